What follows belongs to an exercise in optimizing a design on an open flow for small area and a short achievable clock period; a production flow would make more cautious choices.
In this exercise RTL edits were held to simulation tests only and were not proved equivalent to the original.
Runs are listed by start time; runs that overlapped did not see each other's results, and the first one shown may already differ from the original design.
Not every run is shown, and edits may drop behaviour that the tests do not exercise.
No activity file was given, so power comes from the tool's default toggle rates.

<file path="flow/run.sh">
#!/bin/bash
# synth_recipe.tcl (not shown) runs the flow's synth.tcl, then flattens the netlist and writes it again
# the make line also repeats each setting of config.mk as NAME=value (left out here)
make -C /OpenROAD-flow-scripts/flow DESIGN_CONFIG=/design/flow/config.mk WORK_HOME=/design/flow/orfs CLKGATE_MAP_FILE= SYNTH_SCRIPT=/design/flow/synth_recipe.tcl finish
</file>
<file path="flow/config.mk">
export PLATFORM = sky130hd
export DESIGN_NAME = top
export DESIGN_NICKNAME = top
export VERILOG_FILES = /design/flow/design.v
export SDC_FILE = /design/flow/constraint.sdc
export NUM_CORES = 4
export LEC_CHECK = 0
export CAP_MARGIN = 20
export CORE_MARGIN = 2
export CORE_UTILIZATION = 40
export PLACE_DENSITY = 0.6
export SLEW_MARGIN = 20
</file>
<file path="flow/constraint.sdc">
create_clock -name core_clock -period 14.0 [get_ports {clk}]
set_input_delay 2.8000 -clock core_clock [delete_from_list [all_inputs] [get_ports {clk}]]
set_output_delay 2.8000 -clock core_clock [all_outputs]
set_load 0.01 [all_outputs]
</file>
<file path="flow/design.v">
module top(clk,reset,data,valid,ready,result);
    input clk,reset;
    input [9:0]data;
    input valid;
    output ready;
    output [8:0]result;
    wire [9:0]data_out_fifo;
    wire [8:0]data_out_alu;
    wire ready_out_alu;
    wire done_alu;
    wire full,empty,valid_out;
    wire full_out,empty_out;
    fifo f_in(clk,reset,data,data_out_fifo,valid,valid_out,ready_out_alu,full,empty);
    alu alu1(clk,reset,valid_out,data_out_fifo[3:0],data_out_fifo[7:4],data_out_fifo[9:8],data_out_alu,ready_out_alu,done_alu);
    fifo #(.memory_width(8)) f_out(clk,reset,data_out_alu,result,done_alu,ready,1'b1,full_out,empty_out);
endmodule
module fifo(clk,reset,data_in,data_out,valid,valid_out,ready,full,empty);
    parameter memory_width = 9;
    parameter depth = 8;
    input clk,reset;
    input [memory_width:0]data_in;
    output reg [memory_width:0]data_out;
    input ready;
    input valid;
    output reg valid_out;
    output full,empty;
    reg [memory_width:0] mem [0:7];
    reg [2:0]wptr;
    reg [2:0]rptr;
    reg [3:0]count;
    integer i;
    wire wr = valid && !full;
    wire rd = !empty && (!valid_out || ready);
    assign full  = (count == depth);
    assign empty = (count == 0);
    always@(posedge clk or posedge reset) begin
        if (reset) begin
            wptr <= 0;
            rptr <= 0;
            count <= 0;
            data_out <= 0;
            valid_out <= 0;
            for (i = 0; i < 8; i = i + 1) begin
               mem[i] <= 0;
            end
        end
        else begin
            if (wr) begin
                mem[wptr] <= data_in;
                if (wptr == (depth -1))
                    wptr <= 0;
                else
                    wptr <= wptr + 1;
            end
            if (rd) begin
                data_out <= mem[rptr];
                valid_out <= 1;
                if (rptr == (depth -1))
                    rptr <= 0;
                else
                    rptr <= rptr + 1;
            end
            else if (ready) begin
                valid_out <= 0;
            end
            if (wr && !rd)
                count <= count + 1;
            else if (rd && !wr)
                count <= count - 1;
        end
    end
endmodule
module alu(clk, reset, valid, data1, data2, operand, result, ready, done);
    parameter cycles = 3;
    input clk, reset;
    input valid;
    input [3:0] data1, data2;
    input [1:0] operand;
    output reg [8:0] result;
    output ready;
    output reg done;
    reg [1:0]operand_latch;
    reg [4:0] count;
    reg state;
    reg [3:0]data1_latch,data2_latch;  
    parameter compute = 1'b0;
    parameter wait_state = 1'b1;
    assign ready = (state == compute);
    always @(posedge clk or posedge reset) begin
        if (reset) begin
            done <= 0;
            result <= 0;
            count <= 0;
            state <= compute;
        end else begin
            case (state)
                compute: begin
                    done <= 0;
                    if (valid) begin
                        case (operand)
                            2'b00: begin
                                result <= data1 + data2;   
                                done <= 1;
                            end
                            2'b01: begin
                                result <= data1 - data2;   
                                done <= 1;
                            end
                            2'b10: begin   
                                count <= count + 1;
                                state <= wait_state;
                                operand_latch <= operand;
                                data1_latch <= data1;
                                data2_latch <= data2;
                            end
                            2'b11: begin   
                                if (data2 != 0) begin
                                    count <= count + 1;
                                    state <= wait_state;
                                    operand_latch <= operand;
                                    data1_latch <= data1;
                                    data2_latch <= data2;
                                end else begin
                                    result <= 9'b0;   
                                    done <= 1;
                                end
                            end
                        endcase
                    end
                end
                wait_state: begin
                    if (count == cycles - 1) begin
                        if (operand_latch == 2'b10)
                            result <= data1_latch * data2_latch;
                        else
                            result <= data1_latch / data2_latch;
                        done <= 1;
                        count <= 0;
                        state <= compute;
                    end else begin
                        count <= count + 1;
                    end
                end
            endcase
        end
    end
endmodule
</file>
==> results of run 1 <==
cells in the final DEF, fill, tap and decap left out, types with 13 or more instances in the layout:
cell type	n
o21ai_0	47
nor2_1	67
mux2_2	171
a221oi_1	14
o21a_1	17
a21oi_1	45
clkdlybuf4s50_1	22
o211ai_1	13
xnor2_1	14
nand2_1	63
a222oi_1	19
ha_1	84
clkbuf_16	23
inv_1	42
dfrtp_1	209
nand3_1	16
nor3_1	17
final cells by class:
cell class | instances | area share (%)
repair buffers | 29 | 2.062
inverters | 44 | 1.343
multi-input cells | 735 | 45.50
well taps | 390 | 3.689
flip-flops and latches | 219 | 41.81
clock inverters | 11 | 1.041
clock buffers | 30 | 4.550
logic make-up (layout without fill, tap and decap cells):
family	Yosys count	in the layout	share of synthesized area, %
other cells	1	5	0.03164
xor+xnor	23	23	1.700
buf+inv	85	114	2.692
flops	219	219	46.66
compound gates	212	212	12.68
mux	180	180	17.18
simple gates	224	224	9.015
fa+ha+maj	91	91	10.05
per-layer routing:
layer / vias up / share of wire, % / global-route usage (%)
li1: 3830 / - / -
met1: 3945 / 45 / 22.65
met2: 135 / 49 / 29.56
met3: 41 / 3.2 / 2.541
met4: 0 / 2.3 / 4.339
met5: - / 0 / 0
sequential cells by signal (all words and copies together) (netlist names), 4 cells and up:
signal	cells
f_in.count	4
f_out.data_out	9
f_in.data_out	10
f_out.count	4
alu1.data2_latch	4
alu1.result	9
alu1.data1_latch	4
f_in.mem	80
f_out.mem	72
alu1.count	5
through the flow:
| stage | power (mW) | instance area [um2] | setup slack, ps |
|---|---|---|---|
| global route | 3.231 | 13230 | 702.7 |
| detailed placement | 2.391 | 12470 | 1908 |
| global placement | 2.355 | 12470 | 2210 |
| CTS | 3.010 | 13210 | 1802 |
| finish | 2.989 | 13230 | 1708 |
| floorplan | 2.069 | 11870 | 3065 |
worst min-delay path by stage:
stage	cells past startpoint	endpoint	slack (ps)	from
6_report	2	f_out.data_out[1]	480	f_out.data_out[1]
5_1_grt	0	alu1.data1_latch[0]	510	f_in.data_out[0]
4_1_cts	0	alu1.data1_latch[0]	480	f_in.data_out[0]
3_5_place_dp	0	alu1.data1_latch[0]	470	f_in.data_out[0]
3_3_place_gp	2	f_out.data_out[1]	460	f_out.data_out[1]
2_1_floorplan	0	alu1.operand_latch[0]	440	f_in.data_out[8]
worst max-delay path, delay by kind of cell, from the launching register on:
kind | cells | cell delay, ps
buffers and inverters | 2 | 340
AND/OR/NAND/NOR | 17 | 3670
multiplexers | 1 | 350
adder cells (fa/ha/maj) | 8 | 2310
AO/OA/AOI/OAI | 22 | 4980
flip-flops | 1 | 530
power breakdown:
group	total (mW)	switching [mW]	internal, mW
Combinational	1.21	0.604	0.605
Clock	0.609	0.250	0.359
Sequential	1.17	0.219	0.952
Total	2.99	1.07	1.92
==> impl_metrics.csv, run 1 <==
group,metric,value,unit
synth,synthTopCellsByArea,"dfrtp_1, mux2_2, ha_1",
synth,yosys.cell_count.top_type,"dfrtp_1",
placement,routabilityCongestion,0.8071,
worst_setup_path,cp-endpoint,"alu1.result[0]",
timing,slew_violations,0,
clocking,clockBufferDepth,3,
floorplan,dieArea,0.03103,mm2
detailed_routing,vias,7951,
detailed_routing,ant_nets,0,
global_route,grtUsageTotal,17.14,%
worst_setup_path,ff2ff_path_depth,50,
synth,synthDistinctLibCells,67,
timing,tns,0,ps
floorplan,ios,23,
cells_and_area,stdcell_count,1458,
clocking,ctsResizeCount,0,
floorplan,dieHeight,176.1,um
clocking,root_buffer,"clkbuf_16",
detailed_routing,drtIter0Drc,571,
placement,io_buffers,22,
clocking,cts_tree,"built",
cells_and_area,nNetsFinal,1156,
cells_and_area,utilization,44.98,%
synth,yosys_register_bits,219,
worst_setup_path,crit_type,"register to register",
synth,syn_avg_cell_area,11.45,um2
timing,max_slew_margin,45.96,%
global_route,grt_antenna_before_repair,0,
timing,final_hold_viol_count,0,
timing,final.period_utilization,87.80,%
synth,synth_common_cells,"dfrtp_1, mux2_2, ha_1",
cells_and_area,antenna_cells,0,
worst_setup_path,crit_fanout,9,
outcome,status,"no timing/DRC/antenna violations",
detailed_routing,dr.pass1.iters,5,
flow_run,max_cap_violations,0,
global_route,grt_max_degree,149,
power,leakagePower,5.777,nW
worst_setup_path,timing.rr.end,"alu1.result[0]",
timing,tightestPinTransition,810.6,ps
worst_setup_path,worst_setup_path_end_kind,"register",
floorplan,die_w,176.1,um
cells_and_area,fillCellCount,2724,
worst_setup_path,required,14380,ps
detailed_routing,wire_per_inst,17.63,um
clocking,numClockSinks,219,
floorplan,rows,63,
global_route,grt_first_pass_wirelength,43040,um
synth,synth_top_area_cell,"dfrtp_1",
cells_and_area,drive_above_1_share,20.97,%
placement,dp_cells,1416,
synth,async_flop_share,95.43,%
detailed_routing,viasPerCell,5.453,
floorplan,initial_core_util,40.31,%
clocking,ctsHoldBuffers,0,
floorplan,design.core.area,0.02940,mm2
timing,finalSetupViolations,0,
worst_setup_path,critical-path-max-stage-delay,610,ps
worst_setup_path,crit_start,"alu1.data2_latch[0]",
clocking,clk_pin_slew,60,ps
synth,synthCells,1035,
synth,synth_top_area_share,44.13,%
timing,min_period,12290,ps
synth,ys.flop_type,"dfrtp_1",
detailed_routing,totalWireLength,25700,um
cells_and_area,multiInputGateArea,0.006018,mm2
clocking,htreeDepth,1,
placement,dp_hpwl,17230,um
timing,rsz0062_at_grt,"false",
clocking,numCtsBuffers,23,
clocking,postCtsSetupBuffers,0,
detailed_routing,drc_errors,0,
synth,ys_warn_count,5,
global_route,grt_overflow,0,
synth,synth_area,0.01185,mm2
min_path,hp-class,"register to register",
cells_and_area,seq_area,0.005530,mm2
timing,fmax,81.35,MHz
clocking,clk_latency,520,ps
worst_setup_path,cp.arrival,12670,ps
worst_setup_path,cpMaxStageDelayCell,"o31ai_1",
cells_and_area,area_delta_synth_final,11.59,%
power,powerDensity,226.0,mW/mm2
timing,hold_ws,477.9,ps
power,peakVddDrop,120.4,uV
worst_setup_path,rrSetupSlack,1710,ps
worst_setup_path,crit_path_frequent_cell,"ha_1",
timing,finClkSkew,23.34,ps
worst_setup_path,start_kind,"register",
global_route,grt_pass1_vias,8249,
synth,synth_seq_area_share,46.66,%
worst_setup_path,r2r_start,"alu1.data2_latch[0]",
synth,synth_edf_count,10,
==> run 2: changes to the inputs <==
==> flow/design.v (replaced) <==
module top(clk,reset,data,valid,ready,result);
    input clk,reset;
    input [9:0]data;
    input valid;
    output ready;
    output [8:0]result;
    reg  [9:0] buf_q [0:8];
    reg  [3:0] wptr, rptr;       
    reg        dv;               
    reg  [1:0] st;               
    reg        done, done_d, rdy;
    reg  [9:0] op_q;
    reg  [7:0] res1;
    reg  [8:0] res2;
    wire [3:0] wptr_inc = (wptr == 4'd8) ? 4'd0 : wptr + 4'd1;
    wire [3:0] rptr_inc = (rptr == 4'd8) ? 4'd0 : rptr + 4'd1;
    wire full    = dv && (wptr == rptr);              
    wire compute = (st == 2'd0);
    wire take    = dv && compute;
    wire nonempty = dv ? !(wptr == rptr_inc) : !(wptr == rptr);
    wire rd      = nonempty && (!dv || compute);
    wire wr      = valid && !full;
    wire [9:0] head = buf_q[rptr];
    wire [1:0] hop  = head[9:8];
    wire long_op    = hop[1] && (!hop[0] || head[7:4] != 4'd0);
    integer i;
    always @(posedge clk) begin
        for (i = 0; i < 9; i = i + 1)
            if (wr && wptr == i) buf_q[i] <= data;
    end
    always @(posedge clk or posedge reset) begin
        if (reset) begin
            wptr <= 0;
            rptr <= 0;
            dv <= 0;
            st <= 0;
            done <= 0;
            done_d <= 0;
            rdy <= 0;
        end else begin
            if (wr) wptr <= wptr_inc;
            if (take) rptr <= rptr_inc;
            if (rd) dv <= 1'b1;
            else if (compute) dv <= 1'b0;
            case (st)
                2'd0: st <= (take && long_op) ? 2'd1 : 2'd0;
                2'd1: st <= 2'd2;
                default: st <= 2'd0;
            endcase
            done <= (take && !long_op) || (st == 2'd2);
            done_d <= done;
            rdy <= done_d;
        end
    end
    always @(posedge clk) begin
        if (take) op_q <= head;
    end
    wire [3:0] a = op_q[3:0];
    wire [3:0] b = op_q[7:4];
    reg  [7:0] alu;
    always @(*) begin
        case (op_q[9:8])
            2'b00: alu = a + b;
            2'b01: alu = a - b;
            2'b10: alu = a * b;
            default: alu = (b == 4'd0) ? 8'd0 : a / b;
        endcase
    end
    always @(posedge clk) begin
        res1 <= alu;
        res2 <= {&res1[7:4], res1};
    end
    assign ready  = rdy;
    assign result = res2;
endmodule
==> run 2 against run 1 <==
Against the previous run: still clean on timing, DRC and antenna; first-iteration DRC count fell by 46%; sequential cell count fell by 88; utilization increased by 1.8 points; final area fell by 39%; area after synthesis is 41% lower; setup slack better by 3500 ps; non-clock buffer count fell by 4; sequential share of layout area grew 4.0 points; synthesized cell count shrank 43%; critical path type unchanged; largest cell class is now sequential cells.
==> impl_metrics.csv, run 2 <==
group,metric,value,unit
worst_setup_path,crit_fanout,8,
clocking,root_buffer,"clkbuf_16",
synth,syn_avg_cell_area,11.80,um2
clocking,numCtsBuffers,17,
placement,io_buffers,22,
floorplan,initial_core_util,40.74,%
placement,routabilityCongestion,0.8713,
worst_setup_path,cp.arrival,9120,ps
clocking,cts_tree,"built",
global_route,grt_max_degree,38,
timing,slew_violations,0,
synth,synth_top_area_share,42.76,%
timing,tightestPinTransition,975.6,ps
synth,synth_common_cells,"edfxtp_1, ha_1, inv_1",
global_route,grtUsageTotal,17.95,%
detailed_routing,vias,4829,
cells_and_area,nNetsFinal,700,
synth,ys_warn_count,2,
detailed_routing,drtIter0Drc,310,
floorplan,dieHeight,136.5,um
worst_setup_path,crit_path_frequent_cell,"ha_1",
timing,max_slew_margin,34.72,%
worst_setup_path,start_kind,"register",
cells_and_area,reg_top3,"buf_q (90), op_q (10), res2 (9)",
global_route,grt_pass1_vias,4946,
timing,finClkSkew,11.87,ps
synth,synth_edf_count,100,
detailed_routing,viasPerCell,5.609,
timing,final_hold_viol_count,0,
floorplan,die_w,136.5,um
cells_and_area,largest-register,"buf_q",
floorplan,ios,23,
clocking,clk_latency,410,ps
timing,rsz0062_at_grt,"false",
timing,min_period,8834,ps
synth,synthDistinctLibCells,69,
cells_and_area,final_cell_mix,"edfxtp_1, ha_1, inv_1",
detailed_routing,drc_errors,0,
global_route,globalRouteMet3Util,3.741,%
clocking,clk_pin_slew,50,ps
worst_setup_path,cpMaxStageDelayCell,"edfxtp_1",
worst_setup_path,worst_setup_path_end_kind,"register",
clocking,ctsHoldBuffers,0,
cells_and_area,fillCellCount,1517,
synth,async_flop_share,10.69,%
global_route,grt_first_pass_wirelength,25540,um
placement,dp_cells,830,
synth,synth_seq_area_share,52.59,%
timing,final.period_utilization,63.10,%
synth,yosys_register_bits,131,
clocking,numClockSinks,131,
detailed_routing,dr.pass1.iters,5,
floorplan,design.core.area,0.01724,mm2
synth,ys.flop_type,"edfxtp_1",
clocking,ctsResizeCount,0,
clocking,htreeDepth,4,
worst_setup_path,critical-path-max-stage-delay,550,ps
synth,synthCells,595,
global_route,grt_antenna_before_repair,0,
flow_run,max_cap_violations,0,
placement,dp_hpwl,10670,um
outcome,status,"no timing/DRC/antenna violations",
synth,synthTopCellsByArea,"edfxtp_1, ha_1, dfrtp_1",
global_route,grt_overflow,0,
timing,tns,0,ps
timing,finalSetupViolations,0,
detailed_routing,totalWireLength,15710,um
clocking,clockBufferDepth,2,
floorplan,rows,48,
timing,hold_ws,324.3,ps
detailed_routing,ant_nets,0,
global_route,gr-usage-met1,22.51,%
timing,fmax,113.2,MHz
cells_and_area,antenna_cells,0,
cells_and_area,stdcell_count,861,
synth,synth_area,0.007023,mm2
cells_and_area,largest_reg_flops,90,
global_route,met2_usage,31.36,%
floorplan,dieArea,0.01863,mm2
worst_setup_path,crit_type,"register to register",
cells_and_area,drive_above_1_share,8.805,%
synth,synth_top_area_cell,"edfxtp_1",
cells_and_area,area_delta_synth_final,14.73,%
clocking,postCtsSetupBuffers,0,
global_route,grt_busiest_layer,"met2",
min_path,hp-class,"register to register",
cells_and_area,final_common_cell,"edfxtp_1",
worst_setup_path,required,14280,ps
synth,yosys.cell_count.top_type,"edfxtp_1",
detailed_routing,wire_per_inst,18.25,um
[run 2: changes by cell type after synthesis, sizes merged, moves of 27 or more]
cell	delta
mux2	-163
nand2	-28
ha	-27
edfxtp	+90
nor2	-34
dfrtp	-195
[run 2: critical path, delay by kind of cell (launching register included)]
family / cells / cell delay (ps)
buffers and inverters: 1 / 230
AO/OA/AOI/OAI: 19 / 3530
multiplexers: 3 / 960
adder cells (fa/ha/maj): 6 / 1960
flip-flops: 1 / 550
AND/OR/NAND/NOR: 8 / 1470
[run 2: through the flow]
stage               setup slack [ps]  area [um2]  utilization [%]
floorplan                       6345        7034                -
global placement                5618        7480            43.39
detailed placement              5279        7480            43.39
CTS                             5239        8058            46.75
global route                    4560        8058            46.75
finish                          5166        8058            46.75
[run 2: cell families (layout without fill, tap and decap cells)]
group	after synthesis	count (layout)	synth area share, %
simple gates	153	153	11.21
compound gates	146	146	14.81
flops	131	131	52.59
fa+ha+maj	63	63	11.87
buf+inv	57	95	3.278
mux	23	23	3.581
xor+xnor	21	21	2.619
other cells	1	4	0.05340
[run 2: layout make-up]
type / count / area (um2) / share of cell area, %
repair buffers: 25 / 242.7 / 3.012
multi-input cells: 410 / 3115 / 38.66
inverters: 39 / 146.4 / 1.817
well taps: 225 / 281.5 / 3.494
clock inverters: 14 / 152.6 / 1.894
clock buffers: 17 / 425.4 / 5.280
flip-flops and latches: 131 / 3694 / 45.84
[run 2: final timing paths]
path / from / endpoint / slack, ps / cells after the start
min reg2reg: res1[1] / res2[1] / 320 / 0
min in group asynchronous: reset / wptr[0] / 2730 / 2
max reg2reg: op_q[4] / res1[0] / 5170 / 37
min: res1[1] / res2[1] / 320 / 0
max in group asynchronous: reset / rptr[3] / 10910 / 2
max: op_q[4] / res1[0] / 5170 / 37
[run 2: routing by layer]
| layer | wire length, um | up-vias |
|---|---|---|
| li1 | - | 2304 |
| met1 | 6869 | 2410 |
| met2 | 8167 | 105 |
| met3 | 538 | 10 |
| met4 | 133 | 0 |
| met5 | 0 | - |
Power of run 2 is left out: the tool's default activity adds up to more than one toggle a clock period on the data nets, which glitch-free logic cannot reach.
==> run 3: changes to the inputs <==
==> flow/design.v (replaced) <==
module top(clk,reset,data,valid,ready,result);
    input clk,reset;
    input [9:0]data;
    input valid;
    output ready;
    output [8:0]result;
    reg  [9:0] buf_q [0:8];
    reg  [3:0] wptr;             
    reg  [3:0] pptr;             
    reg        took;             
    reg        dv;               
    reg        w2, w3;           
    reg        done_d, rdy;
    reg  [3:0] x, y, z;
    reg  [1:0] kind;             
    reg  [8:0] res;
    function [3:0] inc9;
        input [3:0] p;
        case (p)
            4'd0: inc9 = 4'd1;
            4'd1: inc9 = 4'd2;
            4'd2: inc9 = 4'd3;
            4'd3: inc9 = 4'd4;
            4'd4: inc9 = 4'd5;
            4'd5: inc9 = 4'd6;
            4'd6: inc9 = 4'd7;
            4'd7: inc9 = 4'd8;
            default: inc9 = 4'd0;
        endcase
    endfunction
    function [3:0] inc9x2;
        input [3:0] p;
        case (p)
            4'd0: inc9x2 = 4'd2;
            4'd1: inc9x2 = 4'd3;
            4'd2: inc9x2 = 4'd4;
            4'd3: inc9x2 = 4'd5;
            4'd4: inc9x2 = 4'd6;
            4'd5: inc9x2 = 4'd7;
            4'd6: inc9x2 = 4'd8;
            4'd7: inc9x2 = 4'd0;
            default: inc9x2 = 4'd1;
        endcase
    endfunction
    wire [3:0] wptr_inc = inc9(wptr);
    wire [3:0] pptr_inc = inc9(pptr);
    wire [3:0] rptr     = took ? pptr_inc : pptr;          
    wire [3:0] rptr_inc = took ? inc9x2(pptr) : pptr_inc;
    wire [9:0] last = buf_q[pptr];
    wire [3:0] la   = last[3:0];
    wire [3:0] lb   = last[7:4];
    wire [1:0] lop  = last[9:8];
    wire lbz        = (lb == 4'd0);
    wire long_last  = lop[1] && (!lop[0] || !lbz);
    wire busy1      = took && long_last;                   
    wire full     = dv && (wptr == rptr);
    wire compute  = !busy1 && !w2;
    wire take     = dv && compute;
    wire nonempty = dv ? (wptr != rptr_inc) : (wptr != rptr);
    wire rd       = nonempty && (!dv || compute);
    reg  [8:0] wsel;
    integer i;
    always @(*) begin
        for (i = 0; i < 9; i = i + 1)
            wsel[i] = !full && (wptr == i);
    end
    always @(posedge clk) begin
        for (i = 0; i < 9; i = i + 1)
            if (valid && wsel[i]) buf_q[i] <= data;
    end
    always @(posedge clk or posedge reset) begin
        if (reset) begin
            wptr <= 0;
            pptr <= 0;
            took <= 0;
            dv <= 0;
            w2 <= 0;
            w3 <= 0;
            done_d <= 0;
            rdy <= 0;
        end else begin
            if (valid && !full) wptr <= wptr_inc;
            pptr <= rptr;
            took <= take;
            if (rd) dv <= 1'b1;
            else if (compute) dv <= 1'b0;
            w2 <= busy1;
            w3 <= w2;
            done_d <= (took && !long_last) || w3;
            rdy <= done_d;
        end
    end
    wire [4:0] dt   = {x, y[3]} - {1'b0, z};
    wire       dge  = !dt[4];
    wire [3:0] dx   = dge ? dt[3:0] : {x[2:0], y[3]};
    wire [3:0] dy   = {y[2:0], dge};
    wire [4:0] ms   = {1'b0, x} + {1'b0, z & {4{y[0]}}};
    wire [3:0] mx   = ms[4:1];
    wire [3:0] my   = {ms[0], y[3:1]};
    wire [3:0] sx   = kind[0] ? dx : mx;
    wire [3:0] sy   = kind[0] ? dy : my;
    wire ldiv0 = (lop == 2'b11) && lbz;
    wire dge1  = la[3] && (lb == 4'd1);
    reg  [3:0] lx, ly;
    always @(*) begin
        case (lop)
            2'b10: begin lx = {1'b0, lb[3:1] & {3{la[0]}}}; ly = {la[0] & lb[0], la[3:1]}; end
            2'b11: begin lx = {3'b000, la[3] && !dge1};     ly = lbz ? 4'd0 : {la[2:0], dge1}; end
            default: begin lx = 4'd0;                       ly = la; end
        endcase
    end
    always @(posedge clk) begin
        if (took) begin
            x <= lx;
            y <= ly;
        end else begin
            x <= sx;
            y <= sy;
        end
        if (took) begin
            z <= lb;
            kind <= ldiv0 ? 2'b00 : lop;
        end
    end
    wire       sub = (kind == 2'b01);
    wire [4:0] as  = {1'b0, y} + {sub, z ^ {4{sub}}} + {4'd0, sub};
    always @(posedge clk) begin
        case (kind)
            2'b10:   res <= {1'b0, mx, my};
            2'b11:   res <= {5'd0, dy};
            2'b01:   res <= {{4{as[4]}}, as};
            default: res <= {4'd0, as};
        endcase
    end
    assign ready  = rdy;
    assign result = res;
endmodule
==> run 3 against run 2 <==
Against the previous run: non-clock buffer count is the same; sequential share of layout area up 6.8 points; wire length decreased by 15%; hold slack improved by 22 ps; cell count is 21% lower; area after synthesis decreased by 16%; count of clock-buffer cells in the layout is 1 higher; synthesized cell count down 22%.
==> impl_metrics.csv, run 3 <==
group,metric,value,unit
synth,synth_top_area_cell,"edfxtp_1",
detailed_routing,dr.pass1.iters,5,
global_route,grt_pass1_vias,3693,
detailed_routing,drtIter0Drc,331,
outcome,status,"no timing/DRC/antenna violations",
placement,routabilityCongestion,0.8627,
synth,ys.flop_type,"edfxtp_1",
synth,synth_common_cells,"edfxtp_1, a21oi_1, nor2_1",
timing,rsz0062_at_grt,"false",
clocking,root_buffer,"clkbuf_16",
clocking,numClockSinks,127,
placement,io_buffers,22,
cells_and_area,largest-register,"buf_q",
synth,synthTopCellsByArea,"edfxtp_1, dfrtp_1, dfxtp_1",
synth,ys_warn_count,2,
timing,fmax,225.4,MHz
synth,yosys_register_bits,127,
clocking,clockBufferDepth,2,
cells_and_area,final_cell_mix,"edfxtp_1, a21oi_1, nor2_1",
detailed_routing,ant_nets,0,
synth,muxShareOfSynthArea,2.898,%
clocking,cts_tree,"built",
worst_setup_path,cpMaxStageDelayCell,"nor3_1",
worst_setup_path,start_kind,"primary input",
timing,min_period,4436,ps
timing,slew_violations,0,
timing,tightestPinTransition,1011,ps
floorplan,dieArea,0.01567,mm2
cells_and_area,final_common_cell,"edfxtp_1",
worst_setup_path,worst_setup_path_end_kind,"register",
placement,dp_hpwl,9028,um
detailed_routing,vias,3778,
global_route,gr-usage-met1,23.30,%
flow_run,max_cap_violations,0,
cells_and_area,nNetsFinal,522,
timing,finalSetupViolations,0,
synth,synth_fa_ha_area_share,6.350,%
synth,async_flop_share,11.02,%
cells_and_area,area_delta_synth_final,15.60,%
synth,yosys.cell_count.top_type,"edfxtp_1",
min_path,hp-class,"register to register",
floorplan,ios,23,
timing,final.period_utilization,31.69,%
clocking,ctsHoldBuffers,0,
cells_and_area,fillCellCount,1267,
global_route,grt_antenna_before_repair,0,
synth,synthXorXnorAreaFrac,2.834,%
synth,synth_top_family_by_area,"compound AO/OA/AOI/OAI gates",
global_route,grt_overflow,0,
global_route,grt_busiest_layer,"met2",
worst_setup_path,crit_family,"simple AND/OR/NAND/NOR gates",
worst_setup_path,required,14060,ps
global_route,grt_first_pass_wirelength,20960,um
detailed_routing,wire_per_inst,19.68,um
floorplan,initial_core_util,40.71,%
worst_setup_path,critical-path-max-stage-delay,550,ps
clocking,clk_latency,420,ps
timing,tns,0,ps
cells_and_area,largest_reg_flops,90,
clocking,postCtsSetupBuffers,0,
clocking,clk_pin_slew,60,ps
synth,synth_seq_area_share,60.86,%
cells_and_area,antenna_cells,0,
worst_setup_path,crit_fanout,10,
global_route,grt_max_degree,36,
clocking,numCtsBuffers,17,
worst_setup_path,cp_num_buf_inv,1,
synth,synthCells,462,
detailed_routing,drc_errors,0,
global_route,met2_usage,28.45,%
cells_and_area,drive_above_1_share,10.93,%
floorplan,rows,44,
cells_and_area,reg_top3,"buf_q (90), res (9)",
detailed_routing,viasPerCell,5.572,
worst_setup_path,cp.arrival,4500,ps
synth,synth_top_area_share,49.09,%
detailed_routing,totalWireLength,13340,um
synth,synthSimpleGateAreaFrac,8.097,%
timing,final_hold_viol_count,0,
timing,max_slew_margin,32.59,%
synth,synth_edf_count,96,
clocking,htreeDepth,4,
synth,synthDistinctLibCells,58,
synth,syn_avg_cell_area,12.71,um2
global_route,grtUsageTotal,17.89,%
global_route,globalRouteMet3Util,4.450,%
floorplan,dieHeight,125.2,um
clocking,ctsResizeCount,0,
floorplan,design.core.area,0.01442,mm2
worst_setup_path,crit_type,"primary input to register",
worst_setup_path,crit_chain,"clkdlybuf4s50_1 > o41ai_4 > nor3_1 > and2_1",
timing,finClkSkew,6.902,ps
synth,synth_compound_area_share,15.30,%
floorplan,die_w,125.2,um
synth,synth_area,0.005872,mm2
==> run 3: cell count changes in the layout (fill, tap and decap cells not counted), sizes merged, moves of 6 or more <==
cell,delta
a221oi,+10
inv,-16
a22oi,+6
nand3,-10
nand2,-10
ha,-32
a21oi,-6
==> run 3: metrics by stage <==
stage	setup slack (ps)	cell area [um2]	hold WS, ps	std cells	utilization, %
6_report	9564	6788	346.8	678	47.06
5_1_grt	9431	6788	373.9	678	47.06
4_1_cts	9609	6788	348.1	678	47.06
3_5_place_dp	9172	6223	334.7	646	43.15
3_3_place_gp	9151	6223	335.2	646	43.15
2_1_floorplan	9917	5872	331.2	462	-
==> run 3: logic make-up (layout without fill, tap and decap cells) <==
kind of cell             count (synthesis)  count (layout)
AO/OA/AOI/OAI                          124             124
XOR/XNOR                                19              19
adder cells (fa/ha/maj)                 28              28
buffers and inverters                   50              82
flip-flops                             127             127
multiplexers                            16              16
AND/OR/NAND/NOR                         98              98
==> run 3: path summary, 6_finish.rpt <==
check                      startpoint     endpoint  slack [ps]  cells after the start
min in group asynchronous       reset      wptr[1]        2730                      2
max in group asynchronous       reset       done_d       10900                      2
max                             valid  buf_q[1][1]        9560                      4
min reg2reg                    done_d          rdy         350                      0
max reg2reg                   pptr[0]  buf_q[1][1]       10380                      7
min                            done_d          rdy         350                      0
==> run 3: cell type report <==
type / count / area [um2] / share of cell area, %
multi-input cells: 285 / 2083 / 30.69
clock buffers: 18 / 429.2 / 6.323
inverters: 25 / 93.84 / 1.382
repair buffers: 25 / 242.7 / 3.576
well taps: 184 / 230.2 / 3.392
flip-flops and latches: 127 / 3573 / 52.65
clock inverters: 14 / 135.1 / 1.991
==> run 3: layer usage <==
metal | wire length [um] | vias up
met5 | 0 | -
met4 | 372 | 0
met3 | 648 | 23
met2 | 6574 | 122
met1 | 5744 | 1848
li1 | - | 1785
Power of run 3 is not shown: the default activity estimate is doubtful for this run.
==> run 4: changes to the inputs <==
--- a/flow/design.v
+++ b/flow/design.v
@@ -58,15 +58,10 @@
     wire take     = dv && compute;
     wire nonempty = dv ? (wptr != rptr_inc) : (wptr != rptr);
     wire rd       = nonempty && (!dv || compute);
-    reg  [8:0] wsel;
     integer i;
-    always @(*) begin
-        for (i = 0; i < 9; i = i + 1)
-            wsel[i] = !full && (wptr == i);
-    end
     always @(posedge clk) begin
         for (i = 0; i < 9; i = i + 1)
-            if (valid && wsel[i]) buf_q[i] <= data;
+            if (!full && wptr == i) buf_q[i] <= data;
     end
     always @(posedge clk or posedge reset) begin
         if (reset) begin
--- a/flow/config.mk
+++ b/flow/config.mk
@@ -8,5 +8,8 @@
 export CAP_MARGIN = 20
 export CORE_MARGIN = 2
 export CORE_UTILIZATION = 40
+export CTS_BUF_LIST = sky130_fd_sc_hd__clkbuf_8
+export CTS_CLUSTER_DIAMETER = 200
+export CTS_CLUSTER_SIZE = 40
 export PLACE_DENSITY = 0.6
 export SLEW_MARGIN = 20
==> run 4 against run 3 <==
Against the previous run: register-to-register slack worse by 120 ps; count of clock-buffer cells in the layout down 1; die area up 1.9%; area after synthesis up 1.9%; synthesized cell count up 3.5%; wire length up 1.6%; global-route usage down 0.062 points; maximum frequency up 8.7%; highest routed layer unchanged; sequential share of layout area up 0.42 points; non-clock buffer count up 4; critical path depth down 3.
==> impl_metrics.csv, run 4 <==
group,metric,value,unit
synth,synthSimpleGateAreaFrac,9.657,%
min_path,worstHoldStart,"done_d",
synth,synth_compound_area_share,15.89,%
clocking,numClockSinks,127,
synth,ys.flop_type,"edfxtp_1",
clocking,clk_pin_slew,70,ps
cells_and_area,final_common_cell,"edfxtp_1",
floorplan,initial_core_util,41.03,%
synth,synth_top_area_share,48.16,%
synth,synthTopCellsByArea,"edfxtp_1, dfrtp_1, dfxtp_1",
timing,final_hold_viol_count,0,
min_path,hp-class,"register to register",
synth,synthXorXnorAreaFrac,2.613,%
floorplan,design.core.area,0.01459,mm2
cells_and_area,drive_above_1_share,9.608,%
synth,synth_top_area_cell,"edfxtp_1",
synth,yosys_register_bits,127,
synth,synth_top_family_by_area,"compound AO/OA/AOI/OAI gates",
placement,dp_cells,662,
detailed_routing,viasPerCell,5.650,
flow_run,max_cap_violations,0,
global_route,grt_antenna_before_repair,0,
clocking,postCtsSetupBuffers,0,
cells_and_area,stdcell_count,694,
cells_and_area,reg_top3,"buf_q (90), res (9)",
placement,io_buffers,22,
timing,fmax,245.1,MHz
clocking,cts_tree,"built",
global_route,grt_pass1_vias,3971,
synth,yosys.cell_count.top_type,"edfxtp_1",
detailed_routing,dr_wl_met2,6870,um
cells_and_area,final_cell_mix,"edfxtp_1, nor2_1, ha_1",
timing,rsz0062_at_grt,"false",
timing,hold_ws,349.8,ps
worst_setup_path,r2r_start,"pptr[0]",
worst_setup_path,start_kind,"register",
synth,synthDistinctLibCells,63,
worst_setup_path,rrSetupSlack,10260,ps
worst_setup_path,critical-path-max-stage-delay,530,ps
floorplan,dieHeight,126.3,um
synth,synth_seq_area_share,59.70,%
cells_and_area,largest_reg_flops,90,
cells_and_area,antenna_cells,0,
synth,ys_warn_count,2,
timing,tightestPinTransition,961.2,ps
worst_setup_path,worst_setup_path_end_kind,"output pin",
detailed_routing,vias,3921,
synth,synth_fa_ha_area_share,6.229,%
worst_setup_path,ff2ff_path_depth,8,
synth,synth_edf_count,96,
timing,max_slew_margin,35.33,%
cells_and_area,design_area,0.006734,mm2
placement,routabilityCongestion,0.7962,
synth,synthCells,478,
detailed_routing,wl_met1,5863,um
worst_setup_path,timing.rr.end,"dv",
outcome,status,"no timing/DRC/antenna violations",
detailed_routing,drc_errors,0,
timing,final.period_utilization,29.14,%
detailed_routing,drtIter0Drc,319,
timing,tns,0,ps
timing,finalSetupViolations,0,
detailed_routing,ant_nets,0,
global_route,grt_first_pass_wirelength,21670,um
clocking,clockBufferDepth,2,
global_route,grt_max_degree,38,
synth,muxShareOfSynthArea,2.383,%
cells_and_area,largest-register,"buf_q",
worst_setup_path,crit_type,"register to output pin",
floorplan,dieArea,0.01596,mm2
clocking,ctsHoldBuffers,0,
global_route,grtUsageTotal,17.83,%
timing,slew_violations,0,
detailed_routing,top_layer_used,"met4",
timing,min_period,4080,ps
detailed_routing,wire_per_inst,19.52,um
worst_setup_path,crit_family,"buffers and inverters",
worst_setup_path,cp_num_buf_inv,1,
clocking,ctsResizeCount,0,
timing,finClkSkew,10.26,ps
worst_setup_path,required,11200,ps
synth,async_flop_share,11.02,%
clocking,htreeDepth,4,
placement,place_area,0.006379,mm2
synth,synth_common_cells,"edfxtp_1, nor2_1, ha_1",
min_path,holdPathEnd,"rdy",
floorplan,rows,44,
detailed_routing,route.met3.wl,675,um
floorplan,ios,23,
min_path,whs_path_depth,0,
detailed_routing,dr.pass1.iters,4,
worst_setup_path,cpMaxStageDelayCell,"clkdlybuf4s50_1",
detailed_routing,totalWireLength,13550,um
worst_setup_path,crit_chain,"clkdlybuf4s50_1",
clocking,root_buffer,"clkbuf_8",
global_route,grt_overflow,0,
worst_setup_path,crit_fanout,1,
clocking,numCtsBuffers,17,
synth,syn_avg_cell_area,12.52,um2
floorplan,die_w,126.3,um
worst_setup_path,cp.arrival,1280,ps
clocking,clk_latency,440,ps
synth,synth_area,0.005986,mm2
cells_and_area,area_delta_synth_final,12.50,%
placement,dp_hpwl,8714,um
cells_and_area,nNetsFinal,538,
[run 4: cell count changes in the layout (fill, tap and decap cells not counted), moves of 5 or more]
cell,delta
mux2_2,-6
nor2_1,+5
clkbuf_16,-17
clkbuf_8,+17
nand3b_1,+5
a21oi_1,-7
[run 4: worst max-delay path by stage]
stage / start / to / slack (ps) / depth (start not counted)
final: res[0] / result[0] / 9920 / 1
after global routing: rdy / ready / 9850 / 1
after CTS: rdy / ready / 9890 / 1
after detailed placement: valid / wptr[0] / 10120 / 3
after global placement: valid / wptr[0] / 10160 / 3
after floorplan: valid / wptr[0] / 10610 / 2
[run 4: logic make-up (layout without fill, tap and decap cells)]
group / after synthesis / count (layout)
AO/OA/AOI/OAI: 127 / 127
AND/OR/NAND/NOR: 113 / 113
flip-flops: 127 / 127
XOR/XNOR: 17 / 17
buffers and inverters: 52 / 84
adder cells (fa/ha/maj): 28 / 28
multiplexers: 14 / 14
[run 4: stage by stage]
| step | util (%) | setup slack [ps] |
|---|---|---|
| 2_1_floorplan | - | 10610 |
| 3_3_place_gp | 43.72 | 10160 |
| 3_5_place_dp | 43.72 | 10120 |
| 4_1_cts | 46.16 | 9885 |
| 5_1_grt | 46.16 | 9855 |
| 6_report | 46.16 | 9920 |
[run 4: cell type report]
type | count | area [um2]
Clock buffer | 17 | 234.0
Sequential cell | 127 | 3573
Tap cell | 184 | 230.2
Fill cell | 1298 | 7855
Inverter | 23 | 86.33
Multi-Input combinational cell | 299 | 2216
Timing Repair Buffer | 29 | 272.8
Clock inverter | 15 | 121.4
[run 4: metal layers]
layer  global-route usage (%)  up-vias
met4                    5.495        0
li1                         -     1859
met3                    5.103       16
met2                    30.52       96
met5                        0        -
met1                    21.95     1950
Power of run 4 is not shown: the default activity estimate is doubtful for this run.
==> run 5: changes to the inputs <==
--- a/flow/config.mk
+++ b/flow/config.mk
@@ -8,8 +8,7 @@
 export CAP_MARGIN = 20
 export CORE_MARGIN = 2
 export CORE_UTILIZATION = 40
-export CTS_BUF_LIST = sky130_fd_sc_hd__clkbuf_8
-export CTS_CLUSTER_DIAMETER = 200
-export CTS_CLUSTER_SIZE = 40
+export CTS_BUF_LIST = sky130_fd_sc_hd__clkbuf_4
+export CTS_CLUSTER_SIZE = 20
 export PLACE_DENSITY = 0.6
 export SLEW_MARGIN = 20
==> run 5 against run 4 <==
Against the previous run: still clean on timing, DRC and antenna; synthesized cell count unchanged; clock skew rose by 5.9 ps; first-iteration DRC count grew 12%; global-route usage is 0.10 points higher; sequential share of layout area increased by 0.85 points; wire length down 0.18%; sequential cell count unchanged; via count down 0.38%; area after synthesis is the same.
==> impl_metrics.csv, run 5 <==
group,metric,value,unit
floorplan,dieArea,0.01596,mm2
clocking,ctsHoldBuffers,0,
clocking,htreeDepth,4,
synth,ys_warn_count,2,
flow_run,max_cap_violations,0,
worst_setup_path,cp_num_buf_inv,1,
synth,synth_common_cells,"edfxtp_1, nor2_1, ha_1",
synth,yosys_register_bits,127,
timing,tns,0,ps
placement,routabilityCongestion,0.7962,
floorplan,ios,23,
worst_setup_path,critical-path-max-stage-delay,530,ps
cells_and_area,fillCellCount,1314,
detailed_routing,drc_errors,0,
clocking,clk_latency,560,ps
placement,place_area,0.006379,mm2
synth,syn_avg_cell_area,12.52,um2
worst_setup_path,crit_fanout,1,
synth,synth_edf_count,96,
worst_setup_path,start_kind,"register",
worst_setup_path,worst_setup_path_end_kind,"output pin",
timing,finalSetupViolations,0,
detailed_routing,viasPerCell,5.628,
timing,final_hold_viol_count,0,
cells_and_area,antenna_cells,0,
global_route,grt_first_pass_wirelength,21690,um
clocking,clk_pin_slew,120,ps
clocking,root_buffer,"clkbuf_4",
detailed_routing,dr.pass1.iters,5,
timing,final.period_utilization,30.15,%
cells_and_area,seq_area,0.003573,mm2
placement,io_buffers,22,
worst_setup_path,cp.arrival,1420,ps
timing,tightestPinTransition,968.6,ps
floorplan,initial_core_util,41.03,%
cells_and_area,final_common_cell,"edfxtp_1",
worst_setup_path,crit_type,"register to output pin",
global_route,grt_max_degree,38,
global_route,grt_overflow,0,
cells_and_area,nNetsFinal,538,
placement,dp_cells,662,
global_route,grt_pass1_vias,3971,
floorplan,dieHeight,126.3,um
synth,synth_seq_area_share,59.70,%
cells_and_area,final_cell_mix,"edfxtp_1, nor2_1, ha_1",
clocking,numCtsBuffers,17,
synth,synthDistinctLibCells,63,
floorplan,die_w,126.3,um
worst_setup_path,cpMaxStageDelayCell,"clkdlybuf4s50_1",
floorplan,rows,44,
outcome,status,"no timing/DRC/antenna violations",
cells_and_area,largest-register,"buf_q",
clocking,postCtsSetupBuffers,0,
floorplan,design.core.area,0.01459,mm2
clocking,cts_tree,"built",
placement,dp_hpwl,8714,um
cells_and_area,area_delta_synth_final,10.72,%
detailed_routing,drtIter0Drc,357,
min_path,hp-class,"register to register",
detailed_routing,ant_nets,0,
clocking,ctsResizeCount,0,
cells_and_area,largest_reg_flops,90,
synth,async_flop_share,11.02,%
synth,synth_area,0.005986,mm2
cells_and_area,reg_top3,"buf_q (90), res (9)",
worst_setup_path,crit_family,"buffers and inverters",
global_route,grtUsageTotal,17.92,%
synth,synthCells,478,
synth,synth_top_area_share,48.16,%
detailed_routing,wire_per_inst,19.49,um
timing,fmax,236.9,MHz
timing,min_period,4221,ps
worst_setup_path,crit_chain,"clkdlybuf4s50_1",
synth,yosys.cell_count.top_type,"edfxtp_1",
timing,finClkSkew,16.15,ps
cells_and_area,multiInputGateArea,0.002216,mm2
clocking,numClockSinks,127,
cells_and_area,stdcell_count,694,
global_route,grt_antenna_before_repair,0,
timing,rsz0062_at_grt,"false",
synth,ys.flop_type,"edfxtp_1",
cells_and_area,drive_above_1_share,9.608,%
worst_setup_path,required,11200,ps
detailed_routing,vias,3906,
timing,slew_violations,0,
synth,synthTopCellsByArea,"edfxtp_1, dfrtp_1, dfxtp_1",
timing,max_slew_margin,34.94,%
detailed_routing,totalWireLength,13520,um
cells_and_area,design_area,0.006628,mm2
clocking,clockBufferDepth,2,
synth,synth_top_area_cell,"edfxtp_1",
-- run 5: cells by family (layout without fill, tap and decap cells) --
group | count (synthesis) | count (layout) | synth area share, %
multiplexers | 14 | 14 | 2.383
flip-flops | 127 | 127 | 59.70
AO/OA/AOI/OAI | 127 | 127 | 15.89
adder cells (fa/ha/maj) | 28 | 28 | 6.229
XOR/XNOR | 17 | 17 | 2.613
buffers and inverters | 52 | 84 | 3.533
AND/OR/NAND/NOR | 113 | 113 | 9.657
-- run 5: area by class of cell --
class	count	area share (%)
clock inverters	15	1.831
well taps	184	3.474
flip-flops and latches	127	53.92
multi-input cells	299	33.43
inverters	23	1.303
repair buffers	29	4.116
clock buffers	17	1.926
-- run 5: metal layers --
layer | vias to the layer above | GRT usage (%) | share of wire [%]
li1 | 1864 | - | -
met1 | 1922 | 22.23 | 43
met2 | 102 | 30.39 | 50
met3 | 18 | 4.344 | 4.8
met4 | 0 | 6.981 | 1.8
met5 | - | 0 | 0
-- run 5: through the flow --
stage	worst slack (ps)	utilization, %	hold WS [ps]
after floorplan	10610	-	331.2
after global placement	10160	43.72	333.5
after detailed placement	10120	43.72	336.2
after CTS	9736	45.43	360.4
after global routing	9713	45.43	372.4
final	9779	45.43	357.5
-- run 5: worst paths after layout --
| kind | from | to | slack [ps] | depth (start not counted) |
|---|---|---|---|---|
| min reg2reg | done_d | rdy | 360 | 0 |
| max | res[0] | result[0] | 9780 | 1 |
| min | done_d | rdy | 360 | 0 |
| max reg2reg | pptr[0] | dv | 10240 | 8 |
| max in group asynchronous | reset | w2 | 11010 | 2 |
| min in group asynchronous | reset | wptr[2] | 2590 | 2 |
Power of run 5 is not shown: the default activity estimate is doubtful for this run.
==> run 6: changes to the inputs <==
==> flow/flow/run.sh (new file) <==
#!/bin/bash
# Standard layout with faster port buffers and no CTS dummy loads.
set -uo pipefail
export BUFFER_PORTS_ARGS="-buffer_cell sky130_fd_sc_hd__buf_4"
export CTS_ARGS="-sink_clustering_enable -repair_clock_nets -dont_use_dummy_load"
bash standard.sh > standard.log 2>&1
==> flow/standard.sh (new file) <==
#!/bin/bash
# synth_recipe.tcl (not shown) runs the flow's synth.tcl, then flattens the netlist and writes it again
# the make line also repeats each setting of config.mk as NAME=value (left out here)
make -C /OpenROAD-flow-scripts/flow DESIGN_CONFIG=/design/flow/config.mk WORK_HOME=/design/flow/orfs CLKGATE_MAP_FILE= SYNTH_SCRIPT=/design/flow/synth_recipe.tcl "${@:-finish}"
--- a/flow/config.mk
+++ b/flow/config.mk
@@ -8,7 +8,5 @@
 export CAP_MARGIN = 20
 export CORE_MARGIN = 2
 export CORE_UTILIZATION = 40
-export CTS_BUF_LIST = sky130_fd_sc_hd__clkbuf_4
-export CTS_CLUSTER_SIZE = 20
 export PLACE_DENSITY = 0.6
 export SLEW_MARGIN = 20
removed: flow/run.sh
==> run 6 against run 5 <==
Against the previous run: still clean; first-iteration DRC count decreased by 26%; clock skew hardly changed; sequential share of layout area is 0.90 points lower; critical endpoint is now dv; register-to-register slack gained 20 ps; area after synthesis unchanged; hold slack got worse by 9.7 ps; die area did not move; utilization rose by 0.77 points.
==> impl_metrics.csv, run 6 <==
group,metric,value,unit
synth,ys.flop_type,"edfxtp_1",
cells_and_area,final_common_cell,"edfxtp_1",
global_route,grtUsageTotal,17.16,%
global_route,grt_antenna_before_repair,0,
detailed_routing,drc_errors,0,
detailed_routing,totalWireLength,13000,um
global_route,grt_first_pass_wirelength,21150,um
global_route,grt_pass1_vias,3946,
clocking,cts_tree,"built",
cells_and_area,multiInputGateArea,0.002207,mm2
floorplan,design.core.area,0.01459,mm2
placement,dp_hpwl,8712,um
synth,synthXorXnorAreaFrac,2.613,%
detailed_routing,drtIter0Drc,263,
synth,synth_area,0.005986,mm2
synth,async_flop_share,11.02,%
worst_setup_path,crit_start,"pptr[0]",
clocking,numCtsBuffers,17,
detailed_routing,wire_per_inst,19.14,um
synth,yosys_register_bits,127,
clocking,clk_latency,410,ps
worst_setup_path,required,14280,ps
worst_setup_path,rrSetupSlack,10260,ps
cells_and_area,fillCellCount,1281,
floorplan,dieHeight,126.3,um
worst_setup_path,timing.rr.end,"dv",
min_path,hp-class,"register to register",
synth,synth_seq_area_share,59.70,%
timing,fmax,267.7,MHz
clocking,ctsResizeCount,0,
synth,synthTopCellsByArea,"edfxtp_1, dfrtp_1, dfxtp_1",
worst_setup_path,cp-endpoint,"dv",
timing,max_slew_margin,38.08,%
synth,synth_top_area_cell,"edfxtp_1",
detailed_routing,viasPerCell,5.666,
cells_and_area,nNetsFinal,538,
timing,tightestPinTransition,928.8,ps
timing,rsz0062_at_grt,"false",
timing,finalSetupViolations,0,
cells_and_area,drive_above_1_share,11.92,%
clocking,numClockSinks,127,
clocking,clockBufferDepth,2,
worst_setup_path,cp.arrival,4020,ps
worst_setup_path,start_kind,"register",
worst_setup_path,ff2ff_path_depth,8,
detailed_routing,ant_nets,0,
synth,synthDistinctLibCells,63,
floorplan,dieArea,0.01596,mm2
clocking,postCtsSetupBuffers,0,
clocking,root_buffer,"clkbuf_16",
synth,synth_top_area_share,48.16,%
floorplan,ios,23,
floorplan,rows,44,
synth,synthSimpleGateAreaFrac,9.657,%
synth,synthCells,478,
floorplan,initial_core_util,41.03,%
cells_and_area,seq_area,0.003573,mm2
synth,ys_warn_count,2,
clocking,ctsHoldBuffers,0,
timing,final_hold_viol_count,0,
worst_setup_path,r2r_start,"pptr[0]",
outcome,status,"no timing/DRC/antenna violations",
timing,min_period,3735,ps
synth,muxShareOfSynthArea,2.383,%
synth,syn_avg_cell_area,12.52,um2
global_route,grt_overflow,0,
cells_and_area,largest_reg_flops,90,
cells_and_area,final_cell_mix,"edfxtp_1, nor2_1, buf_4",
synth,synth_common_cells,"edfxtp_1, nor2_1, ha_1",
cells_and_area,antenna_cells,0,
timing,final.period_utilization,26.68,%
cells_and_area,largest-register,"buf_q",
synth,synth_top_family_by_area,"compound AO/OA/AOI/OAI gates",
flow_run,max_cap_violations,0,
worst_setup_path,worst_setup_path_end_kind,"register",
placement,io_buffers,22,
synth,synth_compound_area_share,15.89,%
detailed_routing,vias,3847,
clocking,clk_pin_slew,50,ps
clocking,htreeDepth,4,
timing,finClkSkew,16.01,ps
worst_setup_path,crit_fanout,22,
synth,synth_edf_count,96,
cells_and_area,area_delta_synth_final,12.60,%
timing,tns,0,ps
floorplan,die_w,126.3,um
synth,yosys.cell_count.top_type,"edfxtp_1",
cells_and_area,reg_top3,"buf_q (90), res (9)",
detailed_routing,dr.pass1.iters,5,
worst_setup_path,crit_type,"register to register",
timing,slew_violations,0,
placement,routabilityCongestion,0.8400,
synth,synth_fa_ha_area_share,6.229,%
global_route,grt_max_degree,38,
[run 6: changes by cell type in the layout (fill, tap and decap cells not counted), moves of 3 or more]
cell	previous run	this run
buf_4	7	29
clkbuf_16	0	17
clkbuf_4	17	0
clkdlybuf4s50_1	22	0
clkinv_1	5	2
clkinv_2	3	0
clkinvlp_4	4	0
[run 6: cell type report]
cell class                 count  share of cell area (%)
clock buffer                  17                   6.311
inverter                      23                   1.281
multi-input combinational    299                   32.75
sequential                   127                   53.02
tap                          184                   3.416
timing repair buffer          29                   3.230
[run 6: critical path, cell delays in order (launching register included)]
cell and delay (ps):
dfrtp_1 450, inv_1 130, ha_1 780, or3_1 320, a22o_1 400, a31oi_1 250
or4_1 690, o211a_4 310, a211o_1 280
[run 6: cell families (layout without fill, tap and decap cells)]
family,Yosys count,in the layout
XOR/XNOR,17,17
AND/OR/NAND/NOR,113,113
AO/OA/AOI/OAI,127,127
flip-flops,127,127
multiplexers,14,14
adder cells (fa/ha/maj),28,28
buffers and inverters,52,69
[run 6: worst min-delay path by stage]
stage | from | end | slack (ps) | depth (start not counted)
final | done_d | rdy | 350 | 0
after global routing | done_d | rdy | 350 | 0
after CTS | done_d | rdy | 350 | 0
after detailed placement | done_d | rdy | 340 | 0
after global placement | done_d | rdy | 330 | 0
after floorplan | done_d | rdy | 330 | 0
[run 6: stage by stage]
step	std cells	setup slack, ps	area [um2]	utilization, %	hold WS, ps
4_1_cts	679	10290	6740	46.20	350.8
6_report	679	10260	6740	46.20	347.8
5_1_grt	679	10070	6740	46.20	354.7
3_3_place_gp	662	10470	6315	43.28	333.2
3_5_place_dp	662	10320	6315	43.28	341.1
2_1_floorplan	478	10610	5986	-	331.2
[run 6: routing by layer]
layer | routed length [um] | GRT usage [%] | part of all wire, % | up-vias
li1 | - | - | - | 1849
met1 | 5868 | 22.20 | 45 | 1875
met2 | 6344 | 27.96 | 49 | 106
met3 | 631 | 4.850 | 4.9 | 17
met4 | 151 | 5.753 | 1.2 | 0
met5 | 0 | 0 | 0 | -
Power of run 6 is not shown: the default activity estimate is doubtful for this run.
==> run 7: changes to the inputs <==
==> flow/flow/run.sh (replaced) <==
#!/bin/bash
# Standard layout with faster port buffers and a lighter clock tree.
set -uo pipefail
export BUFFER_PORTS_ARGS="-buffer_cell sky130_fd_sc_hd__buf_2"
export CTS_ARGS="-sink_clustering_enable -repair_clock_nets -dont_use_dummy_load -buf_list sky130_fd_sc_hd__clkbuf_8 -sink_clustering_size 30 -sink_clustering_max_diameter 100"
bash standard.sh > standard.log 2>&1
==> run 7 against run 6 <==
Against the previous run: still clean; sequential share of layout area up 2.1 points; wire length up 0.41%; area after synthesis unchanged; utilization down 1.7 points; register-to-register slack better by 70 ps; hold slack better by 7.9 ps; first-iteration DRC count up 17%; count of clock-buffer cells in the layout unchanged; largest cell class unchanged; highest routed layer unchanged.
==> impl_metrics.csv, run 7 <==
group,metric,value,unit
outcome,status,"no timing/DRC/antenna violations",
detailed_routing,drc_errors,0,
cells_and_area,seq_area,0.003573,mm2
synth,yosys.cell_count.top_type,"edfxtp_1",
cells_and_area,final_common_cell,"edfxtp_1",
cells_and_area,largest_reg_flops,90,
cells_and_area,largest-register,"buf_q",
worst_setup_path,ff2ff_path_depth,8,
cells_and_area,drive_above_1_share,11.74,%
timing,rsz0062_at_grt,"false",
worst_setup_path,crit_cells,1,
worst_setup_path,crit_fanout,1,
worst_setup_path,critical-path-max-stage-delay,360,ps
min_path,worstHoldStart,"done_d",
clocking,clk_pin_slew,60,ps
cells_and_area,antenna_cells,0,
floorplan,die_w,126.3,um
synth,synth_seq_area_share,59.70,%
global_route,grt_first_pass_wirelength,20870,um
clocking,htreeDepth,4,
worst_setup_path,crit_family,"flip-flops",
clocking,postCtsSetupBuffers,0,
global_route,grt_max_degree,38,
worst_setup_path,rrSetupSlack,10330,ps
detailed_routing,ant_nets,0,
global_route,grt_overflow,0,
floorplan,rows,44,
placement,routabilityCongestion,0.8166,
timing,max_slew_margin,31.63,%
placement,place_area,0.006252,mm2
timing,finClkSkew,24.93,ps
timing,min_period,3714,ps
min_path,holdPathEnd,"rdy",
clocking,numClockSinks,127,
worst_setup_path,timing.rr.end,"dv",
worst_setup_path,crit_chain,"buf_2",
cells_and_area,utilization,44.46,%
timing,final_hold_viol_count,0,
worst_setup_path,worst_setup_path_end_kind,"output pin",
timing,fmax,269.2,MHz
detailed_routing,totalWireLength,13050,um
worst_setup_path,start_kind,"register",
min_path,hp-class,"register to register",
clocking,root_buffer,"clkbuf_8",
floorplan,ios,23,
timing,tightestPinTransition,1026,ps
synth,synthDistinctLibCells,63,
synth,async_flop_share,11.02,%
detailed_routing,dr.pass1.iters,5,
cells_and_area,final_cell_mix,"edfxtp_1, nor2_1, ha_1",
synth,ys_warn_count,2,
clocking,clockBufferDepth,2,
synth,yosys_register_bits,127,
cells_and_area,area_delta_synth_final,8.361,%
global_route,grt_pass1_vias,3877,
timing,tns,0,ps
worst_setup_path,cpMaxStageDelayCell,"dfrtp_1",
cells_and_area,multiInputGateArea,0.002207,mm2
floorplan,design.core.area,0.01459,mm2
clocking,ctsHoldBuffers,0,
detailed_routing,wire_per_inst,19.25,um
timing,finalSetupViolations,0,
synth,synth_common_cells,"edfxtp_1, nor2_1, ha_1",
clocking,numCtsBuffers,17,
global_route,grtUsageTotal,17.04,%
cells_and_area,fillCellCount,1291,
floorplan,dieHeight,126.3,um
worst_setup_path,cp_num_buf_inv,1,
timing,slew_violations,0,
detailed_routing,viasPerCell,5.729,
cells_and_area,design_area,0.006486,mm2
floorplan,initial_core_util,41.03,%
cells_and_area,stdcell_count,678,
synth,synth_top_area_cell,"edfxtp_1",
detailed_routing,drtIter0Drc,308,
worst_setup_path,cp.arrival,910,ps
clocking,cts_tree,"built",
cells_and_area,reg_top3,"buf_q (90), res (9)",
flow_run,max_cap_violations,0,
floorplan,dieArea,0.01596,mm2
worst_setup_path,r2r_start,"pptr[0]",
synth,synthCells,478,
placement,dp_cells,661,
cells_and_area,nNetsFinal,537,
clocking,ctsResizeCount,0,
placement,io_buffers,22,
placement,dp_hpwl,8779,um
synth,ys.flop_type,"edfxtp_1",
synth,synth_edf_count,96,
timing,final.period_utilization,26.53,%
synth,synthTopCellsByArea,"edfxtp_1, dfrtp_1, dfxtp_1",
global_route,grt_antenna_before_repair,0,
worst_setup_path,crit_type,"register to output pin",
worst_setup_path,required,11200,ps
synth,synth_area,0.005986,mm2
synth,synth_top_area_share,48.16,%
clocking,clk_latency,440,ps
synth,syn_avg_cell_area,12.52,um2
detailed_routing,vias,3884,
min_path,whs_path_depth,0,
-- run 7: cells by family after synthesis --
logic type	synth area share, %
AOI/OAI and AO/OA	15.89
DFF	59.70
and+or+nand+nor	9.657
buffers and inverters	3.533
adders and majority gates	6.229
xor gates and xnor gates	2.613
muxes	2.383
-- run 7: metal layers --
metal	share of wire (%)	vias up	global-route usage [%]
met4	2.0	0	6.141
met5	0	-	0
met2	48	123	27.89
met1	45	1890	22.36
met3	5.7	23	3.922
li1	-	1848	-
-- run 7: area by class of cell --
cell class                 instances  area share, %
sequential                       127          55.09
tap                              184          3.549
timing repair buffer              28          2.392
clock buffer                      17          3.607
inverter                          23          1.331
multi-input combinational        299          34.03
-- run 7: worst max-delay path by stage --
stage / slack [ps] / end / from
final: 10290 / ready / rdy
after CTS: 10260 / ready / rdy
after global placement: 10470 / dv / pptr[0]
after floorplan: 10610 / wptr[0] / valid
after detailed placement: 10330 / dv / pptr[0]
after global routing: 10040 / dv / pptr[0]
-- run 7: metrics by stage --
stage | hold WS [ps] | worst slack (ps)
floorplan | 331.2 | 10610
global placement | 332.4 | 10470
detailed placement | 347.1 | 10330
CTS | 361.2 | 10260
global route | 363.7 | 10040
finish | 355.6 | 10290
Power of run 7 is not shown: the default activity estimate is doubtful for this run.
==> run 8: changes to the inputs <==
==> flow/flow/run.sh (replaced) <==
#!/bin/bash
# Standard layout with faster port buffers, a lighter clock tree, and the
# resizer's setup repair aimed well below the clock period.
set -uo pipefail
export BUFFER_PORTS_ARGS="-buffer_cell sky130_fd_sc_hd__buf_2"
export CTS_ARGS="-sink_clustering_enable -repair_clock_nets -dont_use_dummy_load -buf_list sky130_fd_sc_hd__clkbuf_8 -sink_clustering_size 30 -sink_clustering_max_diameter 100"
export SETUP_SLACK_MARGIN=10.4
bash standard.sh > standard.log 2>&1
==> run 8 against run 7 <==
Against the previous run: still clean on timing, DRC and antenna; clock skew decreased by 1.0 ps; synthesized cell count unchanged; first-iteration DRC count decreased by 2.6%; setup slack improved by 0.80 ps; sequential cell count unchanged.
==> impl_metrics.csv, run 8 <==
group,metric,value,unit
synth,synth_area,0.005986,mm2
worst_setup_path,worst_setup_path_end_kind,"output pin",
worst_setup_path,critical-path-max-stage-delay,360,ps
min_path,whs_path_depth,0,
min_path,hp-class,"register to register",
synth,synth_top_area_share,48.16,%
clocking,cts_tree,"built",
floorplan,die_w,126.3,um
synth,synth_compound_area_share,15.89,%
floorplan,dieArea,0.01596,mm2
floorplan,dieHeight,126.3,um
synth,synth_fa_ha_area_share,6.229,%
synth,synth_common_cells,"edfxtp_1, nor2_1, ha_1",
clocking,clk_pin_slew,60,ps
cells_and_area,drive_above_1_share,13.16,%
timing,finalSetupViolations,0,
cells_and_area,area_delta_synth_final,8.800,%
timing,tns,0,ps
synth,synth_top_area_cell,"edfxtp_1",
global_route,grt_max_degree,38,
floorplan,rows,44,
detailed_routing,vias,3889,
timing,final_hold_viol_count,0,
timing,rsz0062_at_grt,"true",
synth,synth_edf_count,96,
min_path,worstHoldStart,"done_d",
detailed_routing,ant_nets,0,
timing,final.period_utilization,26.53,%
synth,synthDistinctLibCells,63,
worst_setup_path,timing.rr.end,"dv",
global_route,grt_antenna_before_repair,0,
clocking,root_buffer,"clkbuf_8",
worst_setup_path,cp.arrival,910,ps
timing,slew_violations,0,
clocking,clockBufferDepth,2,
synth,synthXorXnorAreaFrac,2.613,%
synth,synthTopCellsByArea,"edfxtp_1, dfrtp_1, dfxtp_1",
timing,tightestPinTransition,840.3,ps
worst_setup_path,cp_num_buf_inv,1,
synth,syn_avg_cell_area,12.52,um2
detailed_routing,dr.pass1.iters,5,
clocking,htreeDepth,4,
clocking,numClockSinks,127,
placement,routabilityCongestion,0.8166,
synth,muxShareOfSynthArea,2.383,%
detailed_routing,drc_errors,0,
timing,fmax,269.3,MHz
detailed_routing,drtIter0Drc,300,
worst_setup_path,crit_start,"rdy",
worst_setup_path,start_kind,"register",
synth,ys_warn_count,2,
synth,async_flop_share,11.02,%
cells_and_area,largest_reg_flops,90,
synth,ys.flop_type,"edfxtp_1",
synth,yosys_register_bits,127,
detailed_routing,viasPerCell,5.736,
worst_setup_path,crit_type,"register to output pin",
synth,synth_top_family_by_area,"compound AO/OA/AOI/OAI gates",
detailed_routing,totalWireLength,13090,um
clocking,clk_latency,440,ps
floorplan,initial_core_util,41.03,%
flow_run,max_cap_violations,0,
synth,synthSimpleGateAreaFrac,9.657,%
global_route,grt_overflow,0,
cells_and_area,final_cell_mix,"edfxtp_1, nor2_1, nand2_1",
timing,min_period,3714,ps
global_route,grtUsageTotal,17.03,%
worst_setup_path,rrSetupSlack,10580,ps
clocking,numCtsBuffers,17,
global_route,grt_pass1_vias,3876,
min_path,holdPathEnd,"rdy",
global_route,grt_first_pass_wirelength,20860,um
floorplan,design.core.area,0.01459,mm2
floorplan,ios,23,
outcome,status,"no timing/DRC/antenna violations",
worst_setup_path,crit_chain,"buf_2",
cells_and_area,reg_top3,"buf_q (90), res (9)",
timing,finClkSkew,23.91,ps
placement,io_buffers,22,
worst_setup_path,crit_family,"flip-flops",
cells_and_area,nNetsFinal,537,
detailed_routing,wire_per_inst,19.31,um
cells_and_area,antenna_cells,0,
placement,dp_hpwl,8779,um
cells_and_area,final_common_cell,"edfxtp_1",
timing,max_slew_margin,43.46,%
synth,yosys.cell_count.top_type,"edfxtp_1",
worst_setup_path,required,11200,ps
worst_setup_path,cpMaxStageDelayCell,"dfrtp_1",
worst_setup_path,crit_fanout,1,
synth,synthCells,478,
cells_and_area,largest-register,"buf_q",
worst_setup_path,r2r_start,"pptr[0]",
worst_setup_path,ff2ff_path_depth,8,
synth,synth_seq_area_share,59.70,%
-- run 8: cell counts after synthesis --
No cell type changed its count.
-- run 8: layout make-up --
class	count	area, um2
Fill cell	1286	8077
Inverter	23	86.33
Clock buffer	17	234.0
Timing Repair Buffer	28	167.7
Tap cell	184	230.2
Sequential cell	127	3577
Multi-Input combinational cell	299	2217
-- run 8: timing repair --
item / CTS / global route
endpoints found under the hold margin: 0 / 0
setup endpoints to repair: 11 / 74
setup buffers: 0 / 0
hold buffers: 0 / 0
gates resized for setup: 2 / 7
-- run 8: worst max-delay path by stage --
stage / to / slack (ps) / depth (start not counted)
after floorplan: wptr[0] / 10610 / 2
after global placement: dv / 10470 / 8
after detailed placement: dv / 10330 / 8
after CTS: ready / 10260 / 1
after global routing: ready / 10240 / 1
final: ready / 10290 / 1
-- run 8: cells by family after synthesis --
group	Yosys count
XOR/XNOR	17
adder cells (fa/ha/maj)	28
AND/OR/NAND/NOR	113
AO/OA/AOI/OAI	127
multiplexers	14
flip-flops	127
buffers and inverters	52
-- run 8: layer usage --
metal | GRT usage, % | vias to the layer above | routed length, um
met5 | 0 | - | 0
met4 | 6.141 | 0 | 263
met3 | 3.922 | 22 | 586
met2 | 27.89 | 105 | 6249
met1 | 22.33 | 1913 | 5991
li1 | - | 1849 | -
-- run 8: worst register-to-register path: cells and delay by family (launching register included) --
kind / cells / cell delay [ps]
fa+ha+maj: 1 / 390
simple gates: 2 / 940
flops: 1 / 460
compound gates: 4 / 1210
buf+inv: 1 / 290
-- run 8: through the flow --
step	cell area (um2)	util [%]	setup WS [ps]	hold slack [ps]	cells
after floorplan	5986	-	10610	331.2	478
after global placement	6252	42.86	10470	332.4	661
after detailed placement	6252	42.86	10330	347.1	661
after CTS	6491	44.49	10260	361.2	678
after global routing	6513	44.64	10240	363.7	678
final	6513	44.64	10290	355.6	678
Power of run 8 is not shown: the default activity estimate is doubtful for this run.
==> run 9: changes to the inputs <==
--- a/flow/design.v
+++ b/flow/design.v
@@ -85,23 +85,26 @@
             rdy <= done_d;
         end
     end
+    wire [4:0] ms   = {1'b0, x} + {1'b0, z & {4{y[0]}}};
+    wire [3:0] mx   = ms[4:1];
+    wire [3:0] my   = {ms[0], y[3:1]};
     wire [4:0] dt   = {x, y[3]} - {1'b0, z};
     wire       dge  = !dt[4];
     wire [3:0] dx   = dge ? dt[3:0] : {x[2:0], y[3]};
     wire [3:0] dy   = {y[2:0], dge};
-    wire [4:0] ms   = {1'b0, x} + {1'b0, z & {4{y[0]}}};
-    wire [3:0] mx   = ms[4:1];
-    wire [3:0] my   = {ms[0], y[3:1]};
     wire [3:0] sx   = kind[0] ? dx : mx;
     wire [3:0] sy   = kind[0] ? dy : my;
-    wire ldiv0 = (lop == 2'b11) && lbz;
     wire dge1  = la[3] && (lb == 4'd1);
     reg  [3:0] lx, ly;
     always @(*) begin
         case (lop)
+            2'b00: begin lx = la;                           ly = 4'b0001; end
+            2'b01: begin lx = {1'b0, la[3:1]};              ly = {la[0], 3'b000}; end
             2'b10: begin lx = {1'b0, lb[3:1] & {3{la[0]}}}; ly = {la[0] & lb[0], la[3:1]}; end
-            2'b11: begin lx = {3'b000, la[3] && !dge1};     ly = lbz ? 4'd0 : {la[2:0], dge1}; end
-            default: begin lx = 4'd0;                       ly = la; end
+            default: begin
+                if (lbz) begin lx = 4'd0;                   ly = 4'b0001; end
+                else     begin lx = {3'b000, la[3] && !dge1}; ly = {la[2:0], dge1}; end
+            end
         endcase
     end
     always @(posedge clk) begin
@@ -114,17 +117,15 @@
         end
         if (took) begin
             z <= lb;
-            kind <= ldiv0 ? 2'b00 : lop;
+            kind <= (lop == 2'b11 && lbz) ? 2'b00 : lop;
         end
     end
-    wire       sub = (kind == 2'b01);
-    wire [4:0] as  = {1'b0, y} + {sub, z ^ {4{sub}}} + {4'd0, sub};
     always @(posedge clk) begin
         case (kind)
             2'b10:   res <= {1'b0, mx, my};
             2'b11:   res <= {5'd0, dy};
-            2'b01:   res <= {{4{as[4]}}, as};
-            default: res <= {4'd0, as};
+            2'b01:   res <= {{4{dt[4]}}, dt};
+            default: res <= {4'd0, ms};
         endcase
     end
     assign ready  = rdy;
==> run 9 against run 8 <==
Against the previous run: synthesized cell count down 4.8%; sequential cell count unchanged; critical path type unchanged; via count down 4.9%; clock skew down 2.1 ps; area after synthesis down 3.2%; non-clock buffer count up 2; cell count down 3.1%; die area down 3.1%; register-to-register slack better by 50 ps.
==> impl_metrics.csv, run 9 <==
group,metric,value,unit
global_route,grt_pass1_vias,3741,
cells_and_area,largest_reg_flops,90,
cells_and_area,stdcell_count,657,
placement,dp_worst_setup_slack,10050,ps
placement,dp_cells,640,
timing,slew_violations,0,
worst_setup_path,required,11200,ps
clocking,clockBufferDepth,2,
synth,synthDistinctLibCells,64,
timing,finalSetupViolations,0,
detailed_routing,wire_per_inst,19.69,um
clocking,clk_latency,440,ps
timing,final_hold_viol_count,0,
detailed_routing,vias,3699,
cells_and_area,reg_top3,"buf_q (90), res (9)",
worst_setup_path,cp_num_buf_inv,1,
global_route,grt_first_pass_wirelength,20490,um
floorplan,dieArea,0.01546,mm2
placement,dp_hpwl,8791,um
synth,synth_top_area_cell,"edfxtp_1",
outcome,status,"no timing/DRC/antenna violations",
global_route,grt_max_degree,35,
timing,max_slew_margin,45.09,%
synth,synth_edf_count,96,
clocking,clk_pin_slew,50,ps
worst_setup_path,crit_family,"flip-flops",
global_route,grt_overflow,0,
cells_and_area,final_cell_mix,"edfxtp_1, a21oi_1, inv_1",
timing,fmax,270.3,MHz
clocking,root_buffer,"clkbuf_8",
synth,synth_seq_area_share,61.67,%
timing,hold_ws,345.4,ps
synth,yosys.cell_count.top_type,"edfxtp_1",
clocking,numClockSinks,127,
floorplan,dieHeight,124.4,um
floorplan,die_w,124.4,um
cells_and_area,nNetsFinal,514,
placement,io_buffers,22,
synth,syn_avg_cell_area,12.73,um2
worst_setup_path,cp.arrival,900,ps
floorplan,design.core.area,0.01399,mm2
worst_setup_path,worst_setup_path_end_kind,"output pin",
clocking,numCtsBuffers,17,
worst_setup_path,crit_chain,"buf_2",
synth,synth_area,0.005794,mm2
worst_setup_path,critical-path-max-stage-delay,350,ps
detailed_routing,drtIter0Drc,319,
floorplan,rows,43,
floorplan,initial_core_util,41.42,%
floorplan,ios,23,
timing,rsz0062_at_grt,"true",
worst_setup_path,start_kind,"register",
detailed_routing,ant_nets,0,
cells_and_area,largest-register,"buf_q",
detailed_routing,dr.pass1.iters,5,
detailed_routing,drc_errors,0,
worst_setup_path,crit_fanout,1,
placement,routabilityCongestion,0.8218,
synth,synthTopCellsByArea,"edfxtp_1, dfrtp_1, dfxtp_1",
cells_and_area,final_common_cell,"edfxtp_1",
clocking,cts_tree,"built",
cells_and_area,drive_above_1_share,15.30,%
cells_and_area,antenna_cells,0,
timing,tightestPinTransition,817.7,ps
timing,tns,0,ps
synth,ys_warn_count,2,
clocking,htreeDepth,4,
synth,ys.flop_type,"edfxtp_1",
flow_run,max_cap_violations,0,
timing,setup_slack,10300,ps
timing,min_period,3699,ps
min_path,hp-class,"register to register",
timing,finClkSkew,21.80,ps
synth,synth_common_cells,"edfxtp_1, a21oi_1, inv_1",
synth,synth_top_area_share,49.75,%
global_route,grt_antenna_before_repair,0,
detailed_routing,viasPerCell,5.630,
global_route,grtUsageTotal,17.23,%
clocking,postCtsSetupBuffers,0,
cells_and_area,area_delta_synth_final,10.65,%
worst_setup_path,cpMaxStageDelayCell,"dfrtp_1",
timing,final.period_utilization,26.42,%
detailed_routing,totalWireLength,12940,um
synth,synthCells,455,
synth,yosys_register_bits,127,
worst_setup_path,crit_type,"register to output pin",
synth,async_flop_share,11.02,%
==> run 9: through the flow <==
step,area [um2],utilization (%)
after CTS,6347,45.38
after global placement,6100,43.60
final,6411,45.83
after floorplan,5794,-
after global routing,6411,45.83
after detailed placement,6100,43.60
==> run 9: cell families (layout without fill, tap and decap cells) <==
| family | count (synthesis) | count (layout) | share of synthesized area (%) |
|---|---|---|---|
| buffers and inverters | 51 | 73 | 3.671 |
| and+or+nand+nor | 92 | 92 | 8.335 |
| DFF | 127 | 127 | 61.67 |
| xor gates and xnor gates | 13 | 13 | 1.965 |
| muxes | 16 | 16 | 3.131 |
| AOI/OAI and AO/OA | 134 | 134 | 16.22 |
| adders and majority gates | 22 | 22 | 5.010 |
==> run 9: cell type report <==
class | instances | area [um2]
well taps | 180 | 225.2
repair buffers | 30 | 176.4
clock buffers | 17 | 234.0
fillers | 1281 | 7577
multi-input cells | 277 | 2102
flip-flops and latches | 127 | 3576
inverters | 26 | 97.59
==> run 9: timing repair <==
item | in CTS | in global routing
setup endpoints to repair | 71 | 52
hold buffers | 0 | 0
hold endpoints to repair | 0 | 0
resized for setup | 6 | 8
==> run 9: path summary, 6_finish.rpt <==
kind	from	endpoint	slack (ps)	cells past startpoint
setup reg to reg	took	buf_q[0][4]	10630	6
hold reg to reg	done_d	rdy	350	0
min in group asynchronous	reset	wptr[0]	2430	2
hold / removal	done_d	rdy	350	0
setup / recovery	rdy	ready	10300	1
max in group asynchronous	reset	took	11140	2
==> run 9: routing by layer <==
metal  GRT usage, %  wire length (um)
met3          4.381               734
met5              0                 0
met4          6.279               223
met1          22.28              5678
met2          28.09              6302
Power of run 9 is not shown: the default activity estimate is doubtful for this run.

what the ideal ports hide:
The results above use ideal ports. As a check the final layouts listed here were re-extracted and re-timed, cells and wires unchanged. Step 1 (the two cells are an assumption about what drives the block):
set clk [get_ports {clk}]
set_driving_cell -lib_cell sky130_fd_sc_hd__clkbuf_16 $clk
set_driving_cell -lib_cell sky130_fd_sc_hd__buf_2 [delete_from_list [all_inputs] $clk]
Step 2 moves the port delays by t, midway between the first and last clock arrival at a register: inputs arrive t later, outputs are due t later. That takes back most of the time a late clock gives input paths. a / b / c = ideal / step 1 / step 2; a / b = the first two.
run	t, ns	setup slack, ns	worst setup path after step 2
run 1	0.550	1.708 / 1.708 / 1.708	register to register
run 2	0.447	5.166 / 5.166 / 5.166	register to register
run 3	0.456	9.564 / 9.574 / 9.118	input to register
run 4	0.473	9.920 / 9.885 / 10.128	input to register
run 5	0.585	9.779 / 9.747 / 10.135	input to register
run 6	0.445	10.265 / 10.265 / 10.265	register to register
run 7	0.466	10.286 / 10.250 / 10.325	register to register
run 8	0.465	10.286 / 10.251 / 10.459	input to register
run 9	0.459	10.301 / 10.267 / 10.317	input to register
After both steps setup and hold are still met in every run listed. The setup slack of run 3, which loses most, moves by +0.010 ns with the drivers and by -0.446 ns with both steps.
